Background: an optimization exercise with open tools, aiming at small area, a short achievable clock period and few clock cycles. Do not read the settings as production practice. The RTL was checked by simulation tests, not by an equivalence proof against the original design. Order is by start time. A run may have started before the one above it ended, and the first run may already hold edits. The series may have gaps, and a smaller design here may also do less where the tests do not look. Power and IR drop assume default switching activity.

$ cat design.v
`timescale 1ns / 1ps
module ALU(input [63:0] A, B,input [3:0] op,output reg [63:0] result);
    always@(*) begin
        case(op)
            4'b0000 : result = A + B;
            4'b0001 : result = A - B;
            4'b0010 : result = A & B;
            4'b0011 : result = A | B;
            4'b0100 : result = A ^ B;
            4'b0101 : result = A << B[5:0];
            4'b0110 : result = A >> B[5:0];
            4'b0111 : result = $signed(A) >>> B[5:0];
            4'b1000 : result = (A==B) ? 64'd1 : 64'd0;
            4'b1001 : result = (A!=B) ? 64'd1 : 64'd0;
            4'b1010 : result = ($signed(A)<$signed(B)) ? 64'd1 : 64'd0;
            4'b1011 : result = ($signed(A)>=$signed(B)) ? 64'd1 : 64'd0;
            default : result = 64'd0;
        endcase
    end
endmodule
`timescale 1ns / 1ps
module REG_FILE(input clk,input [4:0] RA1, RA2, WA,input [63:0] WD,input W_EN,output [63:0] RD1,RD2);
    reg [63:0] reg_array [31:1];
    assign RD1 = (RA1 == 5'b0) ? 64'b0 : reg_array[RA1];
    assign RD2 = (RA2 == 5'b0) ? 64'b0 : reg_array[RA2];
    always@(posedge clk) begin
        if(W_EN==1 && WA != 5'b0)
            reg_array[WA] <= WD;
    end
endmodule
`timescale 1ns / 1ps
module PC(input clk,input rst,input en,input [1:0] pcsel,input [63:0] branch,immed,output reg [63:0] pc,output [63:0] pc_4);
    reg [63:0] pc2;
    assign pc_4 = pc + 64'd4;
    always@(*) begin
        case(pcsel)
            2'b01: pc2 = branch[0] ? pc + immed : pc_4;    
            2'b10: pc2 = branch & ~64'd1;                  
            2'b11: pc2 = pc + immed;                       
            default: pc2 = pc_4;
        endcase
    end
    always@(posedge clk) begin
        if (rst)
            pc <= 64'd0;
        else if (en)
            pc <= pc2;
    end
endmodule
`timescale 1ns / 1ps
module DECODER(input [31:0] inst,output [4:0] rs2,rd,output reg [4:0] rs1,output reg [63:0] immediate,output reg [3:0] AluFunc,output reg bsel,mwr,werf,typ,output reg [1:0] wdsel, pcsel);
    wire [6:0] opcode,func7;
    wire [5:0] func6;
    wire [2:0] func3;
    assign rs2 = inst[24:20];
    assign rd = inst[11:7];
    assign opcode = inst[6:0];
    assign func3 = inst[14:12];
    assign func7 = inst[31:25];
    assign func6 = inst[31:26];
    always@(*) begin
        AluFunc = 4'b0000;
        immediate = {{52{inst[31]}},inst[31:20]};
        bsel = 0;
        wdsel = 2'b0;
        mwr = 0;
        werf = 0;
        pcsel = 2'b00;
        typ = 1;
        rs1 = inst[19:15];
        case(opcode)
            7'b0110011 : begin      
                    if(func3 == 3'b000)begin
                        if(func7==7'b0100000)
                            AluFunc = 4'b0001;       
                        else
                            AluFunc = 4'b0000;       
                    end
                    else if(func3 == 3'b111)         
                        AluFunc = 4'b0010;
                    else if(func3 == 3'b110)         
                        AluFunc = 4'b0011;
                    else if(func3 == 3'b100)         
                        AluFunc = 4'b0100;
                    bsel=0;
                    werf=1;
            end
            7'b0010011 : begin      
                    if(func3 == 3'b100)              
                        AluFunc = 4'b0100;
                    else if(func3 == 3'b001)begin    
                        AluFunc = 4'b0101;
                        immediate = {58'b0,inst[25:20]};
                    end
                    else if(func3 == 3'b101)begin
                        if(func6 == 6'b010000)
                            AluFunc = 4'b0111;       
                        else
                            AluFunc = 4'b0110;       
                        immediate = {58'b0,inst[25:20]};
                    end
                    else
                        AluFunc = 4'b0000;           
                    bsel = 1;
                    werf=1;
            end
            7'b0000011 : begin      
                    typ = (func3 != 3'b010);        
                    bsel = 1;
                    wdsel = 2'b01;
                    werf=1;
            end
            7'b0100011 : begin      
                    immediate = {{52{inst[31]}},inst[31:25],inst[11:7]};
                    bsel=1;
                    mwr = 1;
            end
            7'b1100011 : begin      
                    if (func3 == 3'b001)             
                        AluFunc = 4'b1001;
                    else if (func3 == 3'b100)        
                        AluFunc = 4'b1010;
                    else if (func3 == 3'b101)        
                        AluFunc = 4'b1011;
                    else                             
                        AluFunc = 4'b1000;
                    immediate = {{52{inst[31]}},inst[7],inst[30:25],inst[11:8],1'b0};
                    bsel=0;
                    pcsel = 2'b01;
            end
            7'b1100111 : begin      
                    wdsel = 2'b10;
                    bsel=1;
                    werf=1;
                    pcsel = 2'b10;
            end
            7'b1101111 : begin      
                    immediate = {{44{inst[31]}},inst[19:12],inst[20],inst[30:21],1'b0};
                    wdsel = 2'b10;
                    bsel=1;
                    werf=1;
                    pcsel = 2'b11;
                    rs1 = 5'b0;
            end
            default : ;
        endcase
    end
endmodule
`timescale 1ns / 1ps
module main(
    input clk,
    input rst,
    output [63:0] imem_addr,
    input  [31:0] imem_rdata,
    output        dmem_we,
    output [63:0] dmem_addr,
    output [63:0] dmem_wdata,
    input  [63:0] dmem_rdata,
    output        wb_en,
    output [4:0]  wb_rd,
    output [63:0] wb_data
);
    wire [63:0] A,B,immed,pc_out,pc4,res;
    wire [4:0] rs1,rs2,rd;
    wire [3:0] func;
    wire en,imm,mwr,ty;
    wire [1:0] wdsel,pcsel;
    reg [2:0] phase;
    reg [31:0] fetch;
    reg [63:0] val1,val2,out_val,to_mem,b1;
    reg [3:0] op;
    wire [31:0] word = to_mem[2] ? dmem_rdata[63:32] : dmem_rdata[31:0];
    wire [63:0] mem_out = (ty==1'b1) ? dmem_rdata : {{32{word[31]}},word};
    always@(posedge clk) begin
        if (rst)
            phase <= 3'd0;
        else
            phase <= (phase == 3'd4) ? 3'd0 : phase + 3'd1;
    end
    always@(posedge clk) begin
        if (phase == 3'd0)
            fetch <= imem_rdata;
        if (phase == 3'd1) begin
            op <= func;
            val1 <= A;
            val2 <= (imm==0)?B:immed;
            b1 <= B;
        end
        if (rst)
            to_mem <= 64'd0;
        else if (phase == 3'd2)
            to_mem <= res;
        if (phase == 3'd3)
            out_val <= (wdsel==2'b01)? mem_out : ( (wdsel==2'b00)?to_mem : pc4 );
    end
    assign imem_addr = pc_out;
    assign dmem_we = mwr & (phase == 3'd3);
    assign dmem_addr = to_mem;
    assign dmem_wdata = b1;
    assign wb_en = en & (phase == 3'd4);
    assign wb_rd = rd;
    assign wb_data = out_val;
    PC PC(.clk(clk),.rst(rst),.en(phase == 3'd4),.pcsel(pcsel),.branch(to_mem),.immed(immed),.pc(pc_out),.pc_4(pc4));
    DECODER control(.inst(fetch),.rs1(rs1),.rs2(rs2),.rd(rd),.AluFunc(func),.bsel(imm),.immediate(immed),.wdsel(wdsel),.mwr(mwr),.werf(en),.pcsel(pcsel),.typ(ty) );
    REG_FILE rf(.clk(clk),.RA1(rs1),.RA2(rs2),.WA(rd),.WD(out_val),.W_EN(wb_en),.RD1(A),.RD2(B));
    ALU alu32(.A(val1),.B(val2),.op(op),.result(res));
endmodule
$ cat run.sh
#!/bin/bash
# synth_recipe.tcl (not shown) runs the flow's synth.tcl, then flattens the netlist and writes it again
# the make line also repeats each setting of config.mk as NAME=value (left out here)
make -C /OpenROAD-flow-scripts/flow DESIGN_CONFIG=/design/flow/config.mk WORK_HOME=/design/flow/orfs CLKGATE_MAP_FILE= SYNTH_SCRIPT=/design/flow/synth_recipe.tcl finish
$ cat config.mk
export PLATFORM = sky130hd
export DESIGN_NAME = main
export DESIGN_NICKNAME = main
export VERILOG_FILES = /design/flow/design.v
export SDC_FILE = /design/flow/constraint.sdc
export NUM_CORES = 4
export LEC_CHECK = 0
export CAP_MARGIN = 20
export CORE_MARGIN = 2
export CORE_UTILIZATION = 25
export PLACE_DENSITY = 0.35
export SLEW_MARGIN = 20
$ cat constraint.sdc
create_clock -name core_clock -period 10.0 [get_ports {clk}]
set_input_delay 2.0000 -clock core_clock [delete_from_list [all_inputs] [get_ports {clk}]]
set_output_delay 2.0000 -clock core_clock [all_outputs]
set_load 0.01 [all_outputs]
==> flow_metrics.env, run 1 <==
export IMPL_die_w_um=735.3
export IMPL_timing_final_crit_share_pct=63.31
export IMPL_die_area_um2=540700
export IMPL_viasPerCell=5.842
export IMPL_grt_pass1_vias=104617
export IMPL_utilization_pct=29.57
export IMPL_synth_edff_count=2276
export IMPL_finClkSkew_ns=0.08487
export IMPL_maxCapViolations=0
export IMPL_dpl_cell_count=17833
export IMPL_grt_total_usage_pct=26.89
export IMPL_crit_type="register to register"
export IMPL_yosys_area_top_type_share_pct=51.12
export IMPL_synth_common_cells="2276 x edfxtp_1, 1102 x nand2_1, 831 x a21oi_1"
export IMPL_hold_viol=0
export IMPL_crit_path_max_incr_delay_ns=0.72
export IMPL_root_buffer="clkbuf_16"
export IMPL_post_drt_wl_per_cell_um=40.64
export IMPL_initial_core_util_pct=25.09
export IMPL_syn_avg_cell_area_um2=12.27
export IMPL_crit_required_ns=10.84
export IMPL_preCtsSetupSlack_ns=3.726
export IMPL_h_tree_depth=5
export IMPL_p_leak_nw=52.05
export IMPL_critPathLaunchType="register"
export IMPL_setup_violations=0
export IMPL_vias=108548
export IMPL_crit_fanout=49
export IMPL_first_pass_iters=7
export IMPL_worst_pin_slew_ns=1.428
export IMPL_portBuffers=360
export IMPL_yosysTopAreaCell="edfxtp_1"
export IMPL_cts_resized=0
export IMPL_syn_area_um2=133700
export IMPL_worstSkewPairLatency_ns=0.99
export IMPL_instances_no_fill=18581
export IMPL_synth_seq_cells=2412
export IMPL_nFillCells=54059
export IMPL_final_max_slew_viol_count=0
export IMPL_ys_flop_type="edfxtp_1"
export IMPL_critPathCaptureType="register"
export IMPL_yosysWarnings=5
export IMPL_drc=0
export IMPL_clkTransAtPathRegs_ns=0.06
export IMPL_total_power_w=0.03461
export IMPL_wirelength_um=755100
export IMPL_cts_inserted_buffers=309
export IMPL_core_area_um2=532800
export IMPL_area_growth_pct=17.82
export IMPL_fmax_ghz=0.1580
export IMPL_io_pins=361
export IMPL_async_flop_share_pct=0
export IMPL_gp_congestion=0.9941
export IMPL_postCtsSetupBuffers=0
export IMPL_tns_ns=0
export IMPL_antenna_found_initial=99
export IMPL_relSlewSlack_pct=3.772
export IMPL_worst_slack_ns=3.670
export IMPL_grt_overflow=0
export IMPL_grt_setup_unrepaired="no"
export IMPL_drt_iter0_drc=13612
export IMPL_yosysUniqueCellTypes=109
export IMPL_path_cells="nand2b_1 -> nor3_2 -> buf_4 -> and2_0 -> nor2_2 -> a22oi_1 -> nor2_1 -> a21oi_1 -> o21ai_0 -> ha_1 -> a21oi_1 -> o21a_1 -> o32ai_1 -> or3_1 -> a211oi_1 -> nor2_1 -> a311o_1 -> mux2i_1 -> a221oi_1 -> nor2_1"
export IMPL_critical_path_arrival_ns=7.17
export IMPL_cts_tree="yes"
export IMPL_path_common_cell="nor2_1"
export IMPL_yosysSeqAreaShare_pct=53.15
export IMPL_critical_path_slowest_cell="and2_0"
export IMPL_status="finished clean"
export IMPL_dp_hpwl_um=507400
export IMPL_cts_hold_buf=0
export IMPL_peakVddDrop_mv=0.1328
export IMPL_synthCells=10901
export IMPL_fin_crit_ns=6.331
export IMPL_cts_sinks=2412
export IMPL_grt_pass1_wl_um=995500
export IMPL_hp_class="register to register"
export IMPL_powerDensity_nw_per_um2=219.7
export IMPL_final_antenna_net_count=0
export IMPL_drive_above_1_share_pct=15.99
export IMPL_die_h_um=735.3
export IMPL_ys_top_cells_by_area="edfxtp_1 51%, mux4_2 11%, mux2i_1 4.1%"
export IMPL_grt_max_degree=134
export IMPL_synth_most_common_cell="edfxtp_1"
export IMPL_ctsLongestPathBuffers=4
export IMPL_nets=11497
export IMPL_fp_row_count=268
export IMPL_syn_nets=11271
## report_power, final
part	switching [W]	internal, W
sequential	0.000462	0.0114
combinational	0.00803	0.00360
clock	0.00471	0.00644
total	0.0132	0.0214
## cells in the final DEF, fill, tap and decap left out, drive strengths merged, types with 40 or more instances in the layout
cell	instances
a31oi	106
and2	43
a221oi	73
a221o	45
a21o	104
diode	193
nand2	1102
buf	466
ha	269
o211ai	53
and3	40
a22oi	51
mux4	677
a311oi	141
o31ai	53
o21bai	50
clkbuf	396
nor2b	90
nor3	97
clkinv	118
a211oi	146
inv	237
nand3	357
edfxtp	2276
o221ai	446
nor4	47
mux2i	544
o22ai	240
xnor2	79
xor2	55
clkdlybuf4s50	359
nor2	727
mux2	77
a21oi	833
nand4	62
o21ai	395
dfxtp	136
## worst paths after layout
check                           startpoint         to  slack [ns]  cells past startpoint
worst max-delay path              fetch[4]  PC.pc[58]        3.67                     20
worst min-delay path              phase[0]   phase[0]        0.51                      1
worst max register to register    fetch[4]  PC.pc[58]        3.67                     20
worst min register to register    phase[0]   phase[0]        0.51                      1
## per-layer routing
metal / routed length, um / vias to the layer above / track usage, %
met1: 316800 / 57484 / 35.83
met3: 57530 / 1185 / 5.199
li1: - / 44097 / -
met5: 178 / - / 0
met4: 44160 / 28 / 13.61
met2: 336500 / 5754 / 41.63
## stage by stage
| step | hold WS (ns) | area (um2) |
|---|---|---|
| global route | 0.5343 | 157300 |
| floorplan | 0.4633 | 133700 |
| CTS | 0.5140 | 157000 |
| global placement | 0.4933 | 147100 |
| detailed placement | 0.5045 | 147200 |
| finish | 0.5123 | 157500 |
## final cells by class
class | count | area (um2) | share of cell area [%]
sequential | 2412 | 71090 | 45.12
multi-input combinational | 7351 | 58750 | 37.29
tap | 7020 | 8783 | 5.575
clock buffer | 395 | 8277 | 5.254
timing repair buffer | 826 | 7824 | 4.966
clock inverter | 157 | 1473 | 0.9348
inverter | 227 | 863.3 | 0.5480
antenna | 193 | 483.0 | 0.3066
## worst max-delay path: cells and delay by family (launching register included)
kind            cells  cell delay (ns)
compound gates      9             2.41
fa+ha+maj           1             0.51
buf+inv             1             0.58
flops               1             0.45
mux                 1             0.14
simple gates        8             2.08
## sequential cells by signal (all words and copies together), names as in the netlist, named ones only
register and cells:
PC.pc 64, b1 64, fetch 32, op 4
out_val 64, phase 3, rf.reg_array 1984, to_mem 64
val1 64, val2 64
## logic make-up after synthesis
logic type | Yosys count | synth area share [%]
AND/OR/NAND/NOR | 2678 | 8.813
adder cells (fa/ha/maj) | 272 | 2.562
buffers and inverters | 1138 | 3.391
flip-flops | 2412 | 53.15
multiplexers | 1298 | 16.12
AO/OA/AOI/OAI | 2969 | 15.08
XOR/XNOR | 134 | 0.8777
Testbench counts, summed over its fixed seeds: cycles 150,150.
==> inputs of run 2 (changes only) <==
==> design.v (replaced) <==
`timescale 1ns / 1ps
module ALU(
    input  [63:0] A, B,
    input         sub,               
    input         sel_add, sel_and, sel_or, sel_xor, sel_sh,
    input         sh_left, sh_arith,
    output [63:0] result,
    output        eq, lt
);
    wire [63:0] bx  = sub ? ~B : B;
    wire [63:0] sum = A + bx + {63'd0, sub};
    assign eq = (A == B);
    assign lt = (A[63] ^ B[63]) ? A[63] : sum[63];
    wire [63:0] sin;
    wire [63:0] sout;
    genvar i;
    generate for (i = 0; i < 64; i = i + 1) begin : rev
        assign sin[i] = sh_left ? A[63-i] : A[i];
    end endgenerate
    wire        fill = sh_arith & A[63];
    wire [63:0] r = $signed({fill, sin}) >>> B[5:0];
    assign sout = r;
    wire [63:0] shres;
    generate for (i = 0; i < 64; i = i + 1) begin : rev2
        assign shres[i] = sh_left ? sout[63-i] : sout[i];
    end endgenerate
    assign result = ({64{sel_add}} & sum)
                  | ({64{sel_and}} & (A & B))
                  | ({64{sel_or}}  & (A | B))
                  | ({64{sel_xor}} & (A ^ B))
                  | ({64{sel_sh}}  & shres);
endmodule
`timescale 1ns / 1ps
module REG_FILE(input clk,input [4:0] RA1, RA2, WA,input [63:0] WD,input W_EN,output [63:0] RD1,RD2);
    reg [63:0] reg_array [31:1];
    assign RD1 = (RA1 == 5'b0) ? 64'b0 : reg_array[RA1];
    assign RD2 = (RA2 == 5'b0) ? 64'b0 : reg_array[RA2];
    always@(posedge clk) begin
        if(W_EN==1 && WA != 5'b0)
            reg_array[WA] <= WD;
    end
endmodule
`timescale 1ns / 1ps
module PC(
    input             clk, rst,
    input             redirect,         
    input      [63:0] redirect_pc,
    input             hold,             
    input             predict,          
    input      [63:0] predict_pc,
    output reg [63:0] pc
);
    always @(posedge clk) begin
        if (rst)
            pc <= 64'd0;
        else if (redirect)
            pc <= redirect_pc;
        else if (hold)
            pc <= pc;
        else if (predict)
            pc <= predict_pc;
        else
            pc <= pc + 64'd4;
    end
endmodule
`timescale 1ns / 1ps
module DECODER(
    input  [31:0] inst,
    output [63:0] imm,
    output        is_load, is_store, is_branch, is_jal, is_jalr,
    output        wen,                 
    output        use1, use2,          
    output        bsel,                
    output        sub,
    output        sel_add, sel_and, sel_or, sel_xor, sel_sh,
    output        sh_left, sh_arith,
    output        lw
);
    wire [6:0] op = inst[6:0];
    wire [2:0] f3 = inst[14:12];
    wire r_t  = (op == 7'b0110011);
    wire i_t  = (op == 7'b0010011);
    assign is_load   = (op == 7'b0000011);
    assign is_store  = (op == 7'b0100011);
    assign is_branch = (op == 7'b1100011);
    assign is_jalr   = (op == 7'b1100111);
    assign is_jal    = (op == 7'b1101111);
    wire [63:0] imm_i = {{52{inst[31]}}, inst[31:20]};
    wire [63:0] imm_s = {{52{inst[31]}}, inst[31:25], inst[11:7]};
    wire [63:0] imm_b = {{52{inst[31]}}, inst[7], inst[30:25], inst[11:8], 1'b0};
    wire [63:0] imm_j = {{44{inst[31]}}, inst[19:12], inst[20], inst[30:21], 1'b0};
    assign imm = is_store ? imm_s : is_branch ? imm_b : is_jal ? imm_j : imm_i;
    assign wen  = (r_t | i_t | is_load | is_jal | is_jalr) & (inst[11:7] != 5'd0);
    assign use1 = ~is_jal;
    assign use2 = r_t | is_store | is_branch;
    assign bsel = ~(r_t | is_branch);
    wire sh   = i_t & (f3 == 3'b001 || f3 == 3'b101);
    wire lxor = (r_t | i_t) & (f3 == 3'b100);
    wire land = r_t & (f3 == 3'b111);
    wire lor  = r_t & (f3 == 3'b110);
    assign sel_sh  = sh;
    assign sel_xor = lxor;
    assign sel_and = land;
    assign sel_or  = lor;
    assign sel_add = ~(sh | lxor | land | lor);
    assign sub      = is_branch | (r_t & (f3 == 3'b000) & (inst[31:25] == 7'b0100000));
    assign sh_left  = (f3 == 3'b001);
    assign sh_arith = (inst[31:26] == 6'b010000);
    assign lw       = (f3 == 3'b010);
endmodule
`timescale 1ns / 1ps
module main(
    input clk,
    input rst,
    output [63:0] imem_addr,
    input  [31:0] imem_rdata,
    output        dmem_we,
    output [63:0] dmem_addr,
    output [63:0] dmem_wdata,
    input  [63:0] dmem_rdata,
    output        wb_en,
    output [4:0]  wb_rd,
    output [63:0] wb_data
);
    reg        d_v;
    reg [31:0] d_ir;
    reg [63:0] d_pc;
    reg        e_v;
    reg [63:0] e_a, e_b, e_imm, e_pc;
    reg [4:0]  e_rs1, e_rs2, e_rd;
    reg        e_wen, e_load, e_store, e_branch, e_jal, e_jalr, e_pred;
    reg        e_bsel, e_sub, e_add, e_and, e_or, e_xor, e_sh, e_left, e_arith, e_lw;
    reg [2:0]  e_f3;
    reg        m_v;
    reg [63:0] m_res, m_sd;
    reg [4:0]  m_rd;
    reg        m_wen, m_load, m_store, m_lw;
    reg        w_v;
    reg [63:0] w_data;
    reg [4:0]  w_rd;
    reg        w_wen;
    wire [4:0]  d_rs1 = d_ir[19:15];
    wire [4:0]  d_rs2 = d_ir[24:20];
    wire [4:0]  d_rd  = d_ir[11:7];
    wire [63:0] d_imm;
    wire d_load, d_store, d_branch, d_jal, d_jalr, d_wen, d_use1, d_use2, d_bsel;
    wire d_sub, d_add, d_and, d_or, d_xor, d_sh, d_left, d_arith, d_lw;
    DECODER dec(.inst(d_ir), .imm(d_imm), .is_load(d_load), .is_store(d_store),
                .is_branch(d_branch), .is_jal(d_jal), .is_jalr(d_jalr), .wen(d_wen),
                .use1(d_use1), .use2(d_use2), .bsel(d_bsel), .sub(d_sub),
                .sel_add(d_add), .sel_and(d_and), .sel_or(d_or), .sel_xor(d_xor),
                .sel_sh(d_sh), .sh_left(d_left), .sh_arith(d_arith), .lw(d_lw));
    wire        wb_write = w_v & w_wen;
    wire [63:0] rf_a, rf_b;
    REG_FILE rf(.clk(clk), .RA1(d_rs1), .RA2(d_rs2), .WA(w_rd), .WD(w_data),
                .W_EN(wb_write), .RD1(rf_a), .RD2(rf_b));
    wire [63:0] d_a = (wb_write && w_rd == d_rs1) ? w_data : rf_a;
    wire [63:0] d_b = (wb_write && w_rd == d_rs2) ? w_data : rf_b;
    wire load_use = e_v & e_load & e_wen &
                    ((d_use1 && e_rd == d_rs1) || (d_use2 && e_rd == d_rs2));
    wire stall    = d_v & load_use;
    wire d_pred   = d_v & (d_jal | (d_branch & d_ir[31]));
    wire [63:0] d_target = d_pc + d_imm;
    wire fwd_m1 = m_v & m_wen & (m_rd == e_rs1);
    wire fwd_w1 = w_v & w_wen & (w_rd == e_rs1);
    wire fwd_m2 = m_v & m_wen & (m_rd == e_rs2);
    wire fwd_w2 = w_v & w_wen & (w_rd == e_rs2);
    wire [63:0] fa = fwd_m1 ? m_res : fwd_w1 ? w_data : e_a;
    wire [63:0] fb = fwd_m2 ? m_res : fwd_w2 ? w_data : e_b;
    wire [63:0] opb = e_bsel ? e_imm : fb;
    wire [63:0] alu_res;
    wire        eq, lt;
    ALU alu(.A(fa), .B(opb), .sub(e_sub), .sel_add(e_add), .sel_and(e_and),
            .sel_or(e_or), .sel_xor(e_xor), .sel_sh(e_sh), .sh_left(e_left),
            .sh_arith(e_arith), .result(alu_res), .eq(eq), .lt(lt));
    reg taken;
    always @(*) begin
        case (e_f3)
            3'b001:  taken = ~eq;
            3'b100:  taken = lt;
            3'b101:  taken = ~lt;
            default: taken = eq;
        endcase
    end
    wire        link = e_jal | e_jalr;
    wire [63:0] alt  = e_pc + ((e_branch & ~e_pred) ? e_imm : 64'd4);
    wire        mispredict = e_v & (e_jalr | (e_branch & (taken ^ e_pred)));
    wire [63:0] redirect_pc = e_jalr ? {alu_res[63:1], 1'b0} : alt;
    wire [63:0] pc;
    PC pcr(.clk(clk), .rst(rst), .redirect(mispredict), .redirect_pc(redirect_pc),
           .hold(stall), .predict(d_pred), .predict_pc(d_target), .pc(pc));
    assign imem_addr = pc;
    always @(posedge clk) begin
        if (rst | mispredict | (d_pred & ~stall))
            d_v <= 1'b0;
        else if (~stall)
            d_v <= 1'b1;
        if (~stall) begin
            d_ir <= imem_rdata;
            d_pc <= pc;
        end
    end
    always @(posedge clk) begin
        e_v <= ~rst & ~mispredict & ~stall & d_v;
        e_a <= d_a;       e_b <= d_b;      e_imm <= d_imm;  e_pc <= d_pc;
        e_rs1 <= d_rs1;   e_rs2 <= d_rs2;  e_rd <= d_rd;
        e_wen <= d_wen;   e_load <= d_load; e_store <= d_store;
        e_branch <= d_branch; e_jal <= d_jal; e_jalr <= d_jalr; e_pred <= d_pred;
        e_bsel <= d_bsel; e_sub <= d_sub;  e_add <= d_add;  e_and <= d_and;
        e_or <= d_or;     e_xor <= d_xor;  e_sh <= d_sh;    e_left <= d_left;
        e_arith <= d_arith; e_lw <= d_lw;  e_f3 <= d_ir[14:12];
    end
    always @(posedge clk) begin
        m_v     <= ~rst & e_v;
        m_res   <= link ? alt : alu_res;
        m_sd    <= fb;
        m_rd    <= e_rd;
        m_wen   <= e_wen;
        m_load  <= e_load;
        m_store <= e_store;
        m_lw    <= e_lw;
    end
    assign dmem_addr  = m_res;
    assign dmem_we    = m_v & m_store;
    assign dmem_wdata = m_sd;
    wire [31:0] word    = m_res[2] ? dmem_rdata[63:32] : dmem_rdata[31:0];
    wire [63:0] ld_data = m_lw ? {{32{word[31]}}, word} : dmem_rdata;
    always @(posedge clk) begin
        w_v    <= ~rst & m_v;
        w_data <= m_load ? ld_data : m_res;
        w_rd   <= m_rd;
        w_wen  <= m_wen;
    end
    assign wb_en   = wb_write;
    assign wb_rd   = w_rd;
    assign wb_data = w_data;
endmodule
==> flow_metrics.env, run 2 <==
export IMPL_ys_flop_type="edfxtp_1"
export IMPL_p_switching_w=0.01116
export IMPL_powerDensity_nw_per_um2=203.4
export IMPL_critPathCaptureType="register"
export IMPL_h_tree_depth=5
export IMPL_routed_top_layer="met5"
export IMPL_met3_length_um=43740
export IMPL_swShare_pct=33.84
export IMPL_final_cell_mix="2080 x edfxtp_1, 1164 x mux4_2, 648 x a21oi_1, 619 x nor2_1, 599 x nand2_1"
export IMPL_yosysWarnings=3
export IMPL_cts_hold_buf=0
export IMPL_worst_pin_slew_ns=1.311
export IMPL_synth_edff_count=2080
export IMPL_post_drt_wl_per_cell_um=38.99
export IMPL_seqPwrFrac_pct=43.0
export IMPL_final_common_cell="edfxtp_1"
export IMPL_first_pass_iters=8
export IMPL_final_antenna_net_count=0
export IMPL_timing_final_crit_share_pct=85.66
export IMPL_postLayoutCellArea_um2=162100
export IMPL_internal_power_w=0.02181
export IMPL_hold_start="e_lw"
export IMPL_rr_startpoint="w_rd[4]"
export IMPL_place_area_um2=151300
export IMPL_yosysTopAreaCell="edfxtp_1"
export IMPL_synth_common_cells="2080 x edfxtp_1, 1164 x mux4_2, 658 x nor2_1"
export IMPL_combPwrFrac_pct=21.4
export IMPL_drt_iter0_drc=12110
export IMPL_wirelength_um=705800
export IMPL_syn_nets=10450
export IMPL_grt_max_degree=105
export IMPL_vias=99182
export IMPL_async_flop_share_pct=0
export IMPL_critical_path_slowest_cell="o21ai_0"
export IMPL_yosys_area_top_type_share_pct=45.52
export IMPL_area_growth_pct=18.10
export IMPL_cts_tree="yes"
export IMPL_crit_fanout=57
export IMPL_cts_sinks=2613
export IMPL_nFillCells=54892
export IMPL_clkPwrFrac_pct=35.6
export IMPL_path_delay_family="compound AO/OA/AOI/OAI gates"
export IMPL_core_area_um2=547600
export IMPL_utilization_pct=29.59
export IMPL_fmax_ghz=0.1167
export IMPL_yosysSeqAreaShare_pct=53.30
export IMPL_p_leak_nw=54.71
export IMPL_critical_path_arrival_ns=9.44
export IMPL_largest_register="rf.reg_array"
export IMPL_relSlewSlack_pct=12.47
export IMPL_hp_class="register to register"
export IMPL_synth_most_common_cell="edfxtp_1"
export IMPL_grt_pass1_vias=98861
export IMPL_dp_hpwl_um=484000
export IMPL_grt_overflow=0
export IMPL_crit_path_max_incr_delay_ns=0.71
export IMPL_io_pins=361
export IMPL_tns_ns=0
export IMPL_largest_register_ffs=1984
export IMPL_die_w_um=744.8
export IMPL_viasPerCell=5.480
export IMPL_grt_total_usage_pct=24.73
export IMPL_initial_core_util_pct=25.06
export IMPL_maxCapViolations=0
export IMPL_cts_resized=0
export IMPL_die_area_um2=554800
export IMPL_startpoint="w_rd[4]"
export IMPL_hold_viol=0
export IMPL_syn_area_um2=137200
export IMPL_portBuffers=360
export IMPL_grt_setup_unrepaired="no"
export IMPL_setup_violations=0
export IMPL_drive_above_1_share_pct=21.59
export IMPL_synth_seq_cells=2613
export IMPL_critPathLaunchType="register"
export IMPL_wl_met1_um=305700
export IMPL_drc=0
export IMPL_status="finished clean"
export IMPL_wl_met2_um=322800
export IMPL_fin_crit_ns=8.566
export IMPL_ys_top_cells_by_area="edfxtp_1 46%, mux4_2 19%, dfxtp_1 7.8%"
export IMPL_fp_row_count=272
export IMPL_peakVddDrop_mv=0.1274
export IMPL_nets=10831
export IMPL_root_buffer="clkbuf_16"
export IMPL_gp_congestion=1.004
export IMPL_finClkSkew_ns=0.08037
export IMPL_antenna_found_initial=119
export IMPL_worstSkewPairLatency_ns=0.97
export IMPL_grt_pass1_wl_um=931400
export IMPL_crit_type="register to register"
export IMPL_final_max_slew_viol_count=0
export IMPL_postCtsSetupBuffers=0
export IMPL_worst_path_buf_inv=3
export IMPL_die_h_um=744.8
export IMPL_synthCells=10032
export IMPL_crit_required_ns=10.87
export IMPL_clkTransAtPathRegs_ns=0.06
export IMPL_cts_inserted_buffers=330
export IMPL_ctsLongestPathBuffers=4
export IMPL_syn_avg_cell_area_um2=13.68
export IMPL_yosysUniqueCellTypes=102
==> run 2: final cells by class <==
type / count / area, um2 / area share, %
clock buffer: 428 / 8812 / 5.438
tap: 7261 / 9085 / 5.606
timing repair buffer: 784 / 7269 / 4.486
inverter: 235 / 889.6 / 0.5490
clock inverter: 158 / 1480 / 0.9134
multi-input combinational: 6449 / 60860 / 37.56
sequential: 2613 / 73230 / 45.19
antenna: 172 / 430.4 / 0.2656
==> run 2: kinds of logic after synthesis <==
kind of cell | synth area share [%]
XOR/XNOR | 1.754
multiplexers | 22.40
AND/OR/NAND/NOR | 6.840
AO/OA/AOI/OAI | 10.03
flip-flops | 53.30
buffers and inverters | 2.742
adder cells (fa/ha/maj) | 2.934
==> run 2: worst paths after layout <==
| check | endpoint | slack, ns | cells after the start |
|---|---|---|---|
| setup / recovery | pcr.pc[19] | 1.43 | 25 |
| hold / removal | m_lw | 0.34 | 0 |
| setup reg to reg | pcr.pc[19] | 1.43 | 25 |
| hold reg to reg | m_lw | 0.34 | 0 |
==> run 2: worst register-to-register path, stage by stage (launching register included) <==
cell	delay [ns]
dfxtp_1	0.65
xnor2_1	0.20
nand4_1	0.36
nor2_4	0.24
buf_12	0.29
mux2i_1	0.69
nand2_1	0.08
o21ai_0	0.10
inv_1	0.08
a21oi_1	0.28
xnor2_1	0.12
ha_1	0.42
a21oi_1	0.22
o21bai_1	0.09
a21oi_1	0.48
o22ai_1	0.13
o21ai_0	0.71
o211ai_1	0.51
a221oi_1	0.47
nand2_1	0.13
a311oi_1	0.33
mux2_1	0.42
or2_2	0.54
buf_4	0.33
or4_1	0.55
o21ai_0	0.10
==> run 2: power by group through the flow <==
stage	Sequential, W	Combinational (W)	Clock, W
after floorplan	0.0142	0.00229	0
after global placement	0.0144	0.00695	0
after detailed placement	0.0144	0.00698	0
after CTS	0.0141	0.00700	0.0121
after global routing	0.0142	0.00729	0.0124
final	0.0142	0.00705	0.0117
==> run 2: per-layer routing <==
| metal | up-vias | global-route usage, % |
|---|---|---|
| met2 | 4121 | 39.30 |
| li1 | 40930 | - |
| met1 | 53275 | 33.74 |
| met4 | 12 | 10.18 |
| met5 | - | 0 |
| met3 | 844 | 3.738 |
==> run 2: per-stage QoR <==
step / hold WS, ns / setup slack [ns] / std cells / total power, W
after floorplan: 0.3096 / 2.376 / 10032 / 0.01648
after global routing: 0.3477 / 1.245 / 18058 / 0.03389
after detailed placement: 0.3262 / 1.790 / 17342 / 0.02134
after CTS: 0.3452 / 1.792 / 17928 / 0.03320
after global placement: 0.3223 / 1.463 / 17334 / 0.02132
final: 0.3410 / 1.434 / 18100 / 0.03297
Testbench counts for the RTL of run 2, summed over its fixed seeds: cycles 38,287.
==> inputs of run 3 (changes only) <==
==> design.v (replaced) <==
`timescale 1ns / 1ps
module ALU(
    input  [63:0] A, B,
    input         sub,               
    input         sel_add, sel_and, sel_or, sel_xor, sel_sh,
    input         sh_left, sh_arith,
    output [63:0] result,
    output [63:0] sum
);
    wire [63:0] bx  = sub ? ~B : B;
    assign sum = A + bx + {63'd0, sub};
    wire [63:0] sin;
    wire [63:0] sout;
    genvar i;
    generate for (i = 0; i < 64; i = i + 1) begin : rev
        assign sin[i] = sh_left ? A[63-i] : A[i];
    end endgenerate
    wire        fill = sh_arith & A[63];
    wire [63:0] r = $signed({fill, sin}) >>> B[5:0];
    assign sout = r;
    wire [63:0] shres;
    generate for (i = 0; i < 64; i = i + 1) begin : rev2
        assign shres[i] = sh_left ? sout[63-i] : sout[i];
    end endgenerate
    assign result = ({64{sel_add}} & sum)
                  | ({64{sel_and}} & (A & B))
                  | ({64{sel_or}}  & (A | B))
                  | ({64{sel_xor}} & (A ^ B))
                  | ({64{sel_sh}}  & shres);
endmodule
module CMP(
    input  [63:0] A, B,
    output        eq, lt
);
    wire [63:0] l0, e0;
    genvar i, k;
    generate for (i = 0; i < 64; i = i + 1) begin : bit0
        if (i == 63) begin : s
            assign l0[i] = A[i] & ~B[i];
        end else begin : u
            assign l0[i] = ~A[i] & B[i];
        end
        assign e0[i] = ~(A[i] ^ B[i]);
    end endgenerate
    wire [31:0] l1, e1;
    wire [15:0] l2, e2;
    wire [7:0]  l3, e3;
    wire [3:0]  l4, e4;
    wire [1:0]  l5, e5;
    generate
        for (k = 0; k < 32; k = k + 1) begin : g1
            assign l1[k] = l0[2*k+1] | (e0[2*k+1] & l0[2*k]);
            assign e1[k] = e0[2*k+1] & e0[2*k];
        end
        for (k = 0; k < 16; k = k + 1) begin : g2
            assign l2[k] = l1[2*k+1] | (e1[2*k+1] & l1[2*k]);
            assign e2[k] = e1[2*k+1] & e1[2*k];
        end
        for (k = 0; k < 8; k = k + 1) begin : g3
            assign l3[k] = l2[2*k+1] | (e2[2*k+1] & l2[2*k]);
            assign e3[k] = e2[2*k+1] & e2[2*k];
        end
        for (k = 0; k < 4; k = k + 1) begin : g4
            assign l4[k] = l3[2*k+1] | (e3[2*k+1] & l3[2*k]);
            assign e4[k] = e3[2*k+1] & e3[2*k];
        end
        for (k = 0; k < 2; k = k + 1) begin : g5
            assign l5[k] = l4[2*k+1] | (e4[2*k+1] & l4[2*k]);
            assign e5[k] = e4[2*k+1] & e4[2*k];
        end
    endgenerate
    assign lt = l5[1] | (e5[1] & l5[0]);
    assign eq = e5[1] & e5[0];
endmodule
`timescale 1ns / 1ps
module REG_FILE(input clk,input [4:0] RA1, RA2, WA,input [63:0] WD,input W_EN,output reg [63:0] RD1,RD2);
    reg [63:0] reg_array [31:1];
    integer i;
    always @(*) begin
        RD1 = 64'd0;
        RD2 = 64'd0;
        for (i = 1; i < 32; i = i + 1) begin
            RD1 = RD1 | ({64{RA1 == i}} & reg_array[i]);
            RD2 = RD2 | ({64{RA2 == i}} & reg_array[i]);
        end
    end
    always@(posedge clk) begin
        if(W_EN==1 && WA != 5'b0)
            reg_array[WA] <= WD;
    end
endmodule
`timescale 1ns / 1ps
module PC(
    input             clk, rst,
    input             br_mis,           
    input      [63:0] br_pc,
    input             jalr_mis,         
    input      [63:0] jalr_pc,
    input             hold,             
    input             predict,          
    input      [63:0] predict_pc,
    input      [63:0] pc4,
    output reg [63:0] pc
);
    wire [63:0] seq  = hold ? pc : predict ? predict_pc : pc4;
    wire [63:0] base = jalr_mis ? jalr_pc : seq;
    wire [63:0] nxt  = br_mis ? br_pc : base;
    always @(posedge clk) begin
        if (rst)
            pc <= 64'd0;
        else
            pc <= nxt;
    end
endmodule
`timescale 1ns / 1ps
module DECODER(
    input  [31:0] inst,
    output [63:0] imm,
    output        is_load, is_store, is_branch, is_jal, is_jalr,
    output        wen,                 
    output        use1, use2,          
    output        bsel,                
    output        sub,
    output        sel_add, sel_and, sel_or, sel_xor, sel_sh,
    output        sh_left, sh_arith,
    output        lw
);
    wire [6:0] op = inst[6:0];
    wire [2:0] f3 = inst[14:12];
    wire r_t  = (op == 7'b0110011);
    wire i_t  = (op == 7'b0010011);
    assign is_load   = (op == 7'b0000011);
    assign is_store  = (op == 7'b0100011);
    assign is_branch = (op == 7'b1100011);
    assign is_jalr   = (op == 7'b1100111);
    assign is_jal    = (op == 7'b1101111);
    wire [63:0] imm_i = {{52{inst[31]}}, inst[31:20]};
    wire [63:0] imm_s = {{52{inst[31]}}, inst[31:25], inst[11:7]};
    assign imm = is_store ? imm_s : imm_i;
    assign wen  = (r_t | i_t | is_load | is_jal | is_jalr) & (inst[11:7] != 5'd0);
    assign use1 = ~is_jal;
    assign use2 = r_t | is_store | is_branch;
    assign bsel = ~(r_t | is_branch);
    wire sh   = i_t & (f3 == 3'b001 || f3 == 3'b101);
    wire lxor = (r_t | i_t) & (f3 == 3'b100);
    wire land = r_t & (f3 == 3'b111);
    wire lor  = r_t & (f3 == 3'b110);
    assign sel_sh  = sh;
    assign sel_xor = lxor;
    assign sel_and = land;
    assign sel_or  = lor;
    assign sel_add = ~(sh | lxor | land | lor);
    assign sub      = is_branch | (r_t & (f3 == 3'b000) & (inst[31:25] == 7'b0100000));
    assign sh_left  = (f3 == 3'b001);
    assign sh_arith = (inst[31:26] == 6'b010000);
    assign lw       = (f3 == 3'b010);
endmodule
`timescale 1ns / 1ps
module main(
    input clk,
    input rst,
    output [63:0] imem_addr,
    input  [31:0] imem_rdata,
    output        dmem_we,
    output [63:0] dmem_addr,
    output [63:0] dmem_wdata,
    input  [63:0] dmem_rdata,
    output        wb_en,
    output [4:0]  wb_rd,
    output [63:0] wb_data
);
    reg        e_v;
    reg [63:0] e_a, e_b, e_imm, e_alt;
    reg [4:0]  e_rd;
    reg        e_wen, e_load, e_store, e_jal, e_jalr;
    reg        e_bsel, e_sub, e_add, e_and, e_or, e_xor, e_sh, e_left, e_arith, e_lw;
    reg        e_brv, e_jmis, e_uselt, e_inv;
    reg [63:0] m_res, m_sd;
    reg [4:0]  m_rd;
    reg        m_rfwe, m_load, m_we, m_lw;
    reg [63:0] w_data;
    reg [4:0]  w_rd;
    reg        w_en;
    wire [63:0] pc;
    assign imem_addr = pc;
    wire [31:0] ir    = imem_rdata;
    wire [4:0]  d_rs1 = ir[19:15];
    wire [4:0]  d_rs2 = ir[24:20];
    wire [4:0]  d_rd  = ir[11:7];
    wire [63:0] d_imm;
    wire d_load, d_store, d_branch, d_jal, d_jalr, d_wen, d_use1, d_use2, d_bsel;
    wire d_sub, d_add, d_and, d_or, d_xor, d_sh, d_left, d_arith, d_lw;
    DECODER dec(.inst(ir), .imm(d_imm), .is_load(d_load), .is_store(d_store),
                .is_branch(d_branch), .is_jal(d_jal), .is_jalr(d_jalr), .wen(d_wen),
                .use1(d_use1), .use2(d_use2), .bsel(d_bsel), .sub(d_sub),
                .sel_add(d_add), .sel_and(d_and), .sel_or(d_or), .sel_xor(d_xor),
                .sel_sh(d_sh), .sh_left(d_left), .sh_arith(d_arith), .lw(d_lw));
    wire        rf_we = m_rfwe;
    wire [63:0] m_wdata;
    wire [63:0] rf_a, rf_b;
    REG_FILE rf(.clk(clk), .RA1(d_rs1), .RA2(d_rs2), .WA(m_rd), .WD(m_wdata),
                .W_EN(rf_we), .RD1(rf_a), .RD2(rf_b));
    wire [63:0] d_a = (rf_we && m_rd == d_rs1) ? m_wdata : rf_a;
    wire [63:0] d_b = (rf_we && m_rd == d_rs2) ? m_wdata : rf_b;
    wire stall = e_v & e_load & e_wen &
                 ((d_use1 && e_rd == d_rs1) || (d_use2 && e_rd == d_rs2));
    wire jalr0  = d_jalr & (d_rs1 == 5'd0);
    wire d_pred = d_jal | (d_branch & ir[31]) | jalr0;
    wire [20:0] p_imm = ir[2] ? {ir[31], ir[19:12], ir[20], ir[30:21], 1'b0}
                              : {{8{ir[31]}}, ir[31], ir[7], ir[30:25], ir[11:8], 1'b0};
    wire [21:0] p_lo  = {1'b0, pc[20:0]} + {1'b0, p_imm};
    wire [42:0] pc_hi_inc = pc[63:21] + 43'd1;
    wire [42:0] pc_hi_dec = pc[63:21] - 43'd1;
    wire [42:0] p_hi  = (p_lo[21] & ~ir[31]) ? pc_hi_inc :
                        (~p_lo[21] & ir[31]) ? pc_hi_dec : pc[63:21];
    wire [63:0] d_target = jalr0 ? {{52{ir[31]}}, ir[31:21], 1'b0} : {p_hi, p_lo[20:0]};
    wire [21:0] s_lo  = {1'b0, pc[20:0]} + 22'd4;
    wire [63:0] pc4   = {s_lo[21] ? pc_hi_inc : pc[63:21], s_lo[20:0]};
    wire [63:0] d_alt = (d_branch & ~ir[31]) ? {p_hi, p_lo[20:0]} : pc4;
    reg fwd_m1, fwd_m2;
    wire [63:0] fa = fwd_m1 ? m_res : e_a;
    wire [63:0] fb = fwd_m2 ? m_res : e_b;
    wire [63:0] opb = e_bsel ? e_imm : fb;
    wire [63:0] alu_res, alu_sum;
    ALU alu(.A(fa), .B(opb), .sub(e_sub), .sel_add(e_add), .sel_and(e_and),
            .sel_or(e_or), .sel_xor(e_xor), .sel_sh(e_sh), .sh_left(e_left),
            .sh_arith(e_arith), .result(alu_res), .sum(alu_sum));
    wire        eq, lt;
    CMP cmp(.A(fa), .B(fb), .eq(eq), .lt(lt));
    wire        br_mis = e_brv & (e_inv ^ (e_uselt ? lt : eq));
    wire        mispredict = br_mis | e_jmis;
    wire        link = e_jal | e_jalr;
    PC pcr(.clk(clk), .rst(rst), .br_mis(br_mis), .br_pc(e_alt),
           .jalr_mis(e_jmis), .jalr_pc({alu_sum[63:1], 1'b0}),
           .hold(stall), .predict(d_pred), .predict_pc(d_target), .pc4(pc4), .pc(pc));
    always @(posedge clk) begin
        e_v <= ~rst & ~mispredict & ~stall;
        e_a <= d_a;       e_b <= d_b;      e_imm <= d_imm;  e_alt <= d_alt;
        e_rd <= d_rd;
        fwd_m1 <= e_v & e_wen & (e_rd == d_rs1);
        fwd_m2 <= e_v & e_wen & (e_rd == d_rs2);
        e_wen <= d_wen;   e_load <= d_load; e_store <= d_store;
        e_jal <= d_jal; e_jalr <= d_jalr;
        e_bsel <= d_bsel; e_sub <= d_sub;  e_add <= d_add;  e_and <= d_and;
        e_or <= d_or;     e_xor <= d_xor;  e_sh <= d_sh;    e_left <= d_left;
        e_arith <= d_arith; e_lw <= d_lw;
        e_brv  <= ~rst & ~mispredict & ~stall & d_branch;
        e_jmis <= ~rst & ~mispredict & ~stall & d_jalr & ~jalr0;
        e_uselt <= ir[14];
        e_inv  <= ir[12] ^ d_pred;
    end
    always @(posedge clk) begin
        m_res   <= link ? e_alt : alu_res;
        m_sd    <= fb;
        m_rd    <= e_rd;
        m_rfwe  <= ~rst & e_v & e_wen;
        m_load  <= e_load;
        m_we    <= ~rst & e_v & e_store;
        m_lw    <= e_lw;
    end
    assign dmem_addr  = m_res;
    assign dmem_we    = m_we;
    assign dmem_wdata = m_sd;
    wire [31:0] word    = m_res[2] ? dmem_rdata[63:32] : dmem_rdata[31:0];
    wire [63:0] ld_data = m_lw ? {{32{word[31]}}, word} : dmem_rdata;
    assign m_wdata = m_load ? ld_data : m_res;
    always @(posedge clk) begin
        w_data <= m_wdata;
        w_rd   <= m_rd;
        w_en   <= ~rst & m_rfwe;
    end
    assign wb_en   = w_en;
    assign wb_rd   = w_rd;
    assign wb_data = w_data;
endmodule
--- a/config.mk
+++ b/config.mk
@@ -8,5 +8,6 @@
 export CAP_MARGIN = 20
 export CORE_MARGIN = 2
-export CORE_UTILIZATION = 25
-export PLACE_DENSITY = 0.35
+export CORE_UTILIZATION = 35
+export PLACE_DENSITY = 0.45
+export SETUP_SLACK_MARGIN = 5
 export SLEW_MARGIN = 20
==> flow_metrics.env, run 3 <==
export IMPL_fin_crit_ns=5.064
export IMPL_worst_pin_slew_ns=1.359
export IMPL_critical_path_slowest_cell="nor2_4"
export IMPL_powerDensity_nw_per_um2=221.0
export IMPL_first_pass_iters=17
export IMPL_io_pins=361
export IMPL_drive_above_1_share_pct=14.34
export IMPL_yosysUniqueCellTypes=102
export IMPL_clkTransAtPathRegs_ns=0.06
export IMPL_ctsLongestPathBuffers=4
export IMPL_hp_class="register to register"
export IMPL_setup_violations=0
export IMPL_critPathCaptureType="register"
export IMPL_synth_edff_count=1984
export IMPL_vias=110383
export IMPL_antenna_found_initial=81
export IMPL_maxCapViolations=0
export IMPL_grt_max_degree=71
export IMPL_yosysTopAreaCell="edfxtp_1"
export IMPL_worstSkewPairLatency_ns=0.97
export IMPL_peakVddDrop_mv=0.1252
export IMPL_synth_common_cells="1984 x edfxtp_1, 846 x a22oi_1, 637 x nor2_1"
export IMPL_relSlewSlack_pct=9.413
export IMPL_postLayoutCellArea_um2=143000
export IMPL_syn_avg_cell_area_um2=12.20
export IMPL_regArea_um2=69670
export IMPL_wirelength_um=757000
export IMPL_initial_core_util_pct=35.18
export IMPL_yosysSeqAreaShare_pct=58.20
export IMPL_multi_input_area_um2=48730
export IMPL_nFillCells=31452
export IMPL_crit_required_ns=10.86
export IMPL_yosysWarnings=3
export IMPL_grt_overflow=0
export IMPL_synthCells=9802
export IMPL_synth_most_common_cell="edfxtp_1"
export IMPL_grt_pass1_vias=102155
export IMPL_final_common_cell="edfxtp_1"
export IMPL_die_area_um2=346500
export IMPL_final_max_slew_viol_count=0
export IMPL_tns_ns=0
export IMPL_root_buffer="clkbuf_16"
export IMPL_cts_hold_buf=0
export IMPL_cts_sinks=2486
export IMPL_synth_seq_cells=2486
export IMPL_final_cell_mix="1984 x edfxtp_1, 845 x a22oi_1, 529 x a221oi_1, 497 x nor2_1, 497 x a22o_1"
export IMPL_area_growth_pct=19.53
export IMPL_viasPerCell=7.382
export IMPL_ys_flop_type="edfxtp_1"
export IMPL_drt_iter0_drc=24079
export IMPL_drc=0
export IMPL_dp_hpwl_um=458000
export IMPL_path_common_cell="buf_4"
export IMPL_final_antenna_net_count=0
export IMPL_grt_pass1_wl_um=979400
export IMPL_timing_final_crit_share_pct=50.64
export IMPL_critical_path_arrival_ns=5.92
export IMPL_fp_row_count=214
export IMPL_die_h_um=588.6
export IMPL_post_drt_wl_per_cell_um=50.63
export IMPL_portBuffers=360
export IMPL_place_area_um2=131000
export IMPL_largest_register_ffs=1984
export IMPL_yosys_area_top_type_share_pct=49.80
export IMPL_finClkSkew_ns=0.07918
export IMPL_ys_top_cells_by_area="edfxtp_1 50%, dfxtp_1 8.4%, a22oi_1 5.3%"
export IMPL_gp_congestion=1.020
export IMPL_hold_viol=0
export IMPL_syn_area_um2=119600
export IMPL_cts_inserted_buffers=293
export IMPL_crit_fanout=18
export IMPL_status="finished clean"
export IMPL_path_cells="dlygate4sd2_1 -> nand3b_1 -> nor2_4 -> buf_4 -> buf_4 -> a22o_1 -> a221oi_1 -> nand4_1 -> nor3_1 -> a21oi_1"
export IMPL_die_w_um=588.6
export IMPL_crit_path_max_incr_delay_ns=0.75
export IMPL_syn_nets=10179
export IMPL_critPathLaunchType="input port"
export IMPL_largest_register="rf.reg_array"
export IMPL_cts_tree="yes"
export IMPL_h_tree_depth=5
export IMPL_core_area_um2=340100
export IMPL_grt_total_usage_pct=41.94
export IMPL_p_leak_nw=48.36
export IMPL_async_flop_share_pct=0
export IMPL_nets=10513
export IMPL_grt_setup_unrepaired="yes"
export IMPL_fmax_ghz=0.1975
export IMPL_crit_type="input port to register"
==> run 3: cell count changes after synthesis, sizes merged, moves of 124 or more <==
| cell | previous run | this run |
|---|---|---|
| mux4 | 1164 | 69 |
| a22oi | 19 | 846 |
| a22o | 2 | 497 |
| a221oi | 50 | 536 |
| o21ai | 531 | 264 |
| nand4 | 64 | 329 |
| nand2 | 601 | 376 |
| a222oi | 2 | 129 |
| a21oi | 658 | 534 |
==> run 3: cell families after synthesis <==
kind of cell,count (synthesis),share of synthesized area (%)
AOI/OAI and AO/OA,3330,20.84
DFF,2486,58.20
and+or+nand+nor,2008,8.093
buffers and inverters,948,3.081
muxes,501,5.021
adders and majority gates,279,2.931
xor gates and xnor gates,250,1.830
==> run 3: worst paths after layout <==
path / cells after the start / start / slack, ns / end
max: 10 / imem_rdata[17] / 4.94 / e_a[37]
min: 0 / e_lw / 0.34 / m_lw
max reg2reg: 15 / fwd_m2 / 4.95 / pcr.pc[61]
min reg2reg: 0 / e_lw / 0.34 / m_lw
==> run 3: metal layers <==
layer	part of all wire, %	track usage, %
met1	37	54.10
met4	7.4	25.00
met5	0.045	0.3010
met2	41	60.83
met3	14	14.08
==> run 3: cell type report <==
type,instances,area share (%)
diodes,40,0.07000
clock buffers,372,5.558
clock inverters,163,1.311
well taps,4536,3.969
repair buffers,802,5.810
flip-flops and latches,2486,48.72
inverters,184,0.4830
multi-input cells,6369,34.08
==> run 3: critical path: cells and delay by family <==
family                 cells  cell delay [ns]
AO/OA/AOI/OAI              3             0.46
buffers and inverters      3             1.78
AND/OR/NAND/NOR            4             1.55
==> run 3: repair_timing <==
item	in CTS	in global routing
hold endpoints to repair	0	0
endpoints found under the setup margin	261	116
setup buffers	62	13
resized for setup	191	107
pin swaps	21	13
cloned	2	1
==> run 3: power by group <==
group	leakage [nW]	internal, W	switching (W)
clock network	4.79	0.00648	0.00478
registers	22.0	0.0126	0.00101
logic	21.5	0.00195	0.00475
total	48.4	0.0211	0.0105
==> run 3: through the flow <==
| step | hold slack [ns] | instances | utilization [%] | total power, W | setup WS (ns) |
|---|---|---|---|---|---|
| after floorplan | 0.3096 | 9802 | - | 0.01583 | 4.926 |
| after global placement | 0.3162 | 14282 | 38.46 | 0.01993 | 2.623 |
| after detailed placement | 0.3326 | 14290 | 38.53 | 0.01995 | 2.655 |
| after CTS | 0.3448 | 14889 | 41.80 | 0.03115 | 4.971 |
| after global routing | 0.3431 | 14914 | 42.02 | 0.03206 | 4.919 |
| final | 0.3432 | 14952 | 42.05 | 0.03161 | 4.936 |
Testbench counts for the RTL of run 3, summed over its fixed seeds: cycles 33,171.
==> inputs of run 4 (changes only) <==
==> flow/run.sh (new file) <==
#!/bin/bash
set -euo pipefail
bash standard.sh SETUP_SLACK_MARGIN=6.4 finish > flow_make.log 2>&1
==> standard.sh (new file) <==
#!/bin/bash
# synth_recipe.tcl (not shown) runs the flow's synth.tcl, then flattens the netlist and writes it again
# the make line also repeats each setting of config.mk as NAME=value (left out here)
make -C /OpenROAD-flow-scripts/flow DESIGN_CONFIG=/design/flow/config.mk WORK_HOME=/design/flow/orfs CLKGATE_MAP_FILE= SYNTH_SCRIPT=/design/flow/synth_recipe.tcl "${@:-finish}"
--- a/config.mk
+++ b/config.mk
@@ -8,6 +8,6 @@
 export CAP_MARGIN = 20
 export CORE_MARGIN = 2
-export CORE_UTILIZATION = 35
-export PLACE_DENSITY = 0.45
+export CORE_UTILIZATION = 28
+export PLACE_DENSITY = 0.38
 export SETUP_SLACK_MARGIN = 5
 export SLEW_MARGIN = 20
removed: run.sh
==> flow_metrics.env, run 4 <==
export IMPL_status="finished clean"
export IMPL_viasPerCell=6.784
export IMPL_maxCapViolations=0
export IMPL_cts_hold_buf=0
export IMPL_final_max_slew_viol_count=0
export IMPL_largest_register_ffs=1984
export IMPL_first_pass_iters=13
export IMPL_dpl_cell_count=15525
export IMPL_tns_ns=0
export IMPL_timing_final_crit_share_pct=45.28
export IMPL_yosys_area_top_type_share_pct=49.80
export IMPL_grt_overflow=0
export IMPL_ys_top_cells_by_area="edfxtp_1 50%, dfxtp_1 8.4%, a22oi_1 5.3%"
export IMPL_fp_row_count=240
export IMPL_die_w_um=657.6
export IMPL_regArea_um2=70240
export IMPL_total_power_w=0.03424
export IMPL_final_common_cell="edfxtp_1"
export IMPL_worstSkewPairLatency_ns=0.99
export IMPL_syn_nets=10179
export IMPL_hp_class="register to register"
export IMPL_p_leak_nw=56.27
export IMPL_syn_avg_cell_area_um2=12.20
export IMPL_grt_pass1_wl_um=1091000
export IMPL_instances_no_fill=17037
export IMPL_wirelength_um=856800
export IMPL_critical_path_arrival_ns=5.36
export IMPL_core_area_um2=426400
export IMPL_grt_pass1_vias=108323
export IMPL_yosysTopAreaCell="edfxtp_1"
export IMPL_ctsLongestPathBuffers=4
export IMPL_initial_core_util_pct=28.05
export IMPL_largest_register="rf.reg_array"
export IMPL_setup_violations=0
export IMPL_postLayoutCellArea_um2=163000
export IMPL_drc=0
export IMPL_yosysWarnings=3
export IMPL_peakVddDrop_mv=0.1493
export IMPL_synth_seq_cells=2486
export IMPL_hold_viol=0
export IMPL_crit_fanout=7
export IMPL_io_pins=361
export IMPL_synth_common_cells="1984 x edfxtp_1, 846 x a22oi_1, 637 x nor2_1"
export IMPL_post_drt_wl_per_cell_um=50.29
export IMPL_async_flop_share_pct=0
export IMPL_area_growth_pct=36.27
export IMPL_powerDensity_nw_per_um2=210.1
export IMPL_finClkSkew_ns=0.07927
export IMPL_clkTransAtPathRegs_ns=0.06
export IMPL_worst_pin_slew_ns=1.270
export IMPL_ys_flop_type="edfxtp_1"
export IMPL_place_area_um2=134000
export IMPL_final_antenna_net_count=0
export IMPL_nets=11425
export IMPL_drt_iter0_drc=21912
export IMPL_vias=115587
export IMPL_nFillCells=40662
export IMPL_yosysSeqAreaShare_pct=58.20
export IMPL_cts_tree="yes"
export IMPL_final_cell_mix="1984 x edfxtp_1, 839 x a22oi_1, 815 x buf_4, 497 x a22o_1, 466 x nor2_1"
export IMPL_grt_max_degree=106
export IMPL_worst_slack_ns=5.472
export IMPL_die_area_um2=432500
export IMPL_crit_required_ns=10.84
export IMPL_fin_crit_ns=4.528
export IMPL_relSlewSlack_pct=15.31
export IMPL_grt_total_usage_pct=37.69
export IMPL_drive_above_1_share_pct=32.46
export IMPL_preCtsSetupSlack_ns=2.944
export IMPL_synth_edff_count=1984
export IMPL_die_h_um=657.6
export IMPL_cts_inserted_buffers=304
export IMPL_yosysUniqueCellTypes=102
export IMPL_fmax_ghz=0.2208
export IMPL_syn_area_um2=119600
export IMPL_root_buffer="clkbuf_16"
export IMPL_synthCells=9802
export IMPL_antenna_found_initial=74
export IMPL_crit_type="register to register"
export IMPL_portBuffers=360
export IMPL_synth_most_common_cell="edfxtp_1"
export IMPL_gp_congestion=0.9779
export IMPL_cts_sinks=2486
export IMPL_dp_hpwl_um=507900
export IMPL_grt_setup_unrepaired="yes"
export IMPL_critPathLaunchType="register"
export IMPL_critPathCaptureType="register"
export IMPL_multi_input_area_um2=56370
export IMPL_h_tree_depth=5
-- run 4: cell counts after synthesis --
No cell type changed its count.
-- run 4: metal layers --
metal / share of wire (%) / up-vias / global-route usage, %
met4: 8.5 / 18 / 24.61
met3: 13 / 2800 / 11.73
met2: 42 / 10778 / 55.37
met5: 0.023 / - / 0.3768
met1: 37 / 59434 / 47.68
li1: - / 42557 / -
-- run 4: power by group --
part           leakage, nW  switching (W)  internal, W  total, W
logic                 29.2        0.00590      0.00324   0.00914
registers             22.1       0.000772       0.0127    0.0135
clock network         4.98        0.00490      0.00670    0.0116
-- run 4: worst paths after layout --
check        startpoint          to  slack (ns)  depth (start not counted)
max              fwd_m2  pcr.pc[61]        5.47                         19
min                e_lw        m_lw        0.33                          0
min reg2reg        e_lw        m_lw        0.33                          0
max reg2reg      fwd_m2  pcr.pc[61]        5.47                         19
-- run 4: logic make-up (layout without fill, tap and decap cells) --
logic type | count (synthesis) | count (layout) | synth area share (%)
AOI/OAI and AO/OA | 3330 | 3333 | 20.84
xor gates and xnor gates | 250 | 250 | 1.830
adders and majority gates | 279 | 279 | 2.931
buffers and inverters | 948 | 2439 | 3.081
DFF | 2486 | 2486 | 58.20
muxes | 501 | 501 | 5.021
other | 0 | 50 | 0
and+or+nand+nor | 2008 | 2012 | 8.093
-- run 4: what timing repair did --
item,CTS,global route
setup buffers,678,173
pin swaps,362,298
endpoints found under the setup margin,943,470
gates cloned,42,9
resized for setup,2877,489
-- run 4: metrics by stage --
stage / util [%] / hold WS, ns
2_1_floorplan: - / 0.3096
3_3_place_gp: 31.40 / 0.3237
3_5_place_dp: 31.43 / 0.3247
4_1_cts: 37.26 / 0.3274
5_1_grt: 38.21 / 0.3355
6_report: 38.23 / 0.3252
-- run 4: worst max-delay path, cell delays in order, from the launching register on --
cell and delay [ns]:
dfxtp_4 0.36, buf_12 0.17, bufbuf_16 0.31, mux2_4 0.34, ha_1 0.34, a21oi_1 0.20
o21ai_2 0.15, a221oi_4 0.38, o211ai_1 0.21, buf_4 0.20, nor4_4 0.22, buf_4 0.18
nor2_4 0.04, buf_6 0.12, a211oi_4 0.24, buf_6 0.16, buf_12 0.11, nand2_8 0.06
a221o_1 0.29, o32ai_2 0.25
-- run 4: cell type report --
| class | instances | share of cell area (%) |
|---|---|---|
| diodes | 50 | 0.07675 |
| multi-input cells | 6375 | 34.58 |
| clock inverters | 167 | 1.043 |
| clock buffers | 391 | 5.189 |
| repair buffers | 1697 | 11.22 |
| well taps | 5687 | 4.365 |
| flip-flops and latches | 2486 | 43.09 |
| inverters | 184 | 0.4390 |
==> inputs of run 5 (changes only) <==
--- a/design.v
+++ b/design.v
@@ -38,8 +38,9 @@
         if (i == 63) begin : s
             assign l0[i] = A[i] & ~B[i];
+            assign e0[i] = A[i] | ~B[i];
         end else begin : u
             assign l0[i] = ~A[i] & B[i];
-        end
-        assign e0[i] = ~(A[i] ^ B[i]);
+            assign e0[i] = ~A[i] | B[i];
+        end
     end endgenerate
     wire [31:0] l1, e1;
@@ -51,25 +52,27 @@
         for (k = 0; k < 32; k = k + 1) begin : g1
             assign l1[k] = l0[2*k+1] | (e0[2*k+1] & l0[2*k]);
-            assign e1[k] = e0[2*k+1] & e0[2*k];
+            assign e1[k] = l0[2*k+1] | (e0[2*k+1] & e0[2*k]);
         end
         for (k = 0; k < 16; k = k + 1) begin : g2
             assign l2[k] = l1[2*k+1] | (e1[2*k+1] & l1[2*k]);
-            assign e2[k] = e1[2*k+1] & e1[2*k];
+            assign e2[k] = l1[2*k+1] | (e1[2*k+1] & e1[2*k]);
         end
         for (k = 0; k < 8; k = k + 1) begin : g3
             assign l3[k] = l2[2*k+1] | (e2[2*k+1] & l2[2*k]);
-            assign e3[k] = e2[2*k+1] & e2[2*k];
+            assign e3[k] = l2[2*k+1] | (e2[2*k+1] & e2[2*k]);
         end
         for (k = 0; k < 4; k = k + 1) begin : g4
             assign l4[k] = l3[2*k+1] | (e3[2*k+1] & l3[2*k]);
-            assign e4[k] = e3[2*k+1] & e3[2*k];
+            assign e4[k] = l3[2*k+1] | (e3[2*k+1] & e3[2*k]);
         end
         for (k = 0; k < 2; k = k + 1) begin : g5
             assign l5[k] = l4[2*k+1] | (e4[2*k+1] & l4[2*k]);
-            assign e5[k] = e4[2*k+1] & e4[2*k];
+            assign e5[k] = l4[2*k+1] | (e4[2*k+1] & e4[2*k]);
         end
     endgenerate
+    wire le;
     assign lt = l5[1] | (e5[1] & l5[0]);
-    assign eq = e5[1] & e5[0];
+    assign le = l5[1] | (e5[1] & e5[0]);
+    assign eq = le & ~lt;
 endmodule
 `timescale 1ns / 1ps
@@ -203,4 +206,6 @@
     wire [63:0] d_a = (rf_we && m_rd == d_rs1) ? m_wdata : rf_a;
     wire [63:0] d_b = (rf_we && m_rd == d_rs2) ? m_wdata : rf_b;
+    wire fwd_a = e_v & e_wen & (e_rd == d_rs1);
+    wire fwd_b = e_v & e_wen & (e_rd == d_rs2);
     wire stall = e_v & e_load & e_wen &
                  ((d_use1 && e_rd == d_rs1) || (d_use2 && e_rd == d_rs2));
@@ -218,7 +223,6 @@
     wire [63:0] pc4   = {s_lo[21] ? pc_hi_inc : pc[63:21], s_lo[20:0]};
     wire [63:0] d_alt = (d_branch & ~ir[31]) ? {p_hi, p_lo[20:0]} : pc4;
-    reg fwd_m1, fwd_m2;
-    wire [63:0] fa = fwd_m1 ? m_res : e_a;
-    wire [63:0] fb = fwd_m2 ? m_res : e_b;
+    wire [63:0] fa = e_a;
+    wire [63:0] fb = e_b;
     wire [63:0] opb = e_bsel ? e_imm : fb;
     wire [63:0] alu_res, alu_sum;
@@ -231,4 +235,5 @@
     wire        mispredict = br_mis | e_jmis;
     wire        link = e_jal | e_jalr;
+    wire [63:0] ex_res = link ? e_alt : alu_res;
     PC pcr(.clk(clk), .rst(rst), .br_mis(br_mis), .br_pc(e_alt),
            .jalr_mis(e_jmis), .jalr_pc({alu_sum[63:1], 1'b0}),
@@ -236,8 +241,7 @@
     always @(posedge clk) begin
         e_v <= ~rst & ~mispredict & ~stall;
-        e_a <= d_a;       e_b <= d_b;      e_imm <= d_imm;  e_alt <= d_alt;
+        e_a <= fwd_a ? ex_res : d_a;
+        e_b <= fwd_b ? ex_res : d_b;      e_imm <= d_imm;  e_alt <= d_alt;
         e_rd <= d_rd;
-        fwd_m1 <= e_v & e_wen & (e_rd == d_rs1);
-        fwd_m2 <= e_v & e_wen & (e_rd == d_rs2);
         e_wen <= d_wen;   e_load <= d_load; e_store <= d_store;
         e_jal <= d_jal; e_jalr <= d_jalr;
@@ -251,5 +255,5 @@
     end
     always @(posedge clk) begin
-        m_res   <= link ? e_alt : alu_res;
+        m_res   <= ex_res;
         m_sd    <= fb;
         m_rd    <= e_rd;
==> flow_metrics.env, run 5 <==
export IMPL_ys_flop_type="edfxtp_1"
export IMPL_ys_top_cells_by_area="edfxtp_1 50%, dfxtp_1 8.5%, a22oi_1 6.4%"
export IMPL_critical_path_arrival_ns=5.68
export IMPL_powerDensity_nw_per_um2=208.3
export IMPL_drc=0
export IMPL_instances_no_fill=16869
export IMPL_total_power_w=0.03314
export IMPL_crit_type="input port to register"
export IMPL_vias=114428
export IMPL_gp_congestion=0.9634
export IMPL_swShare_pct=33.90
export IMPL_core_area_um2=420800
export IMPL_worst_pin_slew_ns=1.219
export IMPL_regArea_um2=70120
export IMPL_die_area_um2=428200
export IMPL_final_cell_mix="1984 x edfxtp_1, 920 x a22oi_1, 755 x buf_4, 420 x a22o_1, 415 x nor2_1"
export IMPL_grt_overflow=0
export IMPL_combPwrFrac_pct=25.9
export IMPL_largest_register="rf.reg_array"
export IMPL_viasPerCell=6.783
export IMPL_post_drt_wl_per_cell_um=49.93
export IMPL_peakVddDrop_mv=0.1263
export IMPL_syn_nets=10136
export IMPL_setup_violations=0
export IMPL_synth_edff_count=1984
export IMPL_first_pass_iters=13
export IMPL_root_buffer="clkbuf_16"
export IMPL_die_w_um=654.4
export IMPL_preCtsSetupSlack_ns=2.681
export IMPL_cts_hold_buf=0
export IMPL_drt_iter0_drc=21805
export IMPL_dpl_cell_count=15521
export IMPL_yosys_area_top_type_share_pct=50.31
export IMPL_grt_total_usage_pct=37.74
export IMPL_grt_pass1_wl_um=1075000
export IMPL_fp_row_count=238
export IMPL_clkPwrFrac_pct=33.7
export IMPL_synth_common_cells="1984 x edfxtp_1, 1002 x a22oi_1, 642 x clkbuf_1"
export IMPL_h_tree_depth=5
export IMPL_relSlewSlack_pct=18.71
export IMPL_crit_required_ns=10.87
export IMPL_final_common_cell="edfxtp_1"
export IMPL_internal_power_w=0.02190
export IMPL_yosysSeqAreaShare_pct=58.76
export IMPL_largest_register_ffs=1984
export IMPL_final_max_slew_viol_count=0
export IMPL_crit_fanout=6
export IMPL_nFillCells=40216
export IMPL_worstSkewPairLatency_ns=1.01
export IMPL_area_growth_pct=34.32
export IMPL_status="finished clean"
export IMPL_drive_above_1_share_pct=30.29
export IMPL_maxCapViolations=0
export IMPL_synth_seq_cells=2484
export IMPL_io_pins=361
export IMPL_portBuffers=360
export IMPL_wirelength_um=842300
export IMPL_yosysTopAreaCell="edfxtp_1"
export IMPL_fin_crit_ns=4.808
export IMPL_syn_avg_cell_area_um2=12.06
export IMPL_ctsLongestPathBuffers=4
export IMPL_cts_inserted_buffers=300
export IMPL_worst_slack_ns=5.192
export IMPL_p_switching_w=0.01123
export IMPL_yosysUniqueCellTypes=93
export IMPL_cts_sinks=2484
export IMPL_grt_setup_unrepaired="yes"
export IMPL_tns_ns=0
export IMPL_critPathCaptureType="register"
export IMPL_hp_class="register to register"
export IMPL_p_leak_nw=55.16
export IMPL_fmax_ghz=0.2080
export IMPL_synth_most_common_cell="edfxtp_1"
export IMPL_utilization_pct=37.81
export IMPL_grt_max_degree=80
export IMPL_clkTransAtPathRegs_ns=0.06
export IMPL_initial_core_util_pct=28.15
export IMPL_die_h_um=654.4
export IMPL_finClkSkew_ns=0.08855
export IMPL_nets=11245
export IMPL_critPathLaunchType="input port"
export IMPL_grt_pass1_vias=106489
export IMPL_final_antenna_net_count=0
export IMPL_dp_hpwl_um=492400
export IMPL_syn_area_um2=118400
export IMPL_async_flop_share_pct=0
export IMPL_yosysWarnings=3
export IMPL_cts_tree="yes"
export IMPL_seqPwrFrac_pct=40.4
export IMPL_multi_input_area_um2=54840
export IMPL_hold_viol=0
export IMPL_synthCells=9823
export IMPL_antenna_found_initial=77
export IMPL_timing_final_crit_share_pct=48.08
run 5: cell types whose count changed in the layout (fill, tap and decap cells not counted), sizes merged, moves of 63 or more:
cell / before / now
ha: 277 / 213
nor3: 202 / 114
inv: 190 / 253
a22o: 497 / 422
a22oi: 846 / 1002
buf: 1502 / 1277
nor2: 640 / 576
a221oi: 536 / 444
o22ai: 27 / 138
a21oi: 534 / 403
nand3: 229 / 325
run 5: critical path: stages:
cell and delay, ns:
buf_12 0.11, mux2_4 0.30, ha_4 0.17, inv_4 0.05
fa_2 0.20, nor2b_2 0.05, o31a_1 0.27, o41a_1 0.49
o21a_4 0.28, or4_4 0.53, or2_4 0.33, a2bb2oi_2 0.15
xor2_1 0.16, nand2b_4 0.14, a221o_1 0.30, o21ai_1 0.11
run 5: per-stage QoR:
step	hold WS, ns	cell area [um2]
floorplan	0.3096	122700
global placement	0.3117	133100
detailed placement	0.3135	133200
CTS	0.3277	156200
global route	0.3375	159000
finish	0.3280	159100
run 5: final timing paths:
kind                                    start         end  slack, ns  cells after the start
worst min-delay path                     e_lw        m_lw       0.33                      0
worst min register to register           e_lw        m_lw       0.33                      0
worst max register to register         e_bsel     e_a[52]       5.33                     22
worst max-delay path            imem_rdata[2]  pcr.pc[57]       5.19                     16
run 5: logic make-up (layout without fill, tap and decap cells):
family / Yosys count / count (layout) / synth area share (%)
muxes: 454 / 454 / 4.127
other: 0 / 55 / 0
AOI/OAI and AO/OA: 3386 / 3387 / 21.34
and+or+nand+nor: 2002 / 2012 / 8.193
adders and majority gates: 241 / 241 / 2.504
buffers and inverters: 1005 / 2345 / 3.219
xor gates and xnor gates: 251 / 251 / 1.856
DFF: 2484 / 2484 / 58.76
run 5: cell type report:
class                           instances  area share [%]
Clock buffer                          395           5.194
Antenna cell                           55         0.08652
Tap cell                             5640           4.436
Clock inverter                        149          0.9242
Inverter                              246          0.6332
Multi-Input combinational cell       6345           34.47
Timing Repair Buffer                 1554           10.16
Sequential cell                      2484           44.08
Timing Repair inverter                  1        0.005506
run 5: power groups by stage:
stage / clock [W] / sequential (W) / combinational (W)
6_report: 0.0112 / 0.0134 / 0.00858
5_1_grt: 0.0116 / 0.0134 / 0.00874
4_1_cts: 0.0112 / 0.0134 / 0.00797
3_5_place_dp: 0 / 0.0135 / 0.00655
3_3_place_gp: 0 / 0.0136 / 0.00654
2_1_floorplan: 0 / 0.0132 / 0.00269
run 5: timing repair:
action,4_1_cts,5_1_grt
gates cloned,43,5
setup buffers,587,110
endpoints found under the setup margin,1131,587
pin swaps,365,282
hold endpoints to repair,0,0
resized for setup,2542,372
run 5: routing by layer:
| metal | vias to the layer above | global-route usage, % | share of wire [%] |
|---|---|---|---|
| met4 | 36 | 24.94 | 8.3 |
| met3 | 2806 | 10.94 | 12 |
| li1 | 42172 | - | - |
| met5 | - | 0.5433 | 0.030 |
| met1 | 58861 | 47.83 | 38 |
| met2 | 10553 | 55.76 | 42 |
Testbench counts for the RTL of run 5, summed over its fixed seeds: cycles 33,171.
==> inputs of run 6 (changes only) <==
==> flow/run.sh (replaced) <==
#!/bin/bash
# The standard layout (standard.sh: the standard synthesis, floorplan,
# placement, CTS, routing) at the design's clock and constraints, with:
#  - every port still buffered, with buf_2 rather than the delay cell
#    buffer_ports picks by default;
#  - CTS without dummy loads.
# make's output goes to flow_make.log; each tool's own log is in orfs/logs/.
set -euo pipefail
bash standard.sh SETUP_SLACK_MARGIN=6.4 \
  "BUFFER_PORTS_ARGS=-buffer_cell sky130_fd_sc_hd__buf_2" \
  "CTS_ARGS=-sink_clustering_enable -repair_clock_nets -dont_use_dummy_load" \
  finish > flow_make.log 2>&1
==> flow_metrics.env, run 6 <==
export IMPL_drt_iter0_drc=20666
export IMPL_finClkSkew_ns=0.1179
export IMPL_clkTransAtPathRegs_ns=0.06
export IMPL_die_w_um=654.4
export IMPL_r2r_slack_ns=5.45
export IMPL_viasPerCell=6.836
export IMPL_synth_edff_count=1984
export IMPL_final_cell_mix="1984 x edfxtp_1, 921 x a22oi_1, 613 x buf_4, 421 x a22o_1, 408 x nor2_1"
export IMPL_critical_path_arrival_ns=5.67
export IMPL_hp_class="register to register"
export IMPL_yosysWarnings=3
export IMPL_whs_path_depth=0
export IMPL_grt_pass1_wl_um=1055000
export IMPL_combPwrFrac_pct=26.5
export IMPL_synthCells=9823
export IMPL_wirelength_um=826100
export IMPL_powerDensity_nw_per_um2=203.4
export IMPL_synth_seq_cells=2484
export IMPL_syn_area_um2=118400
export IMPL_syn_avg_cell_area_um2=12.06
export IMPL_postLayoutCellArea_um2=153900
export IMPL_grt_setup_unrepaired="yes"
export IMPL_dp_hpwl_um=483700
export IMPL_peakVddDrop_mv=0.1474
export IMPL_maxCapViolations=0
export IMPL_setup_violations=0
export IMPL_area_growth_pct=29.95
export IMPL_post_drt_wl_per_cell_um=50.21
export IMPL_synth_top_family_by_area="compound AO/OA/AOI/OAI gates"
export IMPL_p_switching_w=0.01065
export IMPL_final_max_slew_viol_count=0
export IMPL_reg2reg_depth=21
export IMPL_fp_row_count=238
export IMPL_yosysTopAreaCell="edfxtp_1"
export IMPL_total_power_w=0.03131
export IMPL_grt_max_degree=70
export IMPL_critPathLaunchType="input port"
export IMPL_relSlewSlack_pct=15.93
export IMPL_syn_nets=10136
export IMPL_cts_hold_buf=0
export IMPL_clkPwrFrac_pct=30.6
export IMPL_hold_start="e_b[6]"
export IMPL_largest_register_ffs=1984
export IMPL_portBuffers=360
export IMPL_crit_fanout=6
export IMPL_yosys_area_top_type_share_pct=50.31
export IMPL_ctsLongestPathBuffers=4
export IMPL_yosysUniqueCellTypes=93
export IMPL_tns_ns=0
export IMPL_hold_viol=0
export IMPL_yosysSeqAreaShare_pct=58.76
export IMPL_critPathCaptureType="register"
export IMPL_worst_pin_slew_ns=1.261
export IMPL_synth_fa_ha_area_share_pct=2.504
export IMPL_drive_above_1_share_pct=29.92
export IMPL_status="finished clean"
export IMPL_fin_crit_ns=4.923
export IMPL_die_h_um=654.4
export IMPL_crit_required_ns=10.75
export IMPL_first_pass_iters=9
export IMPL_largest_register="rf.reg_array"
export IMPL_final_common_cell="edfxtp_1"
export IMPL_initial_core_util_pct=28.15
export IMPL_ys_top_cells_by_area="edfxtp_1 50%, dfxtp_1 8.5%, a22oi_1 6.4%"
export IMPL_final_antenna_net_count=0
export IMPL_synthMuxAreaShare_pct=4.127
export IMPL_grt_pass1_vias=105398
export IMPL_worstSkewPairLatency_ns=1.00
export IMPL_synthXorXnorAreaFrac_pct=1.856
export IMPL_die_area_um2=428200
export IMPL_vias=112470
export IMPL_seqPwrFrac_pct=42.9
export IMPL_synth_simple_area_share_pct=8.193
export IMPL_r2r_end="e_a[49]"
export IMPL_drc=0
export IMPL_core_area_um2=420800
export IMPL_rr_startpoint="e_bsel"
export IMPL_timing_final_crit_share_pct=49.23
export IMPL_root_buffer="clkbuf_16"
export IMPL_cts_inserted_buffers=303
export IMPL_nets=11084
export IMPL_crit_type="input port to register"
export IMPL_cts_tree="yes"
export IMPL_antenna_found_initial=68
export IMPL_ys_flop_type="edfxtp_1"
export IMPL_min_to="m_sd[6]"
export IMPL_grt_overflow=0
export IMPL_synth_common_cells="1984 x edfxtp_1, 1002 x a22oi_1, 642 x clkbuf_1"
export IMPL_gp_congestion=0.9666
export IMPL_fmax_ghz=0.2031
export IMPL_synth_compound_area_share_pct=21.34
export IMPL_nFillCells=40555
export IMPL_io_pins=361
export IMPL_async_flop_share_pct=0
export IMPL_swShare_pct=34.01
export IMPL_p_leak_nw=52.92
export IMPL_place_area_um2=131200
export IMPL_synth_most_common_cell="edfxtp_1"
export IMPL_grt_total_usage_pct=37.00
export IMPL_h_tree_depth=5
export IMPL_cts_sinks=2484
export IMPL_internal_power_w=0.02066
run 6: cell families after synthesis:
logic type	count (synthesis)
AO/OA/AOI/OAI	3386
flip-flops	2484
AND/OR/NAND/NOR	2002
buffers and inverters	1005
multiplexers	454
XOR/XNOR	251
adder cells (fa/ha/maj)	241
run 6: stage by stage:
stage	instances	setup WS (ns)	util, %	hold WS, ns
detailed placement	15480	2.811	31.18	0.3658
global route	16411	5.029	36.55	0.3450
floorplan	9823	4.402	-	0.3096
global placement	15477	2.693	31.16	0.3639
CTS	16270	5.104	35.89	0.3391
finish	16453	5.077	36.58	0.3415
run 6: worst max path at each step:
| stage | slack [ns] | startpoint | endpoint |
|---|---|---|---|
| CTS | 5.10 | imem_rdata[2] | pcr.pc[41] |
| floorplan | 4.40 | imem_rdata[2] | pcr.pc[57] |
| global placement | 2.69 | imem_rdata[2] | pcr.pc[49] |
| global route | 5.03 | imem_rdata[2] | pcr.pc[29] |
| detailed placement | 2.81 | imem_rdata[2] | pcr.pc[49] |
| finish | 5.08 | imem_rdata[2] | pcr.pc[29] |
run 6: what timing repair did:
item	CTS	global route
cloned	40	4
gates resized for setup	1611	334
pin swaps	381	271
endpoints found under the setup margin	1077	443
buffers inserted	447	131
run 6: cell type report:
| class | instances | area (um2) | share of cell area, % |
|---|---|---|---|
| Tap cell | 5640 | 7057 | 4.585 |
| Antenna cell | 44 | 110.1 | 0.07154 |
| Clock buffer | 303 | 7582 | 4.927 |
| Multi-Input combinational cell | 6345 | 54680 | 35.53 |
| Sequential cell | 2484 | 69970 | 45.46 |
| Timing Repair Buffer | 1388 | 13470 | 8.750 |
| Inverter | 246 | 1003 | 0.6520 |
| Timing Repair inverter | 3 | 28.78 | 0.01870 |
run 6: power by group through the flow:
stage | Combinational, W | Clock [W] | Sequential, W
3_5_place_dp | 0.00616 | 0 | 0.0136
6_report | 0.00830 | 0.00959 | 0.0134
3_3_place_gp | 0.00614 | 0 | 0.0136
5_1_grt | 0.00848 | 0.0100 | 0.0134
2_1_floorplan | 0.00269 | 0 | 0.0132
4_1_cts | 0.00763 | 0.00966 | 0.0134
run 6: worst max-delay path, stage by stage:
cell	delay, ns
buf_16	0.12
mux2_4	0.31
ha_4	0.18
inv_4	0.06
fa_2	0.22
nor2b_2	0.06
o31a_1	0.27
o41a_1	0.49
buf_6	0.17
o21ai_4	0.27
buf_6	0.14
a21oi_2	0.04
buf_6	0.15
buf_12	0.14
a21oi_4	0.22
o32a_1	0.23
nor4_2	0.05
a31o_2	0.25
a2111oi_4	0.20
o41ai_1	0.10
run 6: metal layers:
layer	share of wire [%]	wire length, um	global-route usage [%]	vias to the layer above
met5	0.029	241	0	-
met4	8.1	66990	23.79	28
met3	12	99810	10.90	2650
met2	43	351200	55.44	10214
met1	37	307900	46.43	58027
li1	-	-	-	41551
==> inputs of run 7 (changes only) <==
--- a/design.v
+++ b/design.v
@@ -8,6 +8,5 @@
     output [63:0] sum
 );
-    wire [63:0] bx  = sub ? ~B : B;
-    assign sum = A + bx + {63'd0, sub};
+    assign sum = A + B + {63'd0, sub};
     wire [63:0] sin;
     wire [63:0] sout;
@@ -154,5 +153,5 @@
     assign sel_or  = lor;
     assign sel_add = ~(sh | lxor | land | lor);
-    assign sub      = is_branch | (r_t & (f3 == 3'b000) & (inst[31:25] == 7'b0100000));
+    assign sub      = (r_t & (f3 == 3'b000) & (inst[31:25] == 7'b0100000));
     assign sh_left  = (f3 == 3'b001);
     assign sh_arith = (inst[31:26] == 6'b010000);
@@ -174,8 +173,8 @@
 );
     reg        e_v;
-    reg [63:0] e_a, e_b, e_imm, e_alt;
+    reg [63:0] e_a, e_b, e_sd, e_alt;
     reg [4:0]  e_rd;
     reg        e_wen, e_load, e_store, e_jal, e_jalr;
-    reg        e_bsel, e_sub, e_add, e_and, e_or, e_xor, e_sh, e_left, e_arith, e_lw;
+    reg        e_sub, e_add, e_and, e_or, e_xor, e_sh, e_left, e_arith, e_lw;
     reg        e_brv, e_jmis, e_uselt, e_inv;
     reg [63:0] m_res, m_sd;
@@ -208,22 +207,28 @@
     wire fwd_a = e_v & e_wen & (e_rd == d_rs1);
     wire fwd_b = e_v & e_wen & (e_rd == d_rs2);
+    wire        b_fwd_p = fwd_b & ~d_bsel & ~d_sub;
+    wire        b_fwd_n = fwd_b & ~d_bsel & d_sub;
+    wire [63:0] b_other = d_bsel ? d_imm : d_sub ? ~d_b : d_b;
     wire stall = e_v & e_load & e_wen &
                  ((d_use1 && e_rd == d_rs1) || (d_use2 && e_rd == d_rs2));
     wire jalr0  = d_jalr & (d_rs1 == 5'd0);
     wire d_pred = d_jal | (d_branch & ir[31]) | jalr0;
-    wire [20:0] p_imm = ir[2] ? {ir[31], ir[19:12], ir[20], ir[30:21], 1'b0}
-                              : {{8{ir[31]}}, ir[31], ir[7], ir[30:25], ir[11:8], 1'b0};
-    wire [21:0] p_lo  = {1'b0, pc[20:0]} + {1'b0, p_imm};
+    wire [20:0] imm_j = {ir[31], ir[19:12], ir[20], ir[30:21], 1'b0};
+    wire [20:0] imm_b = {{8{ir[31]}}, ir[31], ir[7], ir[30:25], ir[11:8], 1'b0};
+    wire [21:0] lo_j  = {1'b0, pc[20:0]} + {1'b0, imm_j};
+    wire [21:0] lo_b  = {1'b0, pc[20:0]} + {1'b0, imm_b};
     wire [42:0] pc_hi_inc = pc[63:21] + 43'd1;
     wire [42:0] pc_hi_dec = pc[63:21] - 43'd1;
-    wire [42:0] p_hi  = (p_lo[21] & ~ir[31]) ? pc_hi_inc :
-                        (~p_lo[21] & ir[31]) ? pc_hi_dec : pc[63:21];
-    wire [63:0] d_target = jalr0 ? {{52{ir[31]}}, ir[31:21], 1'b0} : {p_hi, p_lo[20:0]};
+    wire [21:0] p_lo  = ir[2] ? lo_j : lo_b;
+    wire [42:0] hi_c  = ir[31] ? pc[63:21] : pc_hi_inc;     
+    wire [42:0] hi_nc = ir[31] ? pc_hi_dec : pc[63:21];     
+    wire [42:0] p_hi  = p_lo[21] ? hi_c : hi_nc;
+    wire [63:0] tgt_b = {p_hi, p_lo[20:0]};       
+    wire [63:0] d_target = jalr0 ? {{52{ir[31]}}, ir[31:21], 1'b0} : tgt_b;
     wire [21:0] s_lo  = {1'b0, pc[20:0]} + 22'd4;
     wire [63:0] pc4   = {s_lo[21] ? pc_hi_inc : pc[63:21], s_lo[20:0]};
-    wire [63:0] d_alt = (d_branch & ~ir[31]) ? {p_hi, p_lo[20:0]} : pc4;
+    wire [63:0] d_alt = (d_branch & ~ir[31]) ? tgt_b : pc4;
     wire [63:0] fa = e_a;
-    wire [63:0] fb = e_b;
-    wire [63:0] opb = e_bsel ? e_imm : fb;
+    wire [63:0] opb = e_b;
     wire [63:0] alu_res, alu_sum;
     ALU alu(.A(fa), .B(opb), .sub(e_sub), .sel_add(e_add), .sel_and(e_and),
@@ -231,5 +236,5 @@
             .sh_arith(e_arith), .result(alu_res), .sum(alu_sum));
     wire        eq, lt;
-    CMP cmp(.A(fa), .B(fb), .eq(eq), .lt(lt));
+    CMP cmp(.A(fa), .B(e_b), .eq(eq), .lt(lt));
     wire        br_mis = e_brv & (e_inv ^ (e_uselt ? lt : eq));
     wire        mispredict = br_mis | e_jmis;
@@ -242,9 +247,11 @@
         e_v <= ~rst & ~mispredict & ~stall;
         e_a <= fwd_a ? ex_res : d_a;
-        e_b <= fwd_b ? ex_res : d_b;      e_imm <= d_imm;  e_alt <= d_alt;
+        e_b <= b_fwd_p ? ex_res : b_fwd_n ? ~ex_res : b_other;
+        e_sd <= fwd_b ? ex_res : d_b;
+        e_alt <= d_alt;
         e_rd <= d_rd;
         e_wen <= d_wen;   e_load <= d_load; e_store <= d_store;
         e_jal <= d_jal; e_jalr <= d_jalr;
-        e_bsel <= d_bsel; e_sub <= d_sub;  e_add <= d_add;  e_and <= d_and;
+        e_sub <= d_sub;  e_add <= d_add;  e_and <= d_and;
         e_or <= d_or;     e_xor <= d_xor;  e_sh <= d_sh;    e_left <= d_left;
         e_arith <= d_arith; e_lw <= d_lw;
@@ -256,5 +263,5 @@
     always @(posedge clk) begin
         m_res   <= ex_res;
-        m_sd    <= fb;
+        m_sd    <= e_sd;
         m_rd    <= e_rd;
         m_rfwe  <= ~rst & e_v & e_wen;
--- a/flow/run.sh
+++ b/flow/run.sh
@@ -7,5 +7,5 @@
 # make's output goes to flow_make.log; each tool's own log is in orfs/logs/.
 set -euo pipefail
-bash standard.sh SETUP_SLACK_MARGIN=6.4 \
+bash standard.sh SETUP_SLACK_MARGIN=5.5 \
   "BUFFER_PORTS_ARGS=-buffer_cell sky130_fd_sc_hd__buf_2" \
   "CTS_ARGS=-sink_clustering_enable -repair_clock_nets -dont_use_dummy_load" \
==> flow_metrics.env, run 7 <==
export IMPL_status="finished clean"
export IMPL_grt_pass1_wl_um=1052000
export IMPL_critical_path_arrival_ns=5.51
export IMPL_tns_ns=0
export IMPL_area_growth_pct=19.75
export IMPL_synth_most_common_cell="edfxtp_1"
export IMPL_timing_final_crit_share_pct=47.33
export IMPL_initial_core_util_pct=28.16
export IMPL_grt_setup_unrepaired="yes"
export IMPL_syn_area_um2=121400
export IMPL_largest_register="rf.reg_array"
export IMPL_crit_fanout=45
export IMPL_setup_violations=0
export IMPL_crit_required_ns=10.78
export IMPL_r2r_slack_ns=5.42
export IMPL_syn_nets=10532
export IMPL_vias=110740
export IMPL_die_area_um2=438900
export IMPL_synthCells=10152
export IMPL_critPathCapture="e_a[42]"
export IMPL_wirelength_um=818900
export IMPL_viasPerCell=6.766
export IMPL_p_leak_nw=49.73
export IMPL_synth_edff_count=1984
export IMPL_r2r_end="e_b[17]"
export IMPL_die_h_um=662.5
export IMPL_yosysWarnings=3
export IMPL_maxCapViolations=0
export IMPL_synth_seq_cells=2535
export IMPL_root_buffer="clkbuf_16"
export IMPL_critPathLaunchType="input port"
export IMPL_clkTransAtPathRegs_ns=0.05
export IMPL_die_w_um=662.5
export IMPL_final_cell_mix="1984 x edfxtp_1, 957 x a22oi_1, 585 x nor2_1, 496 x dfxtp_1, 467 x a221oi_1"
export IMPL_h_tree_depth=5
export IMPL_async_flop_share_pct=0
export IMPL_final_antenna_net_count=0
export IMPL_crit_type="input port to register"
export IMPL_yosysTopAreaCell="edfxtp_1"
export IMPL_powerDensity_nw_per_um2=207.1
export IMPL_io_pins=361
export IMPL_synth_common_cells="1984 x edfxtp_1, 968 x a22oi_1, 722 x nor2_1"
export IMPL_cts_tree="yes"
export IMPL_syn_avg_cell_area_um2=11.96
export IMPL_cts_sinks=2535
export IMPL_fin_crit_ns=4.733
export IMPL_relSlewSlack_pct=12.19
export IMPL_grt_pass1_vias=104984
export IMPL_worstSkewPairLatency_ns=0.99
export IMPL_grt_overflow=0
export IMPL_startpoint="imem_rdata[18]"
export IMPL_fp_row_count=241
export IMPL_hp_class="register to register"
export IMPL_portBuffers=360
export IMPL_dp_hpwl_um=498900
export IMPL_reg2reg_depth=15
export IMPL_antenna_found_initial=63
export IMPL_post_drt_wl_per_cell_um=50.03
export IMPL_drive_above_1_share_pct=19.56
export IMPL_ctsLongestPathBuffers=4
export IMPL_grt_total_usage_pct=35.63
export IMPL_peakVddDrop_mv=0.1406
export IMPL_drt_iter0_drc=20088
export IMPL_gp_congestion=0.9833
export IMPL_ys_top_cells_by_area="edfxtp_1 49%, dfxtp_1 9.1%, a22oi_1 6.0%"
export IMPL_final_max_slew_viol_count=0
export IMPL_yosysUniqueCellTypes=92
export IMPL_fmax_ghz=0.2113
export IMPL_drc=0
export IMPL_final_common_cell="edfxtp_1"
export IMPL_yosys_area_top_type_share_pct=49.07
export IMPL_critPathCaptureType="register"
export IMPL_hold_viol=0
export IMPL_core_area_um2=431200
export IMPL_finClkSkew_ns=0.1148
export IMPL_worst_pin_slew_ns=1.317
export IMPL_total_power_w=0.03011
export IMPL_cts_inserted_buffers=312
export IMPL_largest_register_ffs=1984
export IMPL_rr_startpoint="e_a[3]"
export IMPL_grt_max_degree=92
export IMPL_yosysSeqAreaShare_pct=58.15
export IMPL_first_pass_iters=11
export IMPL_nets=11011
export IMPL_ys_flop_type="edfxtp_1"
## run 7: cell type report
type,count,area [um2]
diodes,29,72.57
clock buffers,312,7807
fillers,42639,285800
inverters,244,929.6
multi-input cells,6568,50570
flip-flops and latches,2535,70690
well taps,5710,7144
repair buffers,970,8172
## run 7: where the power goes
| group | switching [W] | internal [W] |
|---|---|---|
| combinational | 0.00497 | 0.00181 |
| clock | 0.00439 | 0.00544 |
| sequential | 0.000715 | 0.0128 |
| total | 0.0101 | 0.0200 |
## run 7: worst min-delay path by stage
stage / start / end / cells after the start
finish: e_sd[6] / m_sd[6] / 0
global route: e_sd[31] / m_sd[31] / 0
CTS: e_sd[6] / m_sd[6] / 0
detailed placement: e_sd[22] / m_sd[22] / 0
global placement: e_sd[41] / m_sd[41] / 0
floorplan: e_lw / m_lw / 0
## run 7: timing repair
item                       4_1_cts  5_1_grt
pin swaps                       64       95
resized for setup              330      235
gates cloned                     9        5
buffers inserted               111       51
setup endpoints to repair      351      172
hold buffers                     0        0
## run 7: logic make-up after synthesis
logic type,after synthesis,synth area share (%)
AOI/OAI and AO/OA,3465,21.17
xor gates and xnor gates,251,1.811
adders and majority gates,282,2.925
buffers and inverters,1054,3.315
DFF,2535,58.15
muxes,373,4.074
and+or+nand+nor,2192,8.556
## run 7: per-layer routing
| metal | vias to the layer above | part of all wire, % | wire length, um | track usage (%) |
|---|---|---|---|---|
| met3 | 2681 | 11 | 88040 | 9.633 |
| li1 | 41532 | - | - | - |
| met2 | 9537 | 44 | 357200 | 55.06 |
| met1 | 56956 | 36 | 297500 | 42.69 |
| met5 | - | 0.025 | 207 | 0 |
| met4 | 34 | 9.3 | 75960 | 26.03 |
## run 7: stage by stage
step | instance area [um2] | util, % | setup slack, ns | hold slack, ns | cells
finish | 145400 | 33.72 | 5.267 | 0.3097 | 16368
global placement | 132900 | 30.83 | 3.334 | 0.3121 | 15843
global route | 145300 | 33.70 | 5.376 | 0.3235 | 16344
floorplan | 121800 | - | 4.856 | 0.3096 | 10152
CTS | 143400 | 33.26 | 5.328 | 0.3150 | 16275
detailed placement | 133000 | 30.84 | 3.500 | 0.3121 | 15843
## run 7: worst max-delay path, cell delays in order
cell,delay (ns)
buf_2,0.31
nand3b_1,0.25
buf_4,0.17
nor2_4,0.04
buf_12,0.24
buf_4,0.56
a22o_1,0.33
a221oi_1,0.29
nand3_1,0.13
nor2_1,0.14
nand4_1,0.11
o22ai_2,0.50
a21oi_1,0.15
Testbench counts for the RTL of run 7, summed over its fixed seeds: cycles 33,171.
==> inputs of run 8 (changes only) <==
--- a/config.mk
+++ b/config.mk
@@ -8,6 +8,6 @@
 export CAP_MARGIN = 20
 export CORE_MARGIN = 2
-export CORE_UTILIZATION = 28
-export PLACE_DENSITY = 0.38
+export CORE_UTILIZATION = 38
+export PLACE_DENSITY = 0.5
 export SETUP_SLACK_MARGIN = 5
 export SLEW_MARGIN = 20
==> flow_metrics.env, run 8 <==
export IMPL_core_area_um2=318100
export IMPL_dp_hpwl_um=482000
export IMPL_fp_row_count=207
export IMPL_internal_power_w=0.01967
export IMPL_grt_setup_unrepaired="yes"
export IMPL_largest_register_ffs=1984
export IMPL_yosysSeqAreaShare_pct=58.15
export IMPL_fmax_ghz=0.2118
export IMPL_drc=0
export IMPL_yosysWarnings=3
export IMPL_wirelength_um=781700
export IMPL_grt_pass1_vias=104424
export IMPL_synth_edff_count=1984
export IMPL_cts_sinks=2535
export IMPL_clkPwrFrac_pct=31.3
export IMPL_syn_nets=10532
export IMPL_crit_required_ns=10.76
export IMPL_ctsLongestPathBuffers=4
export IMPL_critPathLaunchType="input port"
export IMPL_async_flop_share_pct=0
export IMPL_first_pass_iters=10
export IMPL_synth_seq_cells=2535
export IMPL_routed_top_layer="met5"
export IMPL_syn_avg_cell_area_um2=11.96
export IMPL_area_growth_pct=17.79
export IMPL_synthCells=10152
export IMPL_grt_overflow=0
export IMPL_swShare_pct=33.80
export IMPL_synth_common_cells="1984 x edfxtp_1, 968 x a22oi_1, 722 x nor2_1"
export IMPL_failed_checks="capacitance limit, slew limit"
export IMPL_initial_core_util_pct=38.18
export IMPL_syn_area_um2=121400
export IMPL_wl_met2_um=320300
export IMPL_die_w_um=569.3
export IMPL_portBuffers=360
export IMPL_wl_met1_um=265000
export IMPL_final_cell_mix="1984 x edfxtp_1, 960 x a22oi_1, 582 x nor2_1, 500 x dfxtp_1, 466 x a221oi_1"
export IMPL_timing_final_crit_share_pct=47.21
export IMPL_critPathCaptureType="register"
export IMPL_hold_viol=0
export IMPL_synth_most_common_cell="edfxtp_1"
export IMPL_worstSkewPairLatency_ns=0.96
export IMPL_drive_above_1_share_pct=19.57
export IMPL_root_buffer="clkbuf_16"
export IMPL_maxCapViolations=1
export IMPL_dpl_cell_count=14337
export IMPL_antenna_found_initial=88
export IMPL_hp_class="register to register"
export IMPL_place_area_um2=131100
export IMPL_p_switching_w=0.01004
export IMPL_worst_pin_slew_ns=1.766
export IMPL_combPwrFrac_pct=23.6
export IMPL_met3_length_um=118700
export IMPL_critical_path_arrival_ns=5.48
export IMPL_final_common_cell="edfxtp_1"
export IMPL_cts_hold_buf=0
export IMPL_post_drt_wl_per_cell_um=52.63
export IMPL_vias=113606
export IMPL_grt_total_usage_pct=46.17
export IMPL_tns_ns=0
export IMPL_clkTransAtPathRegs_ns=0.06
export IMPL_nets=10989
export IMPL_io_pins=361
export IMPL_setup_violations=0
export IMPL_peakVddDrop_mv=0.1605
export IMPL_die_area_um2=324100
export IMPL_final_max_slew_viol_count=3
export IMPL_postLayoutCellArea_um2=143000
export IMPL_crit_fanout=37
export IMPL_fin_crit_ns=4.721
export IMPL_grt_max_degree=80
export IMPL_gp_congestion=1.062
export IMPL_finClkSkew_ns=0.09026
export IMPL_ys_flop_type="edfxtp_1"
export IMPL_largest_register="rf.reg_array"
export IMPL_status="finished with violations"
export IMPL_h_tree_depth=5
export IMPL_cts_inserted_buffers=291
export IMPL_yosys_area_top_type_share_pct=49.07
export IMPL_viasPerCell=7.650
export IMPL_yosysTopAreaCell="edfxtp_1"
export IMPL_powerDensity_nw_per_um2=207.7
export IMPL_crit_type="input port to register"
export IMPL_nFillCells=29032
export IMPL_drt_iter0_drc=26044
export IMPL_cts_tree="yes"
export IMPL_ys_top_cells_by_area="edfxtp_1 49%, dfxtp_1 9.1%, a22oi_1 6.0%"
export IMPL_instances_no_fill=14851
export IMPL_p_leak_nw=49.57
export IMPL_final_antenna_net_count=0
export IMPL_yosysUniqueCellTypes=92
export IMPL_hold_ws_ns=0.3103
export IMPL_die_h_um=569.3
export IMPL_relSlewSlack_pct=-18.18
export IMPL_grt_pass1_wl_um=1002000
export IMPL_seqPwrFrac_pct=45.1
run 8: kinds of logic (layout without fill, tap and decap cells):
logic type / count (synthesis) / after routing / synth area share (%)
AO/OA/AOI/OAI: 3465 / 3465 / 21.17
XOR/XNOR: 251 / 251 / 1.811
adder cells (fa/ha/maj): 282 / 282 / 2.925
buffers and inverters: 1054 / 1505 / 3.315
flip-flops: 2535 / 2535 / 58.15
multiplexers: 373 / 373 / 4.074
other: 0 / 64 / 0
AND/OR/NAND/NOR: 2192 / 2196 / 8.556
run 8: what timing repair did:
action | in CTS | in global routing
pin swaps | 68 | 82
setup endpoints to repair | 359 | 183
hold endpoints to repair | 0 | 0
cloned | 7 | 8
resized for setup | 381 | 210
setup buffers | 108 | 33
run 8: final cells by class:
| type | count | area [um2] | area share, % |
|---|---|---|---|
| Sequential cell | 2535 | 70690 | 49.43 |
| Tap cell | 4180 | 5230 | 3.657 |
| Clock buffer | 291 | 7282 | 5.092 |
| Timing Repair Buffer | 970 | 8054 | 5.631 |
| Multi-Input combinational cell | 6567 | 50650 | 35.42 |
| Inverter | 244 | 949.7 | 0.6640 |
| Antenna cell | 64 | 160.2 | 0.1120 |
run 8: worst paths after layout:
path                        from       end  slack [ns]  depth (start not counted)
setup / recovery  imem_rdata[24]  e_sd[15]        5.28                         12
hold / removal          e_sd[38]  m_sd[38]        0.31                          0
setup reg to reg         e_a[12]  e_sd[29]        5.41                         14
hold reg to reg         e_sd[38]  m_sd[38]        0.31                          0
run 8: power groups by stage:
stage | Combinational, W | Clock (W) | Sequential, W
floorplan | 0.00260 | 0 | 0.0133
global placement | 0.00624 | 0 | 0.0136
detailed placement | 0.00625 | 0 | 0.0136
CTS | 0.00651 | 0.00927 | 0.0133
global route | 0.00703 | 0.00966 | 0.0134
finish | 0.00700 | 0.00931 | 0.0134
run 8: routing by layer:
layer  global-route usage (%)  vias up
met3                    17.16     3329
met1                    55.87    56475
li1                         -    41543
met2                    66.57    12229
met5                   0.1190        -
met4                    35.21       30
run 8: critical path: stages:
cell and delay [ns]:
buf_4 0.21, nand2b_4 0.23, buf_4 0.19, nor2_4 0.06
buf_12 0.19, buf_4 0.36, a22o_1 0.24, a221oi_1 0.23
nand3_1 0.13, nor4_1 0.58, a21oi_1 0.42, mux2_2 0.49
run 8: per-stage QoR:
stage,utilization [%],setup WS [ns],power (W)
after detailed placement,41.23,3.099,0.01981
after global routing,44.93,5.353,0.03006
after global placement,41.17,3.116,0.01980
after floorplan,-,4.856,0.01593
after CTS,44.44,5.392,0.02913
final,44.97,5.279,0.02970
==> inputs of run 9 (changes only) <==
==> flow/run.sh (replaced) <==
#!/bin/bash
# The standard layout (standard.sh: the standard synthesis, floorplan,
# placement, CTS, routing) at the design's clock and constraints, with:
#  - every port still buffered, with buf_2 rather than the delay cell
#    buffer_ports picks by default;
#  - CTS without dummy loads, with clkbuf_8 at the leaves of the tree.
# make's output goes to flow_make.log; each tool's own log is in orfs/logs/.
set -euo pipefail
bash standard.sh SETUP_SLACK_MARGIN=5.5 \
  "BUFFER_PORTS_ARGS=-buffer_cell sky130_fd_sc_hd__buf_2" \
  "CTS_ARGS=-sink_clustering_enable -repair_clock_nets -dont_use_dummy_load -sink_clustering_buffer sky130_fd_sc_hd__clkbuf_8" \
  finish > flow_make.log 2>&1
--- a/config.mk
+++ b/config.mk
@@ -8,6 +8,6 @@
 export CAP_MARGIN = 20
 export CORE_MARGIN = 2
-export CORE_UTILIZATION = 38
-export PLACE_DENSITY = 0.5
+export CORE_UTILIZATION = 40
+export PLACE_DENSITY = 0.52
 export SETUP_SLACK_MARGIN = 5
 export SLEW_MARGIN = 20
==> flow_metrics.env, run 9 <==
export IMPL_status="finished clean"
export IMPL_cts_sinks=2535
export IMPL_path_delay_family="buffers and inverters"
export IMPL_cts_hold_buf=0
export IMPL_cts_tree="yes"
export IMPL_largest_register_ffs=1984
export IMPL_p_leak_nw=49.01
export IMPL_synthCells=10152
export IMPL_r2r_slack_ns=5.34
export IMPL_ys_flop_type="edfxtp_1"
export IMPL_grt_pass1_vias=105486
export IMPL_vias=113636
export IMPL_core_area_um2=302500
export IMPL_drt_iter0_drc=23934
export IMPL_antenna_found_initial=73
export IMPL_wirelength_um=760200
export IMPL_drc=0
export IMPL_peakVddDrop_mv=0.1123
export IMPL_fp_row_count=202
export IMPL_grt_max_degree=81
export IMPL_critical_path_slowest_cell="o22ai_2"
export IMPL_syn_area_um2=121400
export IMPL_finClkSkew_ns=0.07884
export IMPL_worst_path_buf_inv=3
export IMPL_hp_class="register to register"
export IMPL_hold_viol=0
export IMPL_die_w_um=554.9
export IMPL_die_h_um=554.9
export IMPL_ys_top_cells_by_area="edfxtp_1 49%, dfxtp_1 9.1%, a22oi_1 6.0%"
export IMPL_root_buffer="clkbuf_16"
export IMPL_final_common_cell="edfxtp_1"
export IMPL_worst_slack_ns=5.274
export IMPL_grt_overflow=0
export IMPL_syn_nets=10532
export IMPL_async_flop_share_pct=0
export IMPL_h_tree_depth=5
export IMPL_yosysUniqueCellTypes=92
export IMPL_worst_pin_slew_ns=1.278
export IMPL_dp_hpwl_um=457900
export IMPL_timing_final_crit_share_pct=47.26
export IMPL_maxCapViolations=0
export IMPL_crit_required_ns=10.71
export IMPL_critical_path_arrival_ns=5.43
export IMPL_preCtsSetupSlack_ns=3.604
export IMPL_io_pins=361
export IMPL_grt_setup_unrepaired="yes"
export IMPL_grt_total_usage_pct=47.34
export IMPL_tns_ns=0
export IMPL_path_cells="clkbuf_4 -> or3_1 -> nor2_4 -> buf_12 -> buf_4 -> a22oi_1 -> nand3_1 -> nor2_1 -> nand4_1 -> o22ai_2 -> mux2i_1"
export IMPL_initial_core_util_pct=40.13
export IMPL_cts_inserted_buffers=432
export IMPL_area_growth_pct=16.39
export IMPL_yosysSeqAreaShare_pct=58.15
export IMPL_worstSkewPairLatency_ns=0.92
export IMPL_crit_path_max_incr_delay_ns=0.64
export IMPL_synth_common_cells="1984 x edfxtp_1, 968 x a22oi_1, 722 x nor2_1"
export IMPL_first_pass_iters=14
export IMPL_final_max_slew_viol_count=0
export IMPL_yosysTopAreaCell="edfxtp_1"
export IMPL_fin_crit_ns=4.726
export IMPL_portBuffers=360
export IMPL_final_cell_mix="1984 x edfxtp_1, 958 x a22oi_1, 584 x nor2_1, 497 x dfxtp_1, 467 x a221oi_1"
export IMPL_ctsLongestPathBuffers=4
export IMPL_drive_above_1_share_pct=20.18
export IMPL_yosysWarnings=3
export IMPL_clkTransAtPathRegs_ns=0.06
export IMPL_die_area_um2=308000
export IMPL_critPathCaptureType="register"
export IMPL_crit_type="input port to register"
export IMPL_critPathLaunchType="input port"
export IMPL_fmax_ghz=0.2116
export IMPL_nets=11098
export IMPL_synth_edff_count=1984
export IMPL_post_drt_wl_per_cell_um=51.58
export IMPL_grt_pass1_wl_um=982500
export IMPL_synth_seq_cells=2535
export IMPL_yosys_area_top_type_share_pct=49.07
export IMPL_setup_violations=0
export IMPL_largest_register="rf.reg_array"
export IMPL_synth_most_common_cell="edfxtp_1"
export IMPL_crit_fanout=52
export IMPL_relSlewSlack_pct=14.82
export IMPL_viasPerCell=7.710
export IMPL_gp_congestion=1.046
export IMPL_syn_avg_cell_area_um2=11.96
export IMPL_powerDensity_nw_per_um2=201.6
export IMPL_final_antenna_net_count=0
[run 9: layout make-up]
| type | instances | area (um2) |
|---|---|---|
| Sequential cell | 2535 | 70690 |
| Fill cell | 27148 | 161200 |
| Antenna cell | 44 | 110.1 |
| Timing Repair Buffer | 934 | 7771 |
| Tap cell | 3978 | 4977 |
| Inverter | 244 | 930.9 |
| Clock buffer | 432 | 6362 |
| Multi-Input combinational cell | 6571 | 50470 |
[run 9: through the flow]
step / total power [W] / cell area, um2 / std cells / util [%] / hold WS (ns)
2_1_floorplan: 0.01593 / 121800 / 10152 / - / 0.3096
3_3_place_gp: 0.01968 / 130300 / 14075 / 43.08 / 0.3120
3_5_place_dp: 0.01969 / 130500 / 14080 / 43.13 / 0.3128
4_1_cts: 0.02791 / 139100 / 14596 / 45.96 / 0.3144
5_1_grt: 0.02893 / 141200 / 14700 / 46.68 / 0.3227
6_report: 0.02848 / 141300 / 14738 / 46.71 / 0.3163
[run 9: path summary, 6_finish.rpt]
kind,start,depth (start not counted),to
max reg2reg,m_rfwe,4,rf.reg_array[31][19]
max,imem_rdata[18],11,e_a[54]
min reg2reg,e_sd[0],0,m_sd[0]
min,e_sd[0],0,m_sd[0]
[run 9: worst reg2reg max path, cell delays in order, from the launching register on]
cell,delay [ns]
dfxtp_1,0.97
nand4_1,0.58
nor2_4,0.95
buf_4,0.97
buf_4,0.80
[run 9: layer usage]
layer  GRT usage [%]  share of wire, %  wire length [um]  vias up
met4           38.10                10             79680       39
met5           1.125              0.15              1143        -
met2           67.66                41            308300    12221
li1                -                 -                 -    41703
met3           18.36                15            114900     3536
met1           56.44                34            256200    56137
[run 9: cells by family (layout without fill, tap and decap cells)]
group	after synthesis	in the layout	share of synthesized area, %
AO/OA/AOI/OAI	3465	3465	21.17
AND/OR/NAND/NOR	2192	2200	8.556
XOR/XNOR	251	251	1.811
multiplexers	373	373	4.074
adder cells (fa/ha/maj)	282	282	2.925
other	0	44	0
buffers and inverters	1054	1610	3.315
flip-flops	2535	2535	58.15
[run 9: where the power goes]
| part | total, W | internal, W | switching, W |
|---|---|---|---|
| Combinational | 0.00680 | 0.00174 | 0.00506 |
| Sequential | 0.0134 | 0.0128 | 0.000622 |
| Clock | 0.00828 | 0.00413 | 0.00414 |
| Total | 0.0285 | 0.0187 | 0.00982 |
[run 9: what timing repair did]
action | CTS | global route
gates resized for setup | 322 | 221
buffers inserted | 73 | 85
setup endpoints to repair | 342 | 248
cloned | 11 | 10
pin swaps | 44 | 75

static timing again, ports no longer ideal:
In the flow no input, the clock included, has a driving cell. The finished layouts below were timed again as built, in two steps. Step 1 sets driving cells, clkbuf_16 on the clock port and buf_2 on the other inputs (assumed; they add their load-dependent delay and slew). Step 2 adds t to the input delays and takes it off the output delays; t is the mean of the earliest and latest rising clock arrival at the registers after step 1. Input paths then give back, and output paths get back, about the clock's delay inside the block. Three values: no drivers, after step 1, after step 2; two values: the first two.
run	t, ns	slack for setup (ns)	worst setup path at the end
run 1	1.078	3.669 / 3.669 / 3.669	register to register
run 2	1.061	1.434 / 1.434 / 1.434	register to register
run 3	1.043	4.936 / 4.952 / 3.927	input to register
run 4	1.074	5.472 / 5.472 / 4.506	input to register
run 5	1.066	5.192 / 5.227 / 4.162	input to register
run 6	1.045	5.077 / 5.123 / 4.078	input to register
run 7	1.047	5.267 / 5.358 / 4.311	input to register
run 8	1.006	5.279 / 5.325 / 4.319	input to register
run 9	0.990	5.274 / 5.313 / 4.324	input to register
The setup slack of run 5, which loses most, moves by +0.035 ns with the drivers and by -1.030 ns with both steps.
